Background: an optimization exercise with open tools, aiming at small area and a short achievable clock period. Do not read the settings as production practice.
Where RTL was checked, it was by simulation tests only, not by an equivalence proof against the original.
The runs stand in the order in which they began. Some may have run side by side, so a run need not build on the results above it, and the first need not be the original design.
Not every run is shown, and edits may drop behaviour that the tests do not exercise.
No functional check of the RTL was part of runs 3 and 4.
Power figures rest on the tool's default switching activity, not on a simulated workload.

--- flow/config.mk ---
export PLATFORM = sky130hd
export DESIGN_NAME = rv_exu
export DESIGN_NICKNAME = rv_exu
export VERILOG_FILES = /design/flow/design.v
export SDC_FILE = /design/flow/constraint.sdc
export NUM_CORES = 4
export LEC_CHECK = 0
export CAP_MARGIN = 20
export CORE_MARGIN = 2
export CORE_UTILIZATION = 40
export SLEW_MARGIN = 20
--- flow/constraint.sdc ---
create_clock -name core_clock -period 24.0 [get_ports {clk}]
set_input_delay 4.8000 -clock core_clock [delete_from_list [all_inputs] [get_ports {clk}]]
set_output_delay 4.8000 -clock core_clock [all_outputs]
set_load 0.01 [all_outputs]
--- flow/design.v ---
module ALU (
    input [6:0] opcode,
    input [2:0] func3,
    input [6:0]func7,
    input [31:0] operand1,
    input [31:0] operand2,
    output reg [31:0] alu_out
);
    always @(*)
    begin
        alu_out = 32'b0;
        case (opcode)
            7'b0010011:begin
                case (func3)
                    3'b000:alu_out = operand1 + operand2;
                    3'b010:alu_out=($signed(operand1) < $signed(operand2))?32'b1:32'b0;
                    3'b011:alu_out = (operand1 < operand2)?32'b1:32'b0;
                    3'b100:alu_out = operand1 ^ operand2;
                    3'b110:alu_out = operand1 | operand2;
                    3'b111:alu_out = operand1 & operand2;
                    3'b001:alu_out = operand1 << operand2[4:0];
                    3'b101:begin
                        case (func7)
                        7'b0000000:alu_out = operand1 >> operand2[4:0];
                        7'b0100000:alu_out = $signed(operand1) >>> operand2[4:0];
                        endcase
                    end
                    default:begin  
                        alu_out=32'b0;
                    end
                endcase
            end
            7'b0110011:begin
                case (func3)
                    3'b000:begin
                        case (func7)
                            7'b0000000:alu_out = operand1 + operand2;
                            7'b0100000:alu_out = operand1 - operand2;
                        endcase
                        end
                    3'b001:alu_out = operand1 << operand2[4:0];
                    3'b010:alu_out = ($signed(operand1) < $signed(operand2))?32'b1:32'b0;
                    3'b011:alu_out = (operand1 < operand2)?32'b1:32'b0;
                    3'b100:alu_out = operand1 ^ operand2;
                    3'b101:begin
                        case (func7)
                        7'b0000000:alu_out = operand1 >> operand2[4:0];
                        7'b0100000:alu_out = $signed(operand1) >>> operand2[4:0];
                        endcase
                    end
                    3'b110:alu_out = operand1 | operand2;
                    3'b111:alu_out = operand1 & operand2;
                    default:begin  
                        alu_out=32'b0;
                    end
                endcase
            end
           7'b1100011:begin
                case(func3)
                    3'b000:alu_out=(operand1 == operand2)?1:0;
                    3'b001:alu_out=(operand1 == operand2)?0:1;
                    3'b100:alu_out=($signed(operand1) <$signed(operand2))?1:0;  
                    3'b101:alu_out=($signed(operand1) >=$signed(operand2))?1:0; 
                    3'b110:alu_out=(operand1<operand2)?1:0;  
                    3'b111:alu_out=(operand1>=operand2)?1:0;
                    default:begin  
                        alu_out=32'b0;
                    end   
                endcase
           end
            7'b0000011:begin
                case (func3)
                    3'b000:alu_out=operand1+operand2;
                    3'b001:alu_out=operand1+operand2;
                    3'b010:alu_out=operand1+operand2;
                    3'b100:alu_out=operand1+operand2;
                    3'b101:alu_out=operand1+operand2;
                    default:begin  
                        alu_out=32'b0;
                    end
                endcase
            end
            7'b0100011:begin
                case(func3)
                    3'b000:alu_out=operand1+operand2;
                    3'b001:alu_out=operand1+operand2;
                    3'b010:alu_out=operand1+operand2;
                    default:begin  
                        alu_out=32'b0;
                    end
                endcase
            end
            7'b0110111:alu_out={operand2[31:12],12'b0};
            7'b0010111:alu_out=operand1+{operand2[31:12],12'b0};
            7'b1101111:alu_out=operand1+32'd4;
            7'b1100111:alu_out=operand1+32'd4;
            default:begin  
                alu_out=32'b0;
            end
        endcase
    end
endmodule
module controller(
  input [6:0] opcode,
  input stall, 
  output reg branch,
  output reg memread,
  output reg memtoreg,
  output reg memwrite,
  output reg aluSrc,
  output reg regwrite,
  output reg [1:0] Aluop);
  always @(*)
    begin
      if (stall == 1'b1) begin
        aluSrc = 1'b0;
        memtoreg = 1'b0;
        regwrite = 1'b0;
        memread = 1'b0;
        memwrite = 1'b0;
        branch = 1'b0;
        Aluop = 2'b00;
      end else begin
        case (opcode)
          7'b0000011: begin
            aluSrc = 1'b1;
            memtoreg = 1'b1;
            regwrite = 1'b1;
            memread = 1'b1;
            memwrite = 1'b0;
            branch = 1'b0;
            Aluop = 2'b00;
          end
          7'b0100011: begin
            aluSrc = 1'b1;
            memtoreg = 1'bx;
            regwrite = 1'b0;
            memread = 1'b0;
            memwrite = 1'b1;
            branch = 1'b0;
            Aluop = 2'b00;
          end
          7'b0110011: begin
            aluSrc = 1'b0;
            memtoreg = 1'b0;
            regwrite = 1'b1;
            memread = 1'b0;
            memwrite = 1'b0;
            branch = 1'b0;
            Aluop = 2'b10;
          end
          7'b1100011: begin
            aluSrc = 1'b0;
            memtoreg = 1'bx;
            regwrite = 1'b0;
            memread = 1'b0;
            memwrite = 1'b0;
            branch = 1'b1;
            Aluop = 2'b01;
          end
          7'b0010011: begin
            aluSrc = 1'b1;
            memtoreg = 1'b0;
            regwrite = 1'b1;
            memread = 1'b0;
            memwrite = 1'b0;
            branch = 1'b0;
            Aluop = 2'b00;
          end
          default: begin
            aluSrc = 1'b0;
            memtoreg = 1'b0;
            regwrite = 1'b0;
            memread = 1'b0;
            memwrite = 1'b0;
            branch = 1'b0;
            Aluop = 2'b00;
          end
        endcase
      end
    end
endmodule
module Decoder(
  input [31:0] ir,
  output [4:0] rs1,
  output [4:0] rs2,
  output [4:0] rd,
  output [6:0] opcode,
  output [2:0] fun3,
  output [6:0] fun7
  );
	assign rs1 = ir[19:15];
	assign rs2 = ir[24:20];
	assign rd = ir[11:7];
	assign opcode = ir[6:0];
	assign fun3 = ir[14:12];
	assign fun7 = ir[31:25];
endmodule
module imm(
  input [31:0] ir,
  output [31:0] imme
  );
	assign imme = (ir[6:0] == 7'b0000011 || ir[6:0] == 7'b0010011 || ir[6:0] == 7'b1100111) ? {20'b0, ir[31:20]} :  
			   (ir[6:0] == 7'b0100011) ? {20'b0, ir[31:25], ir[11:7]} :					     
			   (ir[6:0] == 7'b1100011) ? {19'b0, ir[31], ir[7], ir[30:25], ir[11:8], 1'b0} :		     
			   (ir[6:0] == 7'b0110111 || ir[6:0] == 7'b0010111) ? {ir[31:12], 12'b0} :			     
			   (ir[6:0] == 7'b1101111) ? {11'b0, ir[31], ir[19:12], ir[20], ir[30:21], 1'b0} : 32'b0;	     
endmodule
module IFID(
    input clk,
    input rst,
    input [31:0] ir,
    input [31:0] pc_IF, 
    input flush, 
    input hazard_ifid, 
    output reg [31:0] ir_out, 
    output reg [31:0] pc_ID
  );
  always @(posedge clk) begin
      if (rst == 1'b1 || flush == 1'b1) begin
          ir_out  <= 32'b0;
          pc_ID <= 32'b0;
      end
      else if (hazard_ifid) begin
          ir_out <= ir_out;
          pc_ID <= pc_ID;
      end 
	  else begin
          ir_out <= ir;
          pc_ID <= pc_IF;
      end
    end
endmodule
module MEMWB(
  input clk,rst,
  input [31:0] mem_rdata,
  input [31:0] result_alu_in, 
  input [4:0] Rd_in,                 
  input memtoreg_in, regwrite_in ,    
  output reg [31:0] mem_rdata_out, 
  output reg [31:0] result_alu_out,
  output reg [4:0] rd,
  output reg Memtoreg, Regwrite
);
  always @(posedge clk) begin
      if (rst == 1'b1)begin
          mem_rdata_out <= 31'b0;
          result_alu_out <= 31'b0;
          rd <= 5'b0;
          Memtoreg <= 1'b0;
          Regwrite <= 1'b0;  
      end
      else begin
          mem_rdata_out <= mem_rdata;
          result_alu_out <= result_alu_in;
          rd <= Rd_in;
          Memtoreg <= memtoreg_in;
          Regwrite <= regwrite_in;
        end
    end
endmodule
module registerFile(
  input clk,
  input [4:0] rs1,
  input [4:0] rs2,
  input [4:0] rd,
  input [31:0] wdata,
  input wen,
  output reg[31:0] rdata1,
  output reg[31:0] rdata2
);
  integer i;
  reg [31:0] registers [31:0];
  always @ (*)
    begin
          rdata1 = registers[rs1];
          rdata2 = registers[rs2];
        end
  always@(negedge clk)
    begin
      if (wen == 1)
        registers[rd] = wdata;
    end
endmodule
module mux_2to1 (in_0, in_1, sel, out);
input [31:0] in_0, in_1;
input sel;
output reg [31:0] out;
	always @(in_0 or in_1 or sel) begin
		case (sel)
		1'b0:
		  out = in_0;
		1'b1:
		  out = in_1;
		endcase
	end
endmodule
module mux_3to1 (in_0, in_1 , in_2, sel, out);
    input [31:0] in_0, in_1,in_2;
    input [1:0] sel;
    output reg [31:0] out;
    always @(*)
    casex(sel)
        2'b00:
            out = in_0;
        2'b01:
            out = in_1;
        2'b10:
            out = in_2;
        default:
            out = 32'bx;
    endcase
endmodule
module mux_4to1 (in_0, in_1 , in_2 , in_3 , sel , out);
    input [31:0] in_0, in_1,in_2,in_3;
    input [1:0] sel;
    output reg [31:0] out;
    always @(*)
    casex(sel)
        2'b00:
            out = in_0;
        2'b01:
            out = in_1;
        2'b10:
            out = in_2;
		2'b11:
            out = in_3;	
    endcase
endmodule
module adder(
    input  [31:0] a,b, 
    output [31:0] sum
);
assign sum = a + b;
endmodule
module rv_exu (
  input         clk,
  input         rst,
  input  [31:0] instr,
  input  [31:0] pc,
  input         stall,
  input         flush,
  input  [31:0] dmem_rdata,
  output        dmem_re,
  output        dmem_we,
  output [31:0] dmem_addr,
  output [31:0] dmem_wdata,
  output        br_taken,
  output [31:0] br_target,
  output        wb_we,
  output [4:0]  wb_rd,
  output [31:0] wb_data
);
  wire [31:0] ir_ID, pc_ID;
  wire [4:0]  rs1, rs2, rd;
  wire [6:0]  opcode, fun7;
  wire [2:0]  fun3;
  wire [31:0] imme, rdata1, rdata2, operand2, alu_out;
  wire        branch, memread, memtoreg, memwrite, aluSrc, regwrite;
  wire [1:0]  Aluop;
  wire [31:0] mem_rdata_WB, result_WB;
  wire        memtoreg_WB;
  IFID u_ifid (
    .clk(clk), .rst(rst), .ir(instr), .pc_IF(pc), .flush(flush),
    .hazard_ifid(stall), .ir_out(ir_ID), .pc_ID(pc_ID));
  Decoder u_dec (
    .ir(ir_ID), .rs1(rs1), .rs2(rs2), .rd(rd),
    .opcode(opcode), .fun3(fun3), .fun7(fun7));
  imm u_imm (.ir(ir_ID), .imme(imme));
  controller u_ctrl (
    .opcode(opcode), .stall(stall), .branch(branch), .memread(memread),
    .memtoreg(memtoreg), .memwrite(memwrite), .aluSrc(aluSrc),
    .regwrite(regwrite), .Aluop(Aluop));
  registerFile u_rf (
    .clk(clk), .rs1(rs1), .rs2(rs2), .rd(wb_rd), .wdata(wb_data),
    .wen(wb_we), .rdata1(rdata1), .rdata2(rdata2));
  mux_2to1 u_op2 (.in_0(rdata2), .in_1(imme), .sel(aluSrc), .out(operand2));
  ALU u_alu (
    .opcode(opcode), .func3(fun3), .func7(fun7),
    .operand1(rdata1), .operand2(operand2), .alu_out(alu_out));
  adder u_btgt (.a(pc_ID), .b(imme), .sum(br_target));
  MEMWB u_memwb (
    .clk(clk), .rst(rst), .mem_rdata(dmem_rdata), .result_alu_in(alu_out),
    .Rd_in(rd), .memtoreg_in(memtoreg), .regwrite_in(regwrite),
    .mem_rdata_out(mem_rdata_WB), .result_alu_out(result_WB), .rd(wb_rd),
    .Memtoreg(memtoreg_WB), .Regwrite(wb_we));
  mux_2to1 u_wb (.in_0(result_WB), .in_1(mem_rdata_WB), .sel(memtoreg_WB), .out(wb_data));
  assign dmem_re    = memread;
  assign dmem_we    = memwrite;
  assign dmem_addr  = alu_out;
  assign dmem_wdata = rdata2;
  assign br_taken   = branch & alu_out[0];
endmodule
--- flow/run.sh ---
#!/bin/bash
# synth_recipe.tcl (not shown) runs the flow's synth.tcl, then flattens the netlist and writes it again
# the make line also repeats each setting of config.mk as NAME=value (left out here)
make -C /OpenROAD-flow-scripts/flow DESIGN_CONFIG=/design/flow/config.mk WORK_HOME=/design/flow/orfs CLKGATE_MAP_FILE= SYNTH_SCRIPT=/design/flow/synth_recipe.tcl finish
==> summary.md, run 1 <==
| Metric | Value |
|---|---|
| Run status | complete, no violations |
| Max Root-Sink Buffers | 3 |
| Mapped cell area | 64900 um2 |
| GP Congestion | 1.04 |
| DRC Markers | 0 |
| CTS Buf Count | 138 |
| Core area | 161000 um2 |
| Busiest grt layer | met2 |
| Worst-path fanout max | 7 |
| Hold Path Class | flip-flop to flip-flop |
| Setup CP Type | flip-flop to primary output |
| Total Routed Length | 261 mm |
| Area contributors post-synth | edfxtp_1, mux4_2, mux2i_1 |
| Die span in y | 407 um |
| Setup Skew | 0.0643 ns |
| Fraction of registers with async set/reset | 0 |
| # H-tree levels | 4 |
| Mapped Cells | 4855 |
| Fin. max-slew vios | 0 |
| # clock sinks | 1159 |
| Post-synth top area share | 0.474 |
| Area growth syn-to-layout | 20.2% |
| Final nets | 6281 |
| Vias per inst | 6.24 |
| Post-synthesis simple-gate area fraction | 0.0754 |
| Maximum vdd drop | 0.0000780 V |
| Largest family of logic cells by synthesized area | multiplexers |
| WL/cell | 31.3 um |
| R2R Setup Slk | 5.87 ns |
| RSZ-0062 raised after global routing | yes |
| Post-route insts no fill | 8326 |
| WP data required | 19.20 ns |
| Count leader, synth | edfxtp_1 |
| Netlist cell types | 102 |
| I/O pin count | 237 |
| Clk slew on worst S/H paths | 0.06 ns |
| Antenna Nets Post-Route | 0 |
| Syn nets | 5088 |
| Total die area | 166000 um2 |
| Hold_buf cts | 0 |
| Adder-cell share of the synthesized area | 0.0261 |
| Met3 GRT Util | 0.0796 |
| Max_cap viols | 0 |
| Worst Tran Pin Value | 1.13 ns |
| Die Wd | 407 um |
| YS warnings | 6 |
| CP endpoint kind | primary output |
| Clock Root Buffer | clkbuf_16 |
| Leakage | 0.0298 uW |
| Post-Synthesis Mean Instance Area | 13.4 um2 |
| Cell Pwr Density | 74.7 nW/um2 |
| FF+latch count, synth | 1159 |
| Hold Fails Final Rpt | 0 |
| Initial antenna violation count | 20 |
| Vias in the first global route | 52.5k |
| Port buffer count | 236 |
| Initial DRC count | 6543 |
| Multiplexer share of the synthesized area | 0.232 |
| Compound-Gate Fraction of Synth Area | 0.0995 |
| Area leader, netlist | edfxtp_1 |
| Relative slew slack | 0.249 |
| Final setup TNS | 0 ns |
| Fillers | 14.4k |
| Clk latency of the worst-skew pair | 0.79 ns |
| TritonCTS clock tree | built |
| Synth cell count leaders | edfxtp_1, mux2i_1, mux4_2 |
| Grt total ovfl | 0 |
| Initial cell density of the core | 0.403 |
| Ys flop type | edfxtp_1 |
| Hold Slack | 0.499 ns |
| GRT Total Usage | 0.311 |
| Hpwl dp | 163 mm |
| XOR/XNOR Fraction of Synth Area | 0.0125 |
| Vias | 52.0k |
| Setup Viol. Count Final | 0 |
| Number of synthesized flops with an enable pin | 1024 |
| Share of cells above drive strength 1 | 0.157 |
| CP Launch Type | flip-flop |
| Largest net degree at the start of global routing | 108 |
| Seq. cell area | 33500 um2 |
| First-pass iteration count of the detailed router | 6 |
| Tot Pwr | 5830 uW |
| Num rows | 147 |
| Post-synthesis sequential area ratio | 0.515 |
| Met2 Track Usage GR | 0.477 |
| Area occupied by multi-input gates | 29300 um2 |
| Routing usage on met1 | 0.387 |
| Data arrival time of the worst path | 19.02 ns |
| Dpl cells | 7045 |
| First-pass GRT wire length | 364 mm |
-- area by class of cell --
type                    instances  area share
flip-flops and latches       1159       0.429
clock buffers                 145      0.0454
clock inverters              1132      0.0633
inverters                     132     0.00635
diodes                          5    0.000160
multi-input cells            3203       0.376
repair buffers                390      0.0455
well taps                    2160      0.0346
-- cells by family after synthesis --
group,count (synthesis)
AND/OR/NAND/NOR,1016
flip-flops,1159
XOR/XNOR,93
AO/OA/AOI/OAI,970
multiplexers,991
buffers and inverters,493
adder cells (fa/ha/maj),133
-- worst max-delay path, cell delays in order, from the launching register on --
cell and delay, ns:
edfxtp_1 0.37, mux4_2 0.48, mux4_2 0.50, mux2_2 0.38, o21ai_0 0.34, ha_1 0.43, a21o_1 0.28, a21oi_1 0.27
o41ai_2 0.19, a31oi_1 0.73, nor3_1 0.22, buf_4 0.22, or2_2 0.34, a21oi_1 0.22, o22a_1 0.17, mux2i_1 0.10
or3_1 0.48, clkdlybuf4s50_1 0.52
-- report_power, final --
group / switching, uW / internal, uW
sequential: 13.3 / 2230
clock: 1350 / 1450
combinational: 512 / 270
total: 1880 / 3950
-- layout by cell type, fill, tap and decap left out, types with 80 or more instances in the layout --
cell type and n:
a21oi_1 256, a22oi_1 231, buf_4 153, clkbuf_16 141
clkdlybuf4s50_1 234, dfxtp_1 125, edfxtp_1 1024, ha_1 129
inv_1 1173, mux2_2 80, mux2i_1 507, mux4_2 397
nand2_1 254, nand3_1 112, nor2_1 274, o21ai_0 159
-- sequential cells by signal, indices dropped and copies added (netlist names) --
name                    flops
u_memwb.Regwrite            1
u_memwb.rd                  5
u_ifid.ir_out              32
u_rf.registers           1024
u_memwb.Memtoreg            1
u_memwb.result_alu_out     32
u_ifid.pc_ID               32
u_memwb.mem_rdata_out      32
-- metal layers --
layer | vias up | routed length, um
met1 | 26100 | 96800
met3 | 765 | 27300
li1 | 21600 | -
met5 | - | 27
met4 | 4 | 17000
met2 | 3439 | 120000
-- repair_timing --
item | in CTS | in global routing
gates resized for setup | 0 | 6
setup buffers | 0 | 0
setup endpoints to repair | 0 | 11
-- path summary, 6_finish.rpt --
check                              start                    endpoint  depth (start not counted)
hold reg to reg         u_ifid.ir_out[8]               u_memwb.rd[1]                          1
setup / recovery   u_rf.registers[15][8]               dmem_addr[22]                         17
setup reg to reg  u_rf.registers[28][18]  u_memwb.result_alu_out[19]                         18
hold / removal          u_ifid.ir_out[8]               u_memwb.rd[1]                          1
-- stage by stage --
step | instance area, um2 | util | setup WS (ns)
detailed placement | 69500 | 0.432 | 0.921
floorplan | 64900 | - | 2.28
CTS | 78000 | 0.485 | 0.0984
global placement | 69500 | 0.432 | 0.869
finish | 78100 | 0.485 | 0.183
global route | 78100 | 0.485 | -0.0600
==> run 2, diff against run 1 <==
==> flow/design.v (replaced) <==
module rv_exu (
  input         clk,
  input         rst,
  input  [31:0] instr,
  input  [31:0] pc,
  input         stall,
  input         flush,
  input  [31:0] dmem_rdata,
  output        dmem_re,
  output        dmem_we,
  output [31:0] dmem_addr,
  output [31:0] dmem_wdata,
  output        br_taken,
  output [31:0] br_target,
  output        wb_we,
  output [4:0]  wb_rd,
  output [31:0] wb_data
);
  reg [31:0] ir, pc_d;
  always @(posedge clk)
    if (rst | flush) begin
      ir   <= 32'b0;
      pc_d <= 32'b0;
    end else if (!stall) begin
      ir   <= instr;
      pc_d <= pc;
    end
  wire [6:0] op = ir[6:0];
  wire [2:0] f3 = ir[14:12];
  wire [6:0] f7 = ir[31:25];
  wire is_load  = op == 7'b0000011;
  wire is_store = op == 7'b0100011;
  wire is_op    = op == 7'b0110011;
  wire is_opi   = op == 7'b0010011;
  wire is_br    = op == 7'b1100011;
  wire regwrite = is_load | is_op | is_opi;
  reg [31:0] rf [0:31];
  wire [31:0] a  = rf[ir[19:15]];
  wire [31:0] x2 = rf[ir[24:20]];
  wire [31:0] b = is_store ? {20'b0, ir[31:25], ir[11:7]} :
                  (is_op | is_br) ? x2 : {20'b0, ir[31:20]};
  wire f7_zero = f7 == 7'b0000000;
  wire f7_alt  = f7 == 7'b0100000;
  wire sub = is_br | ((is_op | is_opi) & (f3[2:1] == 2'b01)) | (is_op & (f3 == 3'b000) & f7_alt);
  wire [31:0] bx = b ^ {32{sub}};
  wire [32:0] sum = {1'b0, a} + {1'b0, bx} + {32'b0, sub};
  wire ltu = ~sum[32];
  wire lt  = (a[31] ^ b[31]) ? a[31] : sum[31];
  wire eq  = a == b;
  wire [4:0] sh = b[4:0];
  wire [31:0] sll = a << sh;
  wire [31:0] srx = $signed({f7[5] & a[31], a}) >>> sh;
  reg [31:0] res;
  always @(*)
    case (f3)
      3'b000: res = (is_opi | f7_zero | f7_alt) ? sum[31:0] : 32'b0;
      3'b001: res = sll;
      3'b010: res = {31'b0, lt};
      3'b011: res = {31'b0, ltu};
      3'b100: res = a ^ b;
      3'b101: res = (f7_zero | f7_alt) ? srx : 32'b0;
      3'b110: res = a | b;
      default: res = a & b;
    endcase
  wire [31:0] wdata = is_load ? dmem_rdata : res;
  always @(posedge clk)
    if (regwrite & ~stall & ~rst)
      rf[ir[11:7]] <= wdata;
  reg        w_we;
  reg [4:0]  w_rd;
  reg [31:0] w_data;
  always @(posedge clk) begin
    w_we   <= ~rst & regwrite & ~stall;
    w_rd   <= ir[11:7];
    w_data <= wdata;
  end
  wire addr_ok = ~(f3[1] & f3[0]) & ~(f3[2] & (f3[1] | ir[5]));
  reg cond;
  always @(*)
    case (f3)
      3'b000: cond = eq;
      3'b001: cond = ~eq;
      3'b100: cond = lt;
      3'b101: cond = ~lt;
      3'b110: cond = ltu;
      3'b111: cond = ~ltu;
      default: cond = 1'b0;
    endcase
  assign dmem_re    = is_load & ~stall;
  assign dmem_we    = is_store & ~stall;
  assign dmem_addr  = addr_ok ? sum[31:0] : 32'b0;
  assign dmem_wdata = x2;
  assign br_taken   = is_br & ~stall & cond;
  assign br_target  = pc_d + {19'b0, ir[31], ir[7], ir[30:25], ir[11:8], 1'b0};
  assign wb_we      = w_we;
  assign wb_rd      = w_rd;
  assign wb_data    = w_data;
endmodule
==> summary.md, run 2 <==
| Metric | Value |
|---|---|
| Run status | complete, no violations |
| Setup Skew | 0.0747 ns |
| Area leader, netlist | edfxtp_1 |
| GRT Total Usage | 0.290 |
| Hpwl dp | 136 mm |
| Initial antenna violation count | 12 |
| Max Root-Sink Buffers | 3 |
| Syn nets | 4353 |
| Post-route insts no fill | 6430 |
| Util after Layout | 0.465 |
| Num rows | 142 |
| Area contributors post-synth | edfxtp_1, mux4_2, mux2i_1 |
| Hold Path Class | flip-flop to flip-flop |
| First-pass iteration count of the detailed router | 8 |
| Mapped cell area | 60100 um2 |
| Post-synthesis sequential area ratio | 0.549 |
| Post-Synthesis Mean Instance Area | 14.5 um2 |
| Initial DRC count | 5899 |
| Leakage | 0.0229 uW |
| Count leader, synth | edfxtp_1 |
| Fin crit period | 14.60 ns |
| First-pass GRT wire length | 314 mm |
| Fmax | 0.0685 GHz |
| Total die area | 153000 um2 |
| Port buffer count | 236 |
| Seq. cell area | 33000 um2 |
| Grt total ovfl | 0 |
| Die span in y | 392 um |
| Antenna Nets Post-Route | 0 |
| Synth cell count leaders | edfxtp_1, mux2i_1, mux4_2 |
| Mapped Cells | 4143 |
| Area occupied by multi-input gates | 26000 um2 |
| Commonest cells after routing, fill and taps aside | edfxtp_1, mux2i_1, mux4_2, clkdlybuf4s50_1, a22oi_1 |
| Post-synth top area share | 0.511 |
| Post CTS Setup Buffer Count | 0 |
| Worst Tran Pin Value | 1.20 ns |
| Vias per inst | 6.54 |
| Maximum vdd drop | 0.0000726 V |
| Area growth syn-to-layout | 15.8% |
| Max incr delay on CP | 0.88 ns |
| Final setup TNS | 0 ns |
| Hold Fails Final Rpt | 0 |
| Resized Gates After CTS | 0 |
| RSZ-0062 raised after global routing | no |
| Setup CP Type | flip-flop to primary output |
| Clk latency of the worst-skew pair | 0.79 ns |
| Max reg flops | 1024 |
| CTS Buf Count | 120 |
| Setup Viol. Count Final | 0 |
| Number of synthesized flops with an enable pin | 1024 |
| Initial cell density of the core | 0.402 |
| Largest net degree at the start of global routing | 148 |
| DRC Markers | 0 |
| Max_cap viols | 0 |
| Fraction of registers with async set/reset | 0 |
| Design Area, Final | 69600 um2 |
| CP endpoint kind | primary output |
| CP Launch Type | flip-flop |
| Final nets | 4513 |
| WP data required | 19.20 ns |
| I/O pin count | 237 |
| Hold_buf cts | 0 |
| Dpl cells | 6194 |
| # clock sinks | 1136 |
| Vias in the first global route | 41.5k |
| Clock Root Buffer | clkbuf_16 |
| Fillers | 13.0k |
| Fin. max-slew vios | 0 |
| Worst-path fanout max | 50 |
| Placed Area | 65300 um2 |
| Cell Pwr Density | 70.0 nW/um2 |
| Relative slew slack | 0.195 |
| Total Routed Length | 226 mm |
| Core area | 150000 um2 |
| Clk slew on worst S/H paths | 0.06 ns |
| Data arrival time of the worst path | 9.80 ns |
| # H-tree levels | 3 |
| Ys flop type | edfxtp_1 |
| Die Wd | 392 um |
| Period utilization | 0.608 |
| Crit-path cells | buf_4 > buf_4 > buf_4 > mux4_2 > mux4_2 > mux2_2 > mux2i_1 > xnor2_1 > ha_1 > a21oi_1 > o21ai_0 > and3_1 > o311a_1 > o21ai_0 > o21ai_0 > a31oi_1 > nor2_1 > a211o_1 > a21o_1 > clkdlybuf4s50_1 |
| Most common cell after layout, fill and taps aside | edfxtp_1 |
| WL/cell | 35.1 um |
| FF+latch count, synth | 1136 |
| Vias | 42.1k |
| YS warnings | 1 |
| TritonCTS clock tree | built |
| Netlist cell types | 81 |
| Share of cells above drive strength 1 | 0.203 |
| GP Congestion | 1.00 |
| Slowest CP cell | buf_4 |
==> run 2: cell types whose count changed after synthesis, sizes merged, moves of 31 or more <==
cell    delta
nand2    -146
clkbuf    +60
nor2b     -55
mux2      -31
a21oi     -99
nor2      -97
xnor2     -33
buf       -92
o21ai     -80
==> run 2: final cells by class <==
cell class,instances,area share
antenna,5,0.000180
clock buffer,150,0.0471
clock inverter,78,0.0142
inverter,96,0.00517
multi-input combinational,2583,0.374
sequential,1136,0.474
tap,2016,0.0362
timing repair buffer,366,0.0490
==> run 2: metrics by stage <==
stage / hold WS, ns / total power [uW] / setup WS (ns)
5_1_grt: 0.496 / 5000 / 8.81
2_1_floorplan: 0.354 / 2620 / 12.71
4_1_cts: 0.490 / 4880 / 9.46
6_report: 0.487 / 4880 / 9.40
3_5_place_dp: 0.483 / 2900 / 10.32
3_3_place_gp: 0.474 / 2900 / 10.32
==> run 2: critical path, delay by kind of cell (launching register included) <==
family,cells,cell delay [ns]
fa+ha+maj,1,0.41
mux,4,2.10
simple gates,2,0.33
xor+xnor,1,0.14
flops,1,0.49
buf+inv,4,2.93
compound gates,8,2.47
==> run 2: worst paths after layout <==
kind	start	to	slack [ns]	depth (start not counted)
max	flip-flop	br_taken	9.40	20
max reg2reg	flip-flop	rf[29][0]	14.85	20
min	ir[7]	w_rd[0]	0.49	0
min reg2reg	ir[7]	w_rd[0]	0.49	0
==> run 2: cells by family after synthesis <==
logic type / synth area share
DFF: 0.549
and+or+nand+nor: 0.0592
buffers and inverters: 0.0283
adders and majority gates: 0.0231
AOI/OAI and AO/OA: 0.0838
xor gates and xnor gates: 0.0122
muxes: 0.245
==> run 2: power by group <==
part	switching, uW	internal (uW)	total (uW)	leakage [uW]
Clock	832	1170	2000	0.00208
Sequential	16.6	2250	2260	0.0102
Combinational	399	216	615	0.0106
Total	1250	3630	4880	0.0229
==> run 2: routing by layer <==
metal  GRT usage  part of all wire  up-vias
met4       0.134             0.048        2
met3      0.0642              0.11      524
li1            -                 -    17000
met5           0          0.000075        -
met1       0.391              0.38    21800
met2       0.446              0.45     2811
==> run 3, diff against run 2 <==
==> flow/design.v (replaced) <==
module rv_exu (
  input         clk,
  input         rst,
  input  [31:0] instr,
  input  [31:0] pc,
  input         stall,
  input         flush,
  input  [31:0] dmem_rdata,
  output        dmem_re,
  output        dmem_we,
  output [31:0] dmem_addr,
  output [31:0] dmem_wdata,
  output        br_taken,
  output [31:0] br_target,
  output        wb_we,
  output [4:0]  wb_rd,
  output [31:0] wb_data
);
  reg        f_load, f_store, f_op, f_opi, f_br;
  reg [31:7] ir;
  reg [31:0] pc_d;
  always @(posedge clk)
    if (rst | flush) begin
      f_load  <= 1'b0;
      f_store <= 1'b0;
      f_op    <= 1'b0;
      f_opi   <= 1'b0;
      f_br    <= 1'b0;
    end else if (!stall) begin
      f_load  <= instr[6:0] == 7'b0000011;
      f_store <= instr[6:0] == 7'b0100011;
      f_op    <= instr[6:0] == 7'b0110011;
      f_opi   <= instr[6:0] == 7'b0010011;
      f_br    <= instr[6:0] == 7'b1100011;
    end
  always @(posedge clk)
    if (!stall) begin
      ir   <= instr[31:7];
      pc_d <= pc;
    end
  wire [4:0] rd  = ir[11:7];
  wire [2:0] f3  = ir[14:12];
  wire [4:0] rs1 = ir[19:15];
  wire [4:0] rs2 = ir[24:20];
  wire [6:0] f7  = ir[31:25];
  wire regwrite = f_load | f_op | f_opi;
  reg  [31:0] rf [0:31];
  wire [31:0] s1, s2;
  dec5 u_s1 (.a(rs1), .y(s1));
  dec5 u_s2 (.a(rs2), .y(s2));
  wire [31:0] a, x2;
  genvar i, j;
  generate
    for (j = 0; j < 32; j = j + 1) begin : col
      wire [31:0] q;
      for (i = 0; i < 32; i = i + 1) begin : row
        assign q[i] = rf[i][j];
      end
      rd_slice u_a (.q(q), .s(s1), .d(a[j]));
      rd_slice u_b (.q(q), .s(s2), .d(x2[j]));
    end
  endgenerate
  wire f7ok   = (f7 == 7'b0000000) | (f7 == 7'b0100000);
  wire use_x2 = f_op | f_br;
  wire sub    = f_br | (~(f_load | f_store) &
                ((f3[2:1] == 2'b01) | (f_op & (f3 == 3'b000) & f7[5])));
  wire ex     = ~f_load;
  wire sel_sum = ex & (f3 == 3'b000) & (f_opi | f7ok);
  wire sel_p   = ex & ((f3 == 3'b100) | (f3 == 3'b110));
  wire sel_g   = ex & (f3[2:1] == 2'b11);
  wire sel_shr = ex & (f3 == 3'b101) & f7ok;
  wire sel_shl = ex & (f3 == 3'b001);
  wire sel_lt  = ex & (f3 == 3'b010);
  wire sel_ltu = ex & (f3 == 3'b011);
  wire left    = ~f3[2];
  wire arith   = f7[5];
  wire [31:0] b;
  assign b[31:12] = x2[31:12] & {20{use_x2}};
  assign b[11:5]  = use_x2 ? x2[11:5] : ir[31:25];
  assign b[4:0]   = use_x2 ? x2[4:0] : (f_store ? ir[11:7] : ir[24:20]);
  wire [31:0] sum, res;
  wire        lt, ltu, eq;
  alu u_alu (
    .a(a), .b(b), .sub(sub), .left(left), .arith(arith),
    .sel_sum(sel_sum), .sel_p(sel_p), .sel_g(sel_g), .sel_shr(sel_shr),
    .sel_shl(sel_shl), .sel_lt(sel_lt), .sel_ltu(sel_ltu), .sel_rd(f_load),
    .rdata(dmem_rdata), .sum(sum), .res(res), .lt(lt), .ltu(ltu), .eq(eq));
  wire rf_we = regwrite & ~stall & ~rst;
  wire [31:0] wsel;
  dec5 u_w (.a(rd), .y(wsel));
  integer k;
  always @(posedge clk)
    for (k = 0; k < 32; k = k + 1)
      if (rf_we & wsel[k])
        rf[k] <= res;
  reg        w_we;
  reg [4:0]  w_rd;
  reg [31:0] w_data;
  always @(posedge clk) begin
    w_we   <= ~rst & regwrite & ~stall;
    w_rd   <= rd;
    w_data <= res;
  end
  wire addr_ok = ~(f3[1] & f3[0]) & ~(f3[2] & (f3[1] | f_store));
  reg cond;
  always @(*)
    case (f3)
      3'b000: cond = eq;
      3'b001: cond = ~eq;
      3'b100: cond = lt;
      3'b101: cond = ~lt;
      3'b110: cond = ltu;
      3'b111: cond = ~ltu;
      default: cond = 1'b0;
    endcase
  assign dmem_re    = f_load & ~stall;
  assign dmem_we    = f_store & ~stall;
  assign dmem_addr  = sum & {32{addr_ok}};
  assign dmem_wdata = x2;
  assign br_taken   = f_br & ~stall & cond;
  bt_add u_bt (.pc(pc_d), .imm({ir[31], ir[7], ir[30:25], ir[11:8]}), .bt(br_target));
  assign wb_we      = w_we;
  assign wb_rd      = w_rd;
  assign wb_data    = w_data;
endmodule
module dec5 (input [4:0] a, output [31:0] y);
  assign y = 32'b1 << a;
endmodule
module rd_slice (input [31:0] q, input [31:0] s, output d);
  assign d = |(q & s);
endmodule
module bt_add (input [31:0] pc, input [11:0] imm, output [31:0] bt);
  assign bt = pc + {19'b0, imm, 1'b0};
endmodule
module alu (
  input  [31:0] a, b,
  input         sub, left, arith,
  input         sel_sum, sel_p, sel_g, sel_shr, sel_shl, sel_lt, sel_ltu, sel_rd,
  input  [31:0] rdata,
  output [31:0] sum,
  output [31:0] res,
  output        lt, ltu, eq
);
  wire [31:0] bx = b ^ {32{sub}};
  wire [31:0] p = a ^ bx;
  wire [31:0] g = a & bx;
  wire [32:0] c;
  prefix32 u_pfx (.p(p), .g(g), .cin(sub), .c(c));
  assign sum = p ^ c[31:0];
  assign ltu = ~c[32];
  assign lt  = (a[31] ^ b[31]) ? a[31] : sum[31];
  assign eq  = &p;
  wire [31:0] ar;
  genvar i;
  generate
    for (i = 0; i < 32; i = i + 1) begin : rev
      assign ar[i] = a[31 - i];
    end
  endgenerate
  wire [31:0] y0 = left ? ar : a;
  wire fill = ~left & arith & a[31];
  wire [31:0] y1 = b[0] ? {fill, y0[31:1]} : y0;
  wire [31:0] y2 = b[1] ? {{2{fill}}, y1[31:2]} : y1;
  wire [31:0] y3 = b[2] ? {{4{fill}}, y2[31:4]} : y2;
  wire [31:0] y4 = b[3] ? {{8{fill}}, y3[31:8]} : y3;
  wire [31:0] y5 = b[4] ? {{16{fill}}, y4[31:16]} : y4;
  wire [31:0] yr;
  generate
    for (i = 0; i < 32; i = i + 1) begin : rev2
      assign yr[i] = y5[31 - i];
    end
  endgenerate
  assign res = (sum & {32{sel_sum}}) | (p & {32{sel_p}}) | (g & {32{sel_g}}) |
               (y5 & {32{sel_shr}}) | (yr & {32{sel_shl}}) | (rdata & {32{sel_rd}}) |
               {31'b0, (lt & sel_lt) | (ltu & sel_ltu)};
endmodule
module prefix32 (input [31:0] p, g, input cin, output [32:0] c);
  wire [31:0] gg [0:5];
  wire [31:0] pp [0:5];
  assign gg[0] = {g[31:1], g[0] | (p[0] & cin)};
  assign pp[0] = p;
  genvar l, i;
  generate
    for (l = 0; l < 5; l = l + 1) begin : lvl
      for (i = 0; i < 32; i = i + 1) begin : bt
        if ((i >> l) & 1) begin : op
          localparam integer J = ((i >> l) << l) - 1;
          assign gg[l+1][i] = gg[l][i] | (pp[l][i] & gg[l][J]);
          assign pp[l+1][i] = pp[l][i] & pp[l][J];
        end else begin : pass
          assign gg[l+1][i] = gg[l][i];
          assign pp[l+1][i] = pp[l][i];
        end
      end
    end
  endgenerate
  assign c = {gg[5], cin};
endmodule
--- a/flow/config.mk
+++ b/flow/config.mk
@@ -8,4 +8,6 @@
 export CAP_MARGIN = 20
 export CORE_MARGIN = 2
-export CORE_UTILIZATION = 40
+export CORE_UTILIZATION = 55
 export SLEW_MARGIN = 20
+export SYNTH_HIERARCHICAL = 1
+export SYNTH_MINIMUM_KEEP_SIZE = 0
==> summary.md, run 3 <==
| Metric | Value |
|---|---|
| Compound-Gate Fraction of Synth Area | 0.198 |
| Area growth syn-to-layout | 17.1% |
| Tot Pwr | 5170 uW |
| GRT Total Usage | 0.427 |
| Mapped cell area | 52600 um2 |
| TritonCTS clock tree | built |
| RSZ-0062 raised after global routing | no |
| Leakage | 0.0198 uW |
| Fraction of registers with async set/reset | 0 |
| Post-synth top area share | 0.617 |
| Area occupied by multi-input gates | 19300 um2 |
| Dpl cells | 5286 |
| Core area | 94900 um2 |
| Number of synthesized flops with an enable pin | 1081 |
| Vias in the first global route | 40.4k |
| Hold_buf cts | 0 |
| CP Launch Type | flip-flop |
| WP data required | 19.20 ns |
| Area contributors post-synth | edfxtp_1, a22oi_1, nand4_1 |
| GP Congestion | 1.01 |
| Share of cells above drive strength 1 | 0.143 |
| Adder-cell share of the synthesized area | 0.0110 |
| Worst-path fanout max | 37 |
| # clock sinks | 1124 |
| Seq. cell area | 33300 um2 |
| Initial DRC count | 7588 |
| Initial antenna violation count | 24 |
| Initial cell density of the core | 0.554 |
| Post CTS Setup Buffer Count | 0 |
| Registers with the most flip-flops | rf: 1024 flops, pc_d: 32 flops, w_data: 32 flops |
| Fin. max-slew vios | 0 |
| Data arrival time of the worst path | 8.04 ns |
| First-pass iteration count of the detailed router | 9 |
| Slowest CP cell | nor2_2 |
| Fillers | 6856 |
| Hold Fails Final Rpt | 0 |
| DRC Markers | 0 |
| Crit-path cells | or3b_1 > nor2_2 > buf_4 > a22oi_1 > nand4_1 > or4_1 > nor2_1 > a21oi_4 > buf_4 > xor2_1 > ha_1 > a21oi_2 > o21ai_2 > a21oi_4 > o31ai_4 > o21ai_1 > a21oi_1 > xor2_1 > maj3_1 > mux2i_1 > xnor2_1 > o41ai_2 > clkdlybuf4s50_1 |
| Post-synthesis simple-gate area fraction | 0.0945 |
| Max reg flops | 1024 |
| Post-synthesis sequential area ratio | 0.634 |
| Clock Root Buffer | clkbuf_16 |
| Total die area | 98100 um2 |
| Setup CP Type | flip-flop to primary output |
| Fin crit period | 12.84 ns |
| Num rows | 113 |
| WL/cell | 38.8 um |
| Relative slew slack | 0.163 |
| Die Wd | 313 um |
| Final nets | 4281 |
| Commonest cells after routing, fill and taps aside | edfxtp_1, a22oi_1, nand4_1, clkdlybuf4s50_1, buf_4 |
| Antenna Nets Post-Route | 0 |
| Synth cell count leaders | edfxtp_1, a22oi_1, nand4_1 |
| Ys flop type | edfxtp_1 |
| Setup Viol. Count Final | 0 |
| Maximum vdd drop | 0.0000770 V |
| FF+latch count, synth | 1124 |
| Post-route insts no fill | 5503 |
| Hold Slack | 0.551 ns |
| Multiplexer share of the synthesized area | 0.0360 |
| # H-tree levels | 3 |
| Area leader, netlist | edfxtp_1 |
| First-pass GRT wire length | 300 mm |
| Largest family of logic cells by synthesized area | compound AO/OA/AOI/OAI gates |
| Family with the most delay on the worst path | simple AND/OR/NAND/NOR gates |
| Max incr delay on CP | 0.97 ns |
| Max Root-Sink Buffers | 3 |
| WP buf/inv | 3 |
| Mapped Cells | 3743 |
| Clk latency of the worst-skew pair | 0.74 ns |
| Syn nets | 3888 |
| Cell Pwr Density | 83.9 nW/um2 |
| Netlist cell types | 95 |
| CP endpoint kind | primary output |
| Total Routed Length | 213 mm |
| Grt total ovfl | 0 |
| Largest net degree at the start of global routing | 68 |
| Period utilization | 0.535 |
| Post-Synthesis Mean Instance Area | 14.1 um2 |
| Count leader, synth | edfxtp_1 |
| Most common cell after layout, fill and taps aside | edfxtp_1 |
| YS warnings | 9 |
| I/O pin count | 237 |
| Worst Tran Pin Value | 1.25 ns |
| Vias | 42.8k |
| Vias per inst | 7.77 |
| Setup Skew | 0.0842 ns |
| XOR/XNOR Fraction of Synth Area | 0.0157 |
| Hold Path Class | flip-flop to flip-flop |
| Util after Layout | 0.649 |
| Hpwl dp | 139 mm |
| Fmax | 0.0779 GHz |
| Final setup TNS | 0 ns |
| Die span in y | 313 um |
| Run status | complete, no violations |
| Port buffer count | 236 |
| Clk slew on worst S/H paths | 0.07 ns |
| CTS Buf Count | 111 |
| Resized Gates After CTS | 0 |
| Max_cap viols | 0 |
==> run 3: changes by cell type after synthesis, sizes merged, moves of 64 or more <==
cell,before,now
or4,2,67
ha,108,44
mux4,415,44
a21oi,162,56
dfxtp,112,43
buf,117,51
a22oi,229,1039
mux2i,480,64
clkbuf,211,42
nand4,12,281
inv,96,26
nand3,111,31
==> run 3: tightest hold or removal path: cells and delay by family (launching register included) <==
| family | cells | cell delay (ns) |
|---|---|---|
| AO/OA/AOI/OAI | 1 | 0.06 |
| flip-flops | 1 | 0.36 |
| AND/OR/NAND/NOR | 1 | 0.08 |
==> run 3: path summary, 6_finish.rpt <==
path / start / end / slack (ns) / cells after the start
min reg2reg: f_op / f_op / 0.55 / 2
min: f_op / f_op / 0.55 / 2
max: ir[23] / br_taken / 11.16 / 23
max reg2reg: ir[23] / rf[19][0] / 16.00 / 21
==> run 3: report_power, final <==
group          switching, uW  leakage, uW  internal [uW]  total (uW)
clock network            758      0.00185           1050        1810
registers               11.1       0.0103           2250        2270
logic                    728      0.00769            364        1090
==> run 3: routing by layer <==
| metal | vias to the layer above | global-route usage | share of wire |
|---|---|---|---|
| met1 | 21000 | 0.562 | 0.34 |
| li1 | 16900 | - | - |
| met2 | 4034 | 0.623 | 0.43 |
| met5 | - | 0 | 0.00073 |
| met4 | 22 | 0.191 | 0.058 |
| met3 | 813 | 0.175 | 0.17 |
==> run 3: cells by family (layout without fill, tap and decap cells) <==
group                      after synthesis  in the layout
adders and majority gates               46             46
DFF                                   1124           1124
xor gates and xnor gates                94             94
and+or+nand+nor                        887            887
other                                    0              6
muxes                                  129            129
AOI/OAI and AO/OA                     1343           1343
buffers and inverters                  120            609
==> run 3: per-stage QoR <==
stage	setup slack [ns]	area [um2]
2_1_floorplan	12.08	52600
3_3_place_gp	11.98	57700
3_5_place_dp	11.92	57700
4_1_cts	11.32	61500
5_1_grt	10.92	61600
6_report	11.16	61600
==> run 3: final cells by class <==
class,instances,area share
Sequential cell,1124,0.541
Multi-Input combinational cell,2499,0.314
Timing Repair Buffer,373,0.0556
Clock buffer,157,0.0514
Tap cell,1265,0.0257
Clock inverter,52,0.0104
Inverter,27,0.00165
Antenna cell,6,0.000244
==> run 3: modules after synthesis, one instance, submodules excluded <==
module | cells | area [um2] | times used | flops+latches
bt_add | 131 | 956 | 1 | 0
alu | 716 | 5760 | 1 | 0
rv_exu | 1299 | 34400 | 1 | 1124
prefix32 | 112 | 713 | 1 | 0
rd_slice | 21 | 158 | 64 | 0
dec5 | 47 | 214 | 3 | 0
==> run 4, diff against run 3 <==
--- a/flow/design.v
+++ b/flow/design.v
@@ -18,6 +18,7 @@
 );
   reg        f_load, f_store, f_op, f_opi, f_br;
-  reg [31:7] ir;
-  reg [31:0] pc_d;
+  reg [31:20] ir_hi;
+  reg [14:7]  ir_lo;
+  reg [31:0]  pc_d;
   always @(posedge clk)
     if (rst | flush) begin
@@ -36,18 +37,17 @@
   always @(posedge clk)
     if (!stall) begin
-      ir   <= instr[31:7];
-      pc_d <= pc;
-    end
-  wire [4:0] rd  = ir[11:7];
-  wire [2:0] f3  = ir[14:12];
-  wire [4:0] rs1 = ir[19:15];
-  wire [4:0] rs2 = ir[24:20];
-  wire [6:0] f7  = ir[31:25];
+      ir_hi <= instr[31:20];
+      ir_lo <= instr[14:7];
+      pc_d  <= pc;
+    end
+  wire [4:0] rd  = ir_lo[11:7];
+  wire [2:0] f3  = ir_lo[14:12];
+  wire [6:0] f7  = ir_hi[31:25];
   wire regwrite = f_load | f_op | f_opi;
   reg  [31:0] rf [0:31];
   wire [31:0] s1, s2;
-  dec5 u_s1 (.a(rs1), .y(s1));
-  dec5 u_s2 (.a(rs2), .y(s2));
-  wire [31:0] a, x2;
+  dec5 u_s1 (.a(instr[19:15]), .y(s1));
+  dec5 u_s2 (.a(instr[24:20]), .y(s2));
+  wire [31:0] r1, r2;
   genvar i, j;
   generate
@@ -57,8 +57,17 @@
         assign q[i] = rf[i][j];
       end
-      rd_slice u_a (.q(q), .s(s1), .d(a[j]));
-      rd_slice u_b (.q(q), .s(s2), .d(x2[j]));
-    end
-  endgenerate
+      rd_slice u_a (.q(q), .s(s1), .d(r1[j]));
+      rd_slice u_b (.q(q), .s(s2), .d(r2[j]));
+    end
+  endgenerate
+  wire [31:0] wdata;
+  wire byp1 = regwrite & (rd == instr[19:15]);
+  wire byp2 = regwrite & (rd == instr[24:20]);
+  reg  [31:0] a, x2;
+  always @(posedge clk)
+    if (!stall) begin
+      a  <= byp1 ? wdata : r1;
+      x2 <= byp2 ? wdata : r2;
+    end
   wire f7ok   = (f7 == 7'b0000000) | (f7 == 7'b0100000);
   wire use_x2 = f_op | f_br;
@@ -77,7 +86,7 @@
   wire [31:0] b;
   assign b[31:12] = x2[31:12] & {20{use_x2}};
-  assign b[11:5]  = use_x2 ? x2[11:5] : ir[31:25];
-  assign b[4:0]   = use_x2 ? x2[4:0] : (f_store ? ir[11:7] : ir[24:20]);
-  wire [31:0] sum, res;
+  assign b[11:5]  = use_x2 ? x2[11:5] : ir_hi[31:25];
+  assign b[4:0]   = use_x2 ? x2[4:0] : (f_store ? ir_lo[11:7] : ir_hi[24:20]);
+  wire [31:0] sum;
   wire        lt, ltu, eq;
   alu u_alu (
@@ -85,5 +94,5 @@
     .sel_sum(sel_sum), .sel_p(sel_p), .sel_g(sel_g), .sel_shr(sel_shr),
     .sel_shl(sel_shl), .sel_lt(sel_lt), .sel_ltu(sel_ltu), .sel_rd(f_load),
-    .rdata(dmem_rdata), .sum(sum), .res(res), .lt(lt), .ltu(ltu), .eq(eq));
+    .rdata(dmem_rdata), .sum(sum), .res(wdata), .lt(lt), .ltu(ltu), .eq(eq));
   wire rf_we = regwrite & ~stall & ~rst;
   wire [31:0] wsel;
@@ -93,5 +102,5 @@
     for (k = 0; k < 32; k = k + 1)
       if (rf_we & wsel[k])
-        rf[k] <= res;
+        rf[k] <= wdata;
   reg        w_we;
   reg [4:0]  w_rd;
@@ -100,5 +109,5 @@
     w_we   <= ~rst & regwrite & ~stall;
     w_rd   <= rd;
-    w_data <= res;
+    w_data <= wdata;
   end
   wire addr_ok = ~(f3[1] & f3[0]) & ~(f3[2] & (f3[1] | f_store));
@@ -119,5 +128,5 @@
   assign dmem_wdata = x2;
   assign br_taken   = f_br & ~stall & cond;
-  bt_add u_bt (.pc(pc_d), .imm({ir[31], ir[7], ir[30:25], ir[11:8]}), .bt(br_target));
+  bt_add u_bt (.pc(pc_d), .imm({ir_hi[31], ir_lo[7], ir_hi[30:25], ir_lo[11:8]}), .bt(br_target));
   assign wb_we      = w_we;
   assign wb_rd      = w_rd;
@@ -128,5 +137,23 @@
 endmodule
 module rd_slice (input [31:0] q, input [31:0] s, output d);
-  assign d = |(q & s);
+  wire [10:0] n;
+  genvar t;
+  generate
+    for (t = 0; t < 10; t = t + 1) begin : g3
+      aoi222 u (.a(q[3*t]), .b(s[3*t]), .c(q[3*t+1]), .d(s[3*t+1]),
+                .e(q[3*t+2]), .f(s[3*t+2]), .y(n[t]));
+    end
+  endgenerate
+  aoi22 u_last (.a(q[30]), .b(s[30]), .c(q[31]), .d(s[31]), .y(n[10]));
+  nand_or11 u_or (.n(n), .d(d));
+endmodule
+module aoi222 (input a, b, c, d, e, f, output y);
+  assign y = ~((a & b) | (c & d) | (e & f));
+endmodule
+module aoi22 (input a, b, c, d, output y);
+  assign y = ~((a & b) | (c & d));
+endmodule
+module nand_or11 (input [10:0] n, output d);
+  assign d = ~&n[3:0] | ~&n[7:4] | ~&n[10:8];
 endmodule
 module bt_add (input [31:0] pc, input [11:0] imm, output [31:0] bt);
==> summary.md, run 4 <==
| Metric | Value |
|---|---|
| Clk pwr share | 0.368 |
| Max reg flops | 1024 |
| First-pass GRT wire length | 305 mm |
| Setup Skew | 0.101 ns |
| Worst Tran Pin Value | 1.32 ns |
| Hold Path Class | flip-flop to flip-flop |
| I/O pin count | 237 |
| Post CTS Setup Buffer Count | 0 |
| CP Launch Type | input port |
| Final nets | 4050 |
| DRC Markers | 0 |
| WP data required | 19.20 ns |
| Fin. max-slew vios | 0 |
| Clk latency of the worst-skew pair | 0.77 ns |
| Vias per inst | 8.10 |
| Max_cap viols | 0 |
| Count leader, synth | edfxtp_1 |
| Fin crit period | 11.15 ns |
| Antenna Nets Post-Route | 0 |
| Resized Gates After CTS | 0 |
| Fmax | 0.0897 GHz |
| Ys flop type | edfxtp_1 |
| Cell Pwr Density | 80.2 nW/um2 |
| Total Routed Length | 221 mm |
| Util after Layout | 0.647 |
| Clock Root Buffer | clkbuf_16 |
| Post-route insts no fill | 5299 |
| P_int | 3730 uW |
| Setup WS pre-CTS | 12.86 ns |
| CTS Buf Count | 116 |
| Dpl cells | 5067 |
| Post-route setup slack | 12.85 ns |
| WL/cell | 41.8 um |
| Die Wd | 318 um |
| Net Sw Frac | 0.266 |
| Port buffer count | 236 |
| Initial cell density of the core | 0.553 |
| Setup Viol. Count Final | 0 |
| Initial antenna violation count | 13 |
| Setup CP Type | input port to primary output |
| Hold Fails Final Rpt | 0 |
| Relative slew slack | 0.114 |
| Leakage | 0.0212 uW |
| Area contributors post-synth | edfxtp_1, a222oi_1, nand4_1 |
| FF+latch count, synth | 1183 |
| Sequential power share | 0.474 |
| Worst-path fanout max | 9 |
| # H-tree levels | 3 |
| Core area | 98000 um2 |
| Final setup TNS | 0 ns |
| Die span in y | 318 um |
| TritonCTS clock tree | built |
| Share of cells above drive strength 1 | 0.169 |
| Clk slew on worst S/H paths | 0.06 ns |
| Synth cell count leaders | edfxtp_1, a222oi_1, nor2_1 |
| Data arrival time of the worst path | 6.35 ns |
| Post-synth top area share | 0.631 |
| RSZ-0062 raised after global routing | no |
| Number of synthesized flops with an enable pin | 1140 |
| Syn nets | 3663 |
| Total die area | 101000 um2 |
| Mapped cell area | 54200 um2 |
| Run status | complete, no violations |
| GP Congestion | 0.969 |
| # clock sinks | 1183 |
| Area leader, netlist | edfxtp_1 |
| Most common cell after layout, fill and taps aside | edfxtp_1 |
| Hpwl dp | 133 mm |
| Maximum vdd drop | 0.0000770 V |
| Max Root-Sink Buffers | 3 |
| Post-synthesis sequential area ratio | 0.647 |
| R2R Setup Slk | 17.76 ns |
| Area growth syn-to-layout | 17.0% |
| Grt total ovfl | 0 |
| Hold_buf cts | 0 |
| YS warnings | 9 |
| Num rows | 115 |
| Post-Synthesis Mean Instance Area | 15.4 um2 |
| Fillers | 6953 |
| Sw power | 1360 uW |
| Vias | 42.9k |
| Combinational share of power | 0.158 |
| Netlist cell types | 91 |
| First-pass iteration count of the detailed router | 11 |
| Fraction of registers with async set/reset | 0 |
| Period utilization | 0.464 |
| CP endpoint kind | primary output |
| Commonest cells after routing, fill and taps aside | edfxtp_1, a222oi_1, clkdlybuf4s50_1, nand4_1, buf_4 |
| GRT Total Usage | 0.425 |
| Vias in the first global route | 40.7k |
| Mapped Cells | 3518 |
| Initial DRC count | 10.7k |
| Largest net degree at the start of global routing | 73 |
run 4: through the flow:
| stage | power [uW] | instance area, um2 | hold slack, ns |
|---|---|---|---|
| 2_1_floorplan | 2830 | 54200 | 0.454 |
| 3_3_place_gp | 3200 | 59300 | 0.487 |
| 3_5_place_dp | 3210 | 59300 | 0.491 |
| 4_1_cts | 5050 | 63200 | 0.505 |
| 5_1_grt | 5190 | 63400 | 0.548 |
| 6_report | 5090 | 63400 | 0.509 |
run 4: metal layers:
metal | up-vias | routed length, um | GRT usage
li1 | 16800 | - | -
met1 | 20900 | 73200 | 0.551
met2 | 4374 | 94100 | 0.619
met3 | 840 | 35500 | 0.130
met4 | 12 | 18300 | 0.284
met5 | - | 78 | 0
run 4: modules after synthesis (local to each module, per instance), a selection:
module / times used / flip-flops and latches / cells inside
rv_exu: 1 / 1183 / 1442
alu: 1 / 0 / 716
bt_add: 1 / 0 / 147
prefix32: 1 / 0 / 112
dec5: 3 / 0 / 47
nand_or11: 64 / 0 / 4
aoi22: 64 / 0 / 1
aoi222: 640 / 0 / 1
run 4: cells by family (layout without fill, tap and decap cells):
kind of cell / count (synthesis) / count (layout) / share of synthesized area
fa+ha+maj: 46 / 46 / 0.0107
xor+xnor: 101 / 101 / 0.0163
flops: 1183 / 1183 / 0.647
mux: 195 / 195 / 0.0527
simple gates: 826 / 826 / 0.0816
compound gates: 1038 / 1038 / 0.180
buf+inv: 129 / 614 / 0.0117
other cells: 0 / 9 / 0
run 4: final timing paths:
path	start	end	cells after the start
setup / recovery	stall	br_taken	3
hold / removal	f_opi	f_opi	2
setup reg to reg	ir_hi[30]	a[0]	16
hold reg to reg	f_opi	f_opi	2
run 4: critical path: stages:
cell,delay (ns)
clkdlybuf4s50_1,0.62
nor3_1,0.34
clkdlybuf4s50_1,0.59
run 4: final cells by class:
class	count	area, um2	area share
Antenna cell	9	22.5	0.000355
Clock buffer	154	3170	0.0499
Multi-Input combinational cell	2206	19200	0.302
Sequential cell	1183	35100	0.553
Clock inverter	62	781	0.0123
Inverter	25	96.3	0.00152
Timing Repair Buffer	373	3510	0.0553
Tap cell	1287	1610	0.0254
run 4: power groups by stage:
| stage | registers, uW | clock network [uW] | logic [uW] |
|---|---|---|---|
| 6_report | 2410 | 1870 | 806 |
| 5_1_grt | 2410 | 1960 | 825 |
| 3_5_place_dp | 2450 | 0 | 762 |
| 2_1_floorplan | 2430 | 0 | 392 |
| 4_1_cts | 2410 | 1870 | 765 |
| 3_3_place_gp | 2450 | 0 | 751 |
==> run 5, diff against run 4 <==
==> flow/design.v (replaced) <==
module rv_exu (
  input         clk,
  input         rst,
  input  [31:0] instr,
  input  [31:0] pc,
  input         stall,
  input         flush,
  input  [31:0] dmem_rdata,
  output        dmem_re,
  output        dmem_we,
  output [31:0] dmem_addr,
  output [31:0] dmem_wdata,
  output        br_taken,
  output [31:0] br_target,
  output        wb_we,
  output [4:0]  wb_rd,
  output [31:0] wb_data
);
  reg        f_load, f_store, f_op, f_opi, f_br;
  reg [31:7]  ir;
  reg [31:0]  bt;
  always @(posedge clk)
    if (rst | flush) begin
      f_load  <= 1'b0;
      f_store <= 1'b0;
      f_op    <= 1'b0;
      f_opi   <= 1'b0;
      f_br    <= 1'b0;
    end else if (!stall) begin
      f_load  <= instr[6:0] == 7'b0000011;
      f_store <= instr[6:0] == 7'b0100011;
      f_op    <= instr[6:0] == 7'b0110011;
      f_opi   <= instr[6:0] == 7'b0010011;
      f_br    <= instr[6:0] == 7'b1100011;
    end
  reg sub, use_x2;
  wire [6:0] i_op = instr[6:0];
  wire [2:0] i_f3 = instr[14:12];
  wire i_br = i_op == 7'b1100011;
  wire i_op_r = i_op == 7'b0110011;
  wire i_op_i = i_op == 7'b0010011;
  always @(posedge clk)
    if (!stall) begin
      ir     <= instr[31:7];
      bt     <= bt_next;
      sub    <= i_br | ((i_op_r | i_op_i) & (i_f3[2:1] == 2'b01)) |
                (i_op_r & (i_f3 == 3'b000) & instr[30]);
      use_x2 <= i_br | i_op_r;
    end
  wire [4:0] rd  = ir[11:7];
  wire [2:0] f3  = ir[14:12];
  wire [6:0] f7  = ir[31:25];
  wire regwrite = f_load | f_op | f_opi;
  wire [31:0] bt_next;
  bt_add u_bt (.pc(pc), .imm({instr[31], instr[7], instr[30:25], instr[11:8]}),
               .bt(bt_next));
  reg  [31:0] rf [0:31];
  wire [31:0] wdata;
  wire [4:0] ra1 = stall ? ir[19:15] : instr[19:15];
  wire [4:0] ra2 = stall ? ir[24:20] : instr[24:20];
  wire wr_now = regwrite & ~stall;
  wire byp2 = wr_now & (rd == instr[24:20]);
  wire nomem_i = ((i_op == 7'b0000011) & ((i_f3 == 3'b011) | (i_f3[2:1] == 2'b11))) |
                 ((i_op == 7'b0100011) & ((i_f3[1:0] == 2'b11) | i_f3[2]));
  wire nomem_d = (f_load & ((f3 == 3'b011) | (f3[2:1] == 2'b11))) |
                 (f_store & ((f3[1:0] == 2'b11) | f3[2]));
  wire nomem = stall ? nomem_d : nomem_i;
  wire byp1 = wr_now & (rd == instr[19:15]) & ~nomem;
  wire [31:0] s1, s2;
  dec5en u_s1 (.a(ra1), .en(~byp1 & ~nomem), .y(s1));
  dec5en u_s2 (.a(ra2), .en(~byp2), .y(s2));
  wire [31:0] r1, r2;
  genvar i, j;
  generate
    for (j = 0; j < 32; j = j + 1) begin : col
      wire [31:0] q;
      for (i = 0; i < 32; i = i + 1) begin : row
        assign q[i] = rf[i][j];
      end
      rd_slice u_a (.q(q), .s(s1), .w(wdata[j]), .sw(byp1), .d(r1[j]));
      rd_slice u_b (.q(q), .s(s2), .w(wdata[j]), .sw(byp2), .d(r2[j]));
    end
  endgenerate
  reg  [31:0] a, x2;
  always @(posedge clk) begin
    a  <= r1;
    x2 <= r2;
  end
  wire f7ok   = (f7 == 7'b0000000) | (f7 == 7'b0100000);
  wire ex     = ~f_load;
  wire sel_sum = ex & (f3 == 3'b000) & (f_opi | f7ok);
  wire sel_p   = ex & ((f3 == 3'b100) | (f3 == 3'b110));
  wire sel_g   = ex & (f3[2:1] == 2'b11);
  wire sel_shr = ex & (f3 == 3'b101) & f7ok;
  wire sel_shl = ex & (f3 == 3'b001);
  wire sel_lt  = ex & (f3 == 3'b010);
  wire sel_ltu = ex & (f3 == 3'b011);
  wire left    = ~f3[2];
  wire arith   = f7[5];
  wire [31:0] b;
  wire use_imm = ~use_x2 & ~nomem_d;
  assign b[31:12] = x2[31:12] & {20{use_x2}};
  assign b[11:5]  = (x2[11:5] & {7{use_x2}}) | (ir[31:25] & {7{use_imm}});
  assign b[4:0]   = (x2[4:0] & {5{use_x2}}) |
                    ((f_store ? ir[11:7] : ir[24:20]) & {5{use_imm}});
  wire [31:0] sum;
  wire        lt, ltu, eq;
  alu u_alu (
    .a(a), .b(b), .sub(sub), .left(left), .arith(arith),
    .sel_sum(sel_sum), .sel_p(sel_p), .sel_g(sel_g), .sel_shr(sel_shr),
    .sel_shl(sel_shl), .sel_lt(sel_lt), .sel_ltu(sel_ltu), .sel_rd(f_load),
    .rdata(dmem_rdata), .sum(sum), .res(wdata), .lt(lt), .ltu(ltu), .eq(eq));
  wire [31:0] wsel;
  dec5en u_w (.a(rd), .en(wr_now & ~rst), .y(wsel));
  integer k;
  always @(posedge clk)
    for (k = 0; k < 32; k = k + 1)
      if (wsel[k])
        rf[k] <= wdata;
  reg        w_we;
  reg [4:0]  w_rd;
  reg [31:0] w_data;
  always @(posedge clk) begin
    w_we   <= ~rst & regwrite & ~stall;
    w_rd   <= rd;
    w_data <= wdata;
  end
  reg cond;
  always @(*)
    case (f3)
      3'b000: cond = eq;
      3'b001: cond = ~eq;
      3'b100: cond = lt;
      3'b101: cond = ~lt;
      3'b110: cond = ltu;
      3'b111: cond = ~ltu;
      default: cond = 1'b0;
    endcase
  stall_gate u_re (.stall(stall), .n(~f_load), .y(dmem_re));
  stall_gate u_we (.stall(stall), .n(~f_store), .y(dmem_we));
  stall_gate u_brt (.stall(stall), .n(~(f_br & cond)), .y(br_taken));
  assign dmem_addr  = sum;
  assign dmem_wdata = x2;
  assign br_target  = bt;
  assign wb_we      = w_we;
  assign wb_rd      = w_rd;
  assign wb_data    = w_data;
endmodule
module stall_gate (input stall, input n, output y);
  assign y = ~(stall | n);
endmodule
module dec5 (input [4:0] a, output [31:0] y);
  assign y = 32'b1 << a;
endmodule
module dec5en (input [4:0] a, input en, output [31:0] y);
  assign y = {31'b0, en} << a;
endmodule
module rd_slice (input [31:0] q, input [31:0] s, input w, input sw, output d);
  wire [32:0] qq = {w, q};
  wire [32:0] ss = {sw, s};
  wire [10:0] n;
  genvar t;
  generate
    for (t = 0; t < 11; t = t + 1) begin : g3
      aoi222 u (.a(qq[3*t]), .b(ss[3*t]), .c(qq[3*t+1]), .d(ss[3*t+1]),
                .e(qq[3*t+2]), .f(ss[3*t+2]), .y(n[t]));
    end
  endgenerate
  nand_or11 u_or (.n(n), .d(d));
endmodule
module aoi222 (input a, b, c, d, e, f, output y);
  assign y = ~((a & b) | (c & d) | (e & f));
endmodule
module nand_or11 (input [10:0] n, output d);
  assign d = ~&n[3:0] | ~&n[7:4] | ~&n[10:8];
endmodule
module bt_add (input [31:0] pc, input [11:0] imm, output [31:0] bt);
  wire [31:0] g0, p0;
  assign g0[0] = 1'b0;
  assign p0[0] = 1'b0;
  genvar i, l;
  generate
    for (i = 1; i < 32; i = i + 1) begin : pg
      if (i <= 12) begin : lo
        assign g0[i] = pc[i] & imm[i-1];
        assign p0[i] = pc[i] ^ imm[i-1];
      end else begin : hi
        assign g0[i] = 1'b0;
        assign p0[i] = pc[i];
      end
    end
  endgenerate
  wire [31:0] gg [0:9];
  wire [31:0] pp [0:9];
  assign gg[0] = g0;
  assign pp[0] = p0;
  generate
    for (l = 0; l < 5; l = l + 1) begin : up
      for (i = 0; i < 32; i = i + 1) begin : b
        if (((i + 1) % (1 << (l + 1))) == 0) begin : op
          assign gg[l+1][i] = gg[l][i] | (pp[l][i] & gg[l][i - (1 << l)]);
          assign pp[l+1][i] = pp[l][i] & pp[l][i - (1 << l)];
        end else begin : pass
          assign gg[l+1][i] = gg[l][i];
          assign pp[l+1][i] = pp[l][i];
        end
      end
    end
    for (l = 3; l >= 0; l = l - 1) begin : dn
      for (i = 0; i < 32; i = i + 1) begin : b
        if (((i + 1) % (1 << (l + 1))) == (1 << l) && i >= (1 << (l + 1))) begin : op
          assign gg[9-l][i] = gg[8-l][i] | (pp[8-l][i] & gg[8-l][i - (1 << l)]);
        end else begin : pass
          assign gg[9-l][i] = gg[8-l][i];
        end
        assign pp[9-l][i] = pp[8-l][i];
      end
    end
  endgenerate
  assign bt[0] = pc[0];
  generate
    for (i = 1; i < 32; i = i + 1) begin : s
      assign bt[i] = p0[i] ^ gg[9][i-1];
    end
  endgenerate
endmodule
module alu (
  input  [31:0] a, b,
  input         sub, left, arith,
  input         sel_sum, sel_p, sel_g, sel_shr, sel_shl, sel_lt, sel_ltu, sel_rd,
  input  [31:0] rdata,
  output [31:0] sum,
  output [31:0] res,
  output        lt, ltu, eq
);
  wire [31:0] p, g;
  wire [32:0] c;
  genvar i;
  generate
    for (i = 0; i < 32; i = i + 1) begin : pgb
      pg_bit u (.a(a[i]), .b(b[i]), .sub(sub), .p(p[i]), .g(g[i]));
    end
  endgenerate
  prefix32 u_pfx (.p(p), .g(g), .cin(sub), .c(c));
  assign ltu = ~c[32];
  assign lt  = (a[31] ^ b[31]) ? a[31] : ltu;
  assign eq  = &p;
  wire fill = ~left & arith & a[31];
  wire [31:0] y1, y2, y3, y4, y5;
  generate
    for (i = 0; i < 32; i = i + 1) begin : sh
      sh_first u0 (.a0(a[i]), .a1(i < 31 ? a[i+1] : fill),
                   .r0(a[31-i]), .r1(i < 31 ? a[30-i] : 1'b0),
                   .left(left), .s(b[0]), .y(y1[i]));
      mux2i u1 (.a(y1[i]), .b(i + 2 < 32 ? y1[i+2] : fill), .s(b[1]), .y(y2[i]));
      mux2i u2 (.a(y2[i]), .b(i + 4 < 32 ? y2[i+4] : ~fill), .s(b[2]), .y(y3[i]));
      mux2i u3 (.a(y3[i]), .b(i + 8 < 32 ? y3[i+8] : fill), .s(b[3]), .y(y4[i]));
      mux2i u4 (.a(y4[i]), .b(i + 16 < 32 ? y4[i+16] : ~fill), .s(b[4]), .y(y5[i]));
      if (i == 0) begin : r0
        res_bit0 ur (.p(p[i]), .c(c[i]), .g(g[i]), .shr(y5[i]), .shl(y5[31-i]),
                     .rd(rdata[i]), .s_sum(sel_sum), .s_p(sel_p), .s_g(sel_g),
                     .s_shr(sel_shr), .s_shl(sel_shl), .s_rd(sel_rd),
                     .extra((lt & sel_lt) | (ltu & sel_ltu)),
                     .sum(sum[i]), .res(res[i]));
      end else begin : rn
        res_bit ur (.p(p[i]), .c(c[i]), .g(g[i]), .shr(y5[i]), .shl(y5[31-i]),
                    .rd(rdata[i]), .s_sum(sel_sum), .s_p(sel_p), .s_g(sel_g),
                    .s_shr(sel_shr), .s_shl(sel_shl), .s_rd(sel_rd),
                    .sum(sum[i]), .res(res[i]));
      end
    end
  endgenerate
endmodule
module pg_bit (input a, b, sub, output p, g);
  wire bx = b ^ sub;
  assign p = a ^ bx;
  assign g = a & bx;
endmodule
module sh_first (input a0, a1, r0, r1, left, s, output y);
  assign y = left ? (s ? r1 : r0) : (s ? a1 : a0);
endmodule
module mux2i (input a, b, s, output y);
  assign y = ~(s ? b : a);
endmodule
module res_bit (
  input  p, c, g, shr, shl, rd,
  input  s_sum, s_p, s_g, s_shr, s_shl, s_rd,
  output sum, res
);
  assign sum = p ^ c;
  assign res = (sum & s_sum) | (p & s_p) | (g & s_g) | (shr & s_shr) |
               (shl & s_shl) | (rd & s_rd);
endmodule
module res_bit0 (
  input  p, c, g, shr, shl, rd,
  input  s_sum, s_p, s_g, s_shr, s_shl, s_rd, extra,
  output sum, res
);
  assign sum = p ^ c;
  assign res = (sum & s_sum) | (p & s_p) | (g & s_g) | (shr & s_shr) |
               (shl & s_shl) | (rd & s_rd) | extra;
endmodule
module prefix32 (input [31:0] p, g, input cin, output [32:0] c);
  wire [31:0] gg [0:9];
  wire [31:0] pp [0:9];
  assign gg[0] = {g[31:1], g[0] | (p[0] & cin)};
  assign pp[0] = p;
  genvar l, i;
  generate
    for (l = 0; l < 5; l = l + 1) begin : up
      for (i = 0; i < 32; i = i + 1) begin : b
        if (((i + 1) % (1 << (l + 1))) == 0) begin : op
          assign gg[l+1][i] = gg[l][i] | (pp[l][i] & gg[l][i - (1 << l)]);
          assign pp[l+1][i] = pp[l][i] & pp[l][i - (1 << l)];
        end else begin : pass
          assign gg[l+1][i] = gg[l][i];
          assign pp[l+1][i] = pp[l][i];
        end
      end
    end
    for (l = 3; l >= 0; l = l - 1) begin : dn
      for (i = 0; i < 32; i = i + 1) begin : b
        if (((i + 1) % (1 << (l + 1))) == (1 << l) && i >= (1 << (l + 1))) begin : op
          assign gg[9-l][i] = gg[8-l][i] | (pp[8-l][i] & gg[8-l][i - (1 << l)]);
        end else begin : pass
          assign gg[9-l][i] = gg[8-l][i];
        end
        assign pp[9-l][i] = pp[8-l][i];
      end
    end
  endgenerate
  assign c = {gg[9], cin};
endmodule
==> flow/flow/run.sh (new file) <==
#!/bin/bash
# The standard layout (standard.sh, all steps), with changes made only
# through ORFS's own variables:
#  - port buffers are buf_1 cells instead of the delay cell buffer_ports picks
#    by default (every port still gets its buffer);
#  - clock tree: no dummy loads, clkbuf_8/clkbuf_16, clusters of up to 24
#    sinks within 120 um;
#  - repair_timing aims for 13.9 ns of setup slack instead of 0, so that it
#    speeds up the paths that set the achieved period.
# make's output goes to flow.log here; each ORFS step logs under orfs/logs.
set -euo pipefail
export BUFFER_PORTS_ARGS="-buffer_cell sky130_fd_sc_hd__buf_1"
export CTS_ARGS="-sink_clustering_enable -repair_clock_nets -dont_use_dummy_load -buf_list {sky130_fd_sc_hd__clkbuf_8 sky130_fd_sc_hd__clkbuf_16} -sink_clustering_size 24 -sink_clustering_max_diameter 120"
export SETUP_SLACK_MARGIN=13.9
bash standard.sh > flow.log 2>&1
==> flow/standard.sh (new file) <==
#!/bin/bash
# synth_recipe.tcl (not shown) runs the flow's synth.tcl, then flattens the netlist and writes it again
# the make line also repeats each setting of config.mk as NAME=value (left out here)
make -C /OpenROAD-flow-scripts/flow DESIGN_CONFIG=/design/flow/config.mk WORK_HOME=/design/flow/orfs CLKGATE_MAP_FILE= SYNTH_SCRIPT=/design/flow/synth_recipe.tcl "${@:-finish}"
removed: flow/run.sh
==> summary.md, run 5 <==
| Metric | Value |
|---|---|
| Share of cells above drive strength 1 | 0.124 |
| Post-synthesis sequential area ratio | 0.687 |
| Setup Skew | 0.0777 ns |
| P_int | 3240 uW |
| Mapped cell area | 50400 um2 |
| Total Routed Length | 202 mm |
| Hold_sp | f_br |
| Worst hold endpoint | f_br |
| Family with the most delay on the worst path | buffers and inverters |
| Syn nets | 3218 |
| Net Sw Frac | 0.326 |
| Initial cell density of the core | 0.553 |
| Combinational share of power | 0.260 |
| Fin. max-slew vios | 0 |
| Vias in the first global route | 36.9k |
| Ys flop type | edfxtp_1 |
| Leakage | 0.0182 uW |
| Clk slew on worst S/H paths | 0.10 ns |
| CP Launch Type | input port |
| Vias | 38.6k |
| First-pass iteration count of the detailed router | 13 |
| Fin crit period | 10.08 ns |
| Worst Tran Pin Value | 1.06 ns |
| Number of synthesized flops with an enable pin | 1083 |
| Clk pwr share | 0.214 |
| Synth cell count leaders | edfxtp_1, a222oi_1, nand4_1 |
| Relative slew slack | 0.291 |
| Max Root-Sink Buffers | 3 |
| CP endpoint kind | primary output |
| Num rows | 111 |
| Final setup TNS | 0 ns |
| WP data required | 19.20 ns |
| TritonCTS clock tree | built |
| CTS Buf Count | 55 |
| Area leader, netlist | edfxtp_1 |
| Max incr delay on CP | 0.14 ns |
| Hold_buf cts | 0 |
| Largest net degree at the start of global routing | 60 |
| YS warnings | 10 |
| Vias per inst | 8.21 |
| Die Wd | 307 um |
| Area growth syn-to-layout | 11.7% |
| # clock sinks | 1190 |
| Die span in y | 307 um |
| Hold Path Stages | 2 |
| Fmax | 0.0992 GHz |
| Worst R2R Start | ir[13] |
| Total die area | 94100 um2 |
| Setup Viol. Count Final | 0 |
| Mapped Cells | 3059 |
| Final nets | 3668 |
| Initial antenna violation count | 16 |
| DRC Markers | 0 |
| I/O pin count | 237 |
| Cell Pwr Density | 85.5 nW/um2 |
| GRT Total Usage | 0.418 |
| Count leader, synth | edfxtp_1 |
| Commonest cells after routing, fill and taps aside | edfxtp_1, a222oi_1, buf_1, buf_4, nand4_1 |
| # H-tree levels | 2 |
| Grt total ovfl | 0 |
| Netlist cell types | 68 |
| Max_cap viols | 0 |
| Post-synth top area share | 0.645 |
| Port buffer count | 236 |
| Period utilization | 0.420 |
| Setup CP Type | input port to primary output |
| RSZ-0062 raised after global routing | yes |
| GP Congestion | 1.03 |
| Data arrival time of the worst path | 5.28 ns |
| Antenna Nets Post-Route | 0 |
| WP buf/inv | 3 |
| Fraction of registers with async set/reset | 0 |
| Reg2reg end | a[0] |
| Setup WS pre-CTS | 13.79 ns |
| Sw power | 1570 uW |
| Most common cell after layout, fill and taps aside | edfxtp_1 |
| Post-Synthesis Mean Instance Area | 16.5 um2 |
| Area contributors post-synth | edfxtp_1, a222oi_1, dfxtp_1 |
| Hold Path Class | flip-flop to flip-flop |
| Run status | complete, no violations |
| Core area | 91200 um2 |
| Worst-path fanout max | 6 |
| Hold Fails Final Rpt | 0 |
| WL/cell | 43.1 um |
| First-pass GRT wire length | 277 mm |
| R2R Setup Slk | 18.26 ns |
| Slowest CP cell | buf_2 |
| Hpwl dp | 121 mm |
| Max reg flops | 1024 |
| Worst path most repeated cell | buf_2 |
| Clk latency of the worst-skew pair | 0.72 ns |
| Reg2reg path depth | 24 |
| Sequential power share | 0.526 |
| Post-route setup slack | 13.92 ns |
| Maximum vdd drop | 0.0000807 V |
| Crit-path cells | buf_2 > buf_12 > nor2_2 > buf_2 |
| Clock Root Buffer | clkbuf_16 |
| FF+latch count, synth | 1190 |
| Initial DRC count | 9651 |
==> run 5: cell types whose count changed in the layout (fill, tap and decap cells not counted), sizes merged, moves of 59 or more <==
| cell | before | now |
|---|---|---|
| clkbuf | 154 | 57 |
| dfxtp | 43 | 107 |
| a222oi | 671 | 735 |
| clkdlybuf4s50 | 236 | 0 |
| mux2i | 66 | 134 |
| nand2 | 120 | 40 |
| inv | 26 | 85 |
| nor2b | 69 | 1 |
| buf | 137 | 411 |
| mux2 | 85 | 10 |
==> run 5: worst max path at each step <==
stage | start | end | slack (ns) | depth (start not counted)
CTS | stall | br_taken | 13.91 | 4
floorplan | f_load | br_taken | 13.91 | 20
detailed placement | stall | dmem_re | 13.79 | 4
global route | ir[13] | br_taken | 13.88 | 21
finish | stall | dmem_re | 13.92 | 4
global placement | stall | br_taken | 13.79 | 4
==> run 5: cell type report <==
type	instances	area [um2]
Sequential cell	1190	34700
Tap cell	1186	1480
Multi-Input combinational cell	1758	15900
Inverter	86	323
Clock buffer	55	1380
Fill cell	6830	35000
Timing Repair Buffer	418	2500
Antenna cell	6	15.0
==> run 5: per-layer routing <==
layer / up-vias / share of wire / global-route usage
met5: - / 0.00051 / 0.00207
met4: 14 / 0.067 / 0.240
met3: 565 / 0.15 / 0.123
met2: 3603 / 0.44 / 0.627
met1: 19200 / 0.34 / 0.546
li1: 15100 / - / -
==> run 5: stage by stage <==
step	area [um2]	util	power, uW	hold slack (ns)	instances
after floorplan	50500	-	3180	0.460	3059
after global placement	54300	0.595	3700	0.501	4601
after detailed placement	54300	0.595	3720	0.507	4602
after CTS	56100	0.615	4740	0.523	4680
after global routing	56300	0.617	4920	0.557	4694
final	56300	0.617	4810	0.526	4699
==> run 5: cells by family (layout without fill, tap and decap cells) <==
family / after synthesis / after routing / synth area share
xor gates and xnor gates: 92 / 92 / 0.0160
muxes: 176 / 176 / 0.0431
other: 1 / 7 / 0.0000744
and+or+nand+nor: 530 / 530 / 0.0591
DFF: 1190 / 1190 / 0.687
AOI/OAI and AO/OA: 899 / 899 / 0.170
adders and majority gates: 60 / 60 / 0.0157
buffers and inverters: 111 / 559 / 0.00869
==> run 5: modules after synthesis (local to each module, per instance), excerpt <==
| module | area, um2 | cells | flip-flops and latches |
|---|---|---|---|
| prefix32 | 539 | 82 | 0 |
| dec5en | 234 | 47 | 0 |
| res_bit0 | 37.5 | 5 | 0 |
| res_bit | 41.3 | 6 | 0 |
| aoi222 | 10.0 | 1 | 0 |
| rv_exu | 35700 | 1344 | 1190 |
| sh_first | 22.5 | 1 | 0 |
| nand_or11 | 23.8 | 4 | 0 |
| alu | 113 | 19 | 0 |
| bt_add | 823 | 95 | 0 |
| pg_bit | 21.3 | 2 | 0 |
| stall_gate | 3.75 | 1 | 0 |
| mux2i | 10.0 | 1 | 0 |
==> run 5: power groups by stage <==
stage	registers (uW)	logic [uW]	clock network, uW
2_1_floorplan	2560	623	0
5_1_grt	2530	1290	1100
6_report	2530	1250	1030
3_5_place_dp	2570	1150	0
4_1_cts	2530	1180	1030
3_3_place_gp	2570	1130	0
==> run 5: worst reg2reg max path: cells and delay by family, from the launching register on <==
family / cells / cell delay, ns
AOI/OAI and AO/OA: 10 / 2.32
xor gates and xnor gates: 1 / 0.15
adders and majority gates: 2 / 0.67
buffers and inverters: 3 / 0.47
DFF: 1 / 0.51
and+or+nand+nor: 8 / 1.52
==> run 5: what timing repair did <==
action / CTS / global route
endpoints found under the hold margin: 0 / 0
cloned: 5 / 1
buffers inserted: 18 / 12
pin swaps: 8 / 17
setup endpoints to repair: 5 / 2
gates resized for setup: 32 / 17
==> run 6, diff against run 5 <==
--- a/flow/config.mk
+++ b/flow/config.mk
@@ -8,5 +8,5 @@
 export CAP_MARGIN = 20
 export CORE_MARGIN = 2
-export CORE_UTILIZATION = 55
+export CORE_UTILIZATION = 45
 export SLEW_MARGIN = 20
 export SYNTH_HIERARCHICAL = 1
==> summary.md, run 6 <==
| Metric | Value |
|---|---|
| Combinational share of power | 0.255 |
| Maximum vdd drop | 0.0000688 V |
| Count leader, synth | edfxtp_1 |
| Die Wd | 339 um |
| I/O pin count | 237 |
| Placed Area | 54700 um2 |
| Fin. max-slew vios | 0 |
| Multiplexer share of the synthesized area | 0.0431 |
| Dpl cells | 4903 |
| Hold Fails Final Rpt | 0 |
| CTS Buf Count | 56 |
| GRT Total Usage | 0.339 |
| Run status | complete, no violations |
| Syn nets | 3218 |
| Most common cell after layout, fill and taps aside | edfxtp_1 |
| CP endpoint kind | primary output |
| Setup Viol. Count Final | 0 |
| Share of cells above drive strength 1 | 0.120 |
| Max reg flops | 1024 |
| # clock sinks | 1190 |
| Relative slew slack | 0.288 |
| XOR/XNOR Fraction of Synth Area | 0.0160 |
| Total die area | 115000 um2 |
| First-pass GRT wire length | 278 mm |
| Post-synthesis sequential area ratio | 0.687 |
| Clock Root Buffer | clkbuf_16 |
| Largest net degree at the start of global routing | 45 |
| Total Routed Length | 202 mm |
| Hpwl dp | 121 mm |
| Clk latency of the worst-skew pair | 0.68 ns |
| Vias per inst | 7.63 |
| Initial cell density of the core | 0.454 |
| GP Congestion | 0.976 |
| Clk pwr share | 0.216 |
| Ys flop type | edfxtp_1 |
| Num rows | 122 |
| Compound-Gate Fraction of Synth Area | 0.170 |
| Post-synth top area share | 0.645 |
| Data arrival time of the worst path | 5.30 ns |
| Largest family of logic cells by synthesized area | compound AO/OA/AOI/OAI gates |
| # H-tree levels | 2 |
| Die span in y | 339 um |
| Design Area, Final | 56600 um2 |
| Post-Synthesis Mean Instance Area | 16.5 um2 |
| WP data required | 19.20 ns |
| Period utilization | 0.421 |
| Hold Path Class | flip-flop to flip-flop |
| Hold_buf cts | 0 |
| Synth cell count leaders | edfxtp_1, a222oi_1, nand4_1 |
| RSZ-0062 raised after global routing | yes |
| Grt total ovfl | 0 |
| Max incr delay on CP | 0.14 ns |
| Post-synthesis simple-gate area fraction | 0.0591 |
| Cell Pwr Density | 84.6 nW/um2 |
| Area contributors post-synth | edfxtp_1, a222oi_1, dfxtp_1 |
| Max_cap viols | 0 |
| Core area | 111000 um2 |
| Adder-cell share of the synthesized area | 0.0157 |
| Area growth syn-to-layout | 12.2% |
| Worst-path fanout max | 5 |
| DRC Markers | 0 |
| Initial DRC count | 9223 |
| Net Sw Frac | 0.324 |
| Sw power | 1550 uW |
| Number of synthesized flops with an enable pin | 1083 |
| Setup Skew | 0.0529 ns |
| YS warnings | 10 |
| Slowest CP cell | buf_2 |
| Fillers | 9128 |
| First-pass iteration count of the detailed router | 15 |
| Metal2 WL | 89.4 mm |
| WL/cell | 40.5 um |
| Hold Slack | 0.534 ns |
| TritonCTS clock tree | built |
| Antenna Nets Post-Route | 0 |
| Commonest cells after routing, fill and taps aside | edfxtp_1, a222oi_1, buf_1, buf_4, nand4_1 |
| Netlist cell types | 68 |
| Mapped cell area | 50400 um2 |
| Post-route insts no fill | 4996 |
| Final nets | 3662 |
| Sequential power share | 0.529 |
| Worst path most repeated cell | buf_2 |
| Area leader, netlist | edfxtp_1 |
| Setup CP Type | input port to primary output |
| CP Launch Type | input port |
| Tot Pwr | 4790 uW |
| Metal-1 WL | 69.0 mm |
| Port buffer count | 236 |
| Final setup TNS | 0 ns |
| FF+latch count, synth | 1190 |
| Clk slew on worst S/H paths | 0.10 ns |
| Top Metal Used | met5 |
| Leakage | 0.0182 uW |
| Metal3 WL | 28.7 mm |
| Fin crit period | 10.10 ns |
| P_int | 3240 uW |
| Max Root-Sink Buffers | 3 |
| Crit-path cells | buf_2 > buf_12 > nor2_1 > buf_2 |
| Fmax | 0.0990 GHz |
| Mapped Cells | 3059 |
| Worst Tran Pin Value | 1.07 ns |
| Vias | 38.1k |
| Fraction of registers with async set/reset | 0 |
| Vias in the first global route | 37.1k |
| Initial antenna violation count | 16 |
## run 6: cell counts after synthesis
No cell type changed its count.
## run 6: layout make-up
class	instances	area [um2]	share of cell area
well taps	1488	1860	0.0329
diodes	7	17.5	0.000310
inverters	86	323	0.00571
flip-flops and latches	1190	34700	0.613
repair buffers	411	2410	0.0426
multi-input cells	1758	15900	0.281
clock buffers	56	1400	0.0248
## run 6: kinds of logic (layout without fill, tap and decap cells)
group | Yosys count | count (layout)
flops | 1190 | 1190
compound gates | 899 | 899
simple gates | 530 | 530
mux | 176 | 176
buf+inv | 111 | 553
xor+xnor | 92 | 92
fa+ha+maj | 60 | 60
other cells | 1 | 8
## run 6: path summary, 6_finish.rpt
kind          start  endpoint  slack (ns)  cells past startpoint
min            f_br      f_br        0.53                      2
max reg2reg  ir[14]    x2[28]       18.21                     16
min reg2reg    f_br      f_br        0.53                      2
max           stall  br_taken       13.90                      4
## run 6: repair_timing
action                                  CTS  global route
endpoints found under the setup margin    3             2
pin swaps                                 2             7
gates cloned                              2             3
buffers inserted                         13            12
gates resized for setup                  23            17
## run 6: power by group through the flow
stage / sequential [uW] / combinational, uW / clock [uW]
after CTS: 2530 / 1170 / 1040
after global placement: 2570 / 1140 / 0
after detailed placement: 2580 / 1160 / 0
final: 2530 / 1220 / 1030
after floorplan: 2560 / 623 / 0
after global routing: 2540 / 1270 / 1110
## run 6: modules after synthesis (local to each module, per instance), a selection
module | copies in the design | flops+latches | cells inside | area [um2]
rv_exu | 1 | 1190 | 1344 | 35700
bt_add | 1 | 0 | 95 | 823
prefix32 | 1 | 0 | 82 | 539
dec5en | 3 | 0 | 47 | 234
alu | 1 | 0 | 19 | 113
res_bit | 31 | 0 | 6 | 41.3
res_bit0 | 1 | 0 | 5 | 37.5
nand_or11 | 64 | 0 | 4 | 23.8
sh_first | 32 | 0 | 1 | 22.5
pg_bit | 32 | 0 | 2 | 21.3
aoi222 | 704 | 0 | 1 | 10.0
mux2i | 128 | 0 | 1 | 10.0
stall_gate | 3 | 0 | 1 | 3.75
## run 6: critical path: cells and delay by family
kind,cells,cell delay [ns]
buf+inv,3,0.40
simple gates,1,0.10
## run 6: routing by layer
metal,track usage,up-vias
met5,0,-
met4,0.204,10
met3,0.0831,619
met2,0.521,3425
met1,0.436,18900
li1,-,15100
## run 6: metrics by stage
stage               setup slack [ns]   util
floorplan                      13.91      -
CTS                            13.90  0.508
detailed placement             13.81  0.493
global route                   13.84  0.510
global placement               13.78  0.493
finish                         13.90  0.510
==> run 7, diff against run 6 <==
--- a/flow/design.v
+++ b/flow/design.v
@@ -288,7 +288,15 @@
   output sum, res
 );
-  assign sum = p ^ c;
-  assign res = (sum & s_sum) | (p & s_p) | (g & s_g) | (shr & s_shr) |
-               (shl & s_shl) | (rd & s_rd);
+  wire n1, n2;
+  xor2 u_s (.a(p), .b(c), .y(sum));
+  aoi222 u_1 (.a(sum), .b(s_sum), .c(p), .d(s_p), .e(g), .f(s_g), .y(n1));
+  aoi222 u_2 (.a(shr), .b(s_shr), .c(shl), .d(s_shl), .e(rd), .f(s_rd), .y(n2));
+  nand2 u_o (.a(n1), .b(n2), .y(res));
+endmodule
+module xor2 (input a, b, output y);
+  assign y = a ^ b;
+endmodule
+module nand2 (input a, b, output y);
+  assign y = ~(a & b);
 endmodule
 module res_bit0 (
--- a/flow/flow/run.sh
+++ b/flow/flow/run.sh
@@ -6,5 +6,5 @@
 #  - clock tree: no dummy loads, clkbuf_8/clkbuf_16, clusters of up to 24
 #    sinks within 120 um;
-#  - repair_timing aims for 13.9 ns of setup slack instead of 0, so that it
+#  - repair_timing aims for 14.0 ns of setup slack instead of 0, so that it
 #    speeds up the paths that set the achieved period.
 # make's output goes to flow.log here; each ORFS step logs under orfs/logs.
@@ -12,4 +12,4 @@
 export BUFFER_PORTS_ARGS="-buffer_cell sky130_fd_sc_hd__buf_1"
 export CTS_ARGS="-sink_clustering_enable -repair_clock_nets -dont_use_dummy_load -buf_list {sky130_fd_sc_hd__clkbuf_8 sky130_fd_sc_hd__clkbuf_16} -sink_clustering_size 24 -sink_clustering_max_diameter 120"
-export SETUP_SLACK_MARGIN=13.9
+export SETUP_SLACK_MARGIN=14.0
 bash standard.sh > flow.log 2>&1
--- a/flow/config.mk
+++ b/flow/config.mk
@@ -8,5 +8,5 @@
 export CAP_MARGIN = 20
 export CORE_MARGIN = 2
-export CORE_UTILIZATION = 45
+export CORE_UTILIZATION = 50
 export SLEW_MARGIN = 20
 export SYNTH_HIERARCHICAL = 1
==> summary.md, run 7 <==
| Metric | Value |
|---|---|
| Run status | complete, no violations |
| Final nets | 3609 |
| Mapped Cells | 2997 |
| CTS Buf Count | 57 |
| Setup Skew | 0.0914 ns |
| DRC Markers | 0 |
| # clock sinks | 1190 |
| Synth cell count leaders | edfxtp_1, a222oi_1, nand4_1 |
| Area leader, netlist | edfxtp_1 |
| Fmax | 0.0997 GHz |
| Count leader, synth | edfxtp_1 |
| Worst-path fanout max | 24 |
| Clk pwr share | 0.220 |
| Netlist cell types | 68 |
| YS warnings | 10 |
| Hpwl dp | 118 mm |
| Worst R2R Start | ir[13] |
| RSZ-0062 raised after global routing | yes |
| Worst hold endpoint | f_br |
| Total die area | 103000 um2 |
| First-pass iteration count of the detailed router | 15 |
| Syn nets | 3156 |
| Initial antenna violation count | 10 |
| Setup WS pre-CTS | 13.25 ns |
| Area contributors post-synth | edfxtp_1, a222oi_1, dfxtp_1 |
| Compound-Gate Fraction of Synth Area | 0.168 |
| Fin crit period | 10.03 ns |
| Share of cells above drive strength 1 | 0.126 |
| Core area | 99700 um2 |
| Post-synthesis sequential area ratio | 0.691 |
| Port buffer count | 236 |
| Initial cell density of the core | 0.503 |
| Antenna Nets Post-Route | 0 |
| Combinational share of power | 0.249 |
| Post-Synthesis Mean Instance Area | 16.7 um2 |
| Post-route setup slack | 13.97 ns |
| R2R Setup Slk | 17.96 ns |
| Fin. max-slew vios | 0 |
| Most common cell after layout, fill and taps aside | edfxtp_1 |
| I/O pin count | 237 |
| # H-tree levels | 2 |
| Largest family of logic cells by synthesized area | compound AO/OA/AOI/OAI gates |
| Commonest cells after routing, fill and taps aside | edfxtp_1, a222oi_1, buf_1, buf_4, nand4_1 |
| Area growth syn-to-layout | 12.0% |
| Crit. Startpoint | stall |
| First-pass GRT wire length | 273 mm |
| Max Root-Sink Buffers | 3 |
| Post-synth top area share | 0.649 |
| Clk slew on worst S/H paths | 0.09 ns |
| Final setup TNS | 0 ns |
| FF+latch count, synth | 1190 |
| Leakage | 0.0184 uW |
| CP endpoint kind | primary output |
| XOR/XNOR Fraction of Synth Area | 0.0161 |
| Net Sw Frac | 0.320 |
| Setup CP Type | input port to primary output |
| Hold Path Class | flip-flop to flip-flop |
| Reg2reg end | a[30] |
| Grt total ovfl | 0 |
| Number of synthesized flops with an enable pin | 1083 |
| Die Wd | 321 um |
| Sequential power share | 0.531 |
| Vias | 37.9k |
| Adder-cell share of the synthesized area | 0.0158 |
| CP Launch Type | input port |
| Worst Tran Pin Value | 1.01 ns |
| Hold Path Stages | 2 |
| Clk latency of the worst-skew pair | 0.75 ns |
| Max_cap viols | 0 |
| GRT Total Usage | 0.376 |
| Mapped cell area | 50100 um2 |
| WP data required | 19.20 ns |
| Sw power | 1520 uW |
| Period utilization | 0.418 |
| WL/cell | 41.8 um |
| Clock Root Buffer | clkbuf_16 |
| Hold_sp | f_br |
| TritonCTS clock tree | built |
| Total Routed Length | 199 mm |
| Setup Viol. Count Final | 0 |
| Initial DRC count | 9207 |
| Cell Pwr Density | 84.6 nW/um2 |
| Hold Fails Final Rpt | 0 |
| Post-synthesis simple-gate area fraction | 0.0618 |
| Num rows | 116 |
| Data arrival time of the worst path | 5.23 ns |
| P_int | 3230 uW |
| Multiplexer share of the synthesized area | 0.0434 |
| Reg2reg path depth | 22 |
| GP Congestion | 0.953 |
| Vias per inst | 7.99 |
| Hold_buf cts | 0 |
| Largest net degree at the start of global routing | 55 |
| Relative slew slack | 0.330 |
| Max reg flops | 1024 |
| Ys flop type | edfxtp_1 |
| Maximum vdd drop | 0.0000538 V |
| Fraction of registers with async set/reset | 0 |
| Vias in the first global route | 36.3k |
| Die span in y | 321 um |
-- run 7: cell types whose count changed after synthesis, sizes merged --
cell    delta
a222oi    +31
xnor2     -31
inv       -62
a22oi     -31
nand2     +31
o211ai    -31
xor2      +31
-- run 7: how the worst max path moves through the flow --
stage	depth (start not counted)	slack (ns)	end
after detailed placement	3	13.25	br_taken
after CTS	3	13.97	br_taken
final	3	13.97	br_taken
after global placement	3	13.30	br_taken
after global routing	21	13.83	br_taken
after floorplan	20	14.01	br_taken
-- run 7: cell type report --
class	instances	area (um2)
Inverter	24	90.1
Fill cell	7856	43600
Clock buffer	57	1430
Timing Repair Buffer	419	2470
Tap cell	1298	1620
Antenna cell	2	5.00
Multi-Input combinational cell	1758	15900
Sequential cell	1190	34700
-- run 7: modules after synthesis, one instance, submodules excluded, excerpt --
module	flip-flops and latches	cells	cell area, um2	times used
xor2	0	1	8.76	31
nand_or11	0	4	23.8	64
dec5en	0	47	234	3
pg_bit	0	2	21.3	32
stall_gate	0	1	3.75	3
bt_add	0	95	823	1
aoi222	0	1	10.0	766
alu	0	19	113	1
nand2	0	1	3.75	31
sh_first	0	1	22.5	32
prefix32	0	82	539	1
rv_exu	1190	1344	35700	1
-- run 7: critical path, stage by stage --
cell and delay, ns:
buf_8 0.15, nor2_2 0.13, buf_2 0.14
-- run 7: through the flow --
stage / utilization / total power, uW / hold WS, ns / area (um2) / std cells
global route: 0.563 / 4880 / 0.573 / 56200 / 4746
global placement: 0.543 / 3650 / 0.503 / 54100 / 4647
detailed placement: 0.543 / 3670 / 0.524 / 54100 / 4648
CTS: 0.561 / 4700 / 0.538 / 55900 / 4726
finish: 0.563 / 4750 / 0.560 / 56200 / 4748
floorplan: - / 3140 / 0.460 / 50300 / 2997
-- run 7: kinds of logic after synthesis --
kind of cell | after synthesis
buf+inv | 49
fa+ha+maj | 60
other cells | 1
flops | 1190
compound gates | 868
mux | 176
xor+xnor | 92
simple gates | 561
-- run 7: layer usage --
| metal | GRT usage | routed length, um |
|---|---|---|
| met1 | 0.485 | 67200 |
| met2 | 0.572 | 88200 |
| met3 | 0.104 | 29400 |
| met4 | 0.219 | 13800 |
| met5 | 0 | 110 |
-- run 7: power groups by stage --
stage | clock network (uW) | registers [uW] | logic [uW]
final | 1040 | 2520 | 1180
after global routing | 1120 | 2530 | 1230
after CTS | 1050 | 2520 | 1130
after detailed placement | 0 | 2570 | 1100
after global placement | 0 | 2570 | 1080
after floorplan | 0 | 2550 | 588
-- run 7: repair_timing --
action                                  CTS  global route
gates cloned                              4             0
buffers inserted                         17            20
endpoints found under the setup margin    7             3
gates resized for setup                  28            16
endpoints found under the hold margin     0             0
pin swaps                                 8            14
==> run 8, diff against run 7 <==
==> flow/flow/run.sh (replaced) <==
#!/bin/bash
# The standard layout (standard.sh, all steps), with changes made only
# through ORFS's own variables:
#  - port buffers are buf_1 cells instead of the delay cell buffer_ports picks
#    by default (every port still gets its buffer);
#  - clock tree: no dummy loads, clkbuf_8/clkbuf_16, clusters of up to 30
#    sinks within 100 um;
#  - repair_timing aims for 14.0 ns of setup slack instead of 0, so that it
#    speeds up the paths that set the achieved period.
# make's output goes to flow.log here; each ORFS step logs under orfs/logs.
set -euo pipefail
export BUFFER_PORTS_ARGS="-buffer_cell sky130_fd_sc_hd__buf_1"
export CTS_ARGS="-sink_clustering_enable -repair_clock_nets -dont_use_dummy_load -buf_list {sky130_fd_sc_hd__clkbuf_8 sky130_fd_sc_hd__clkbuf_16} -sink_clustering_size 30 -sink_clustering_max_diameter 100"
export SETUP_SLACK_MARGIN=14.0
bash standard.sh > flow.log 2>&1
==> summary.md, run 8 <==
| Metric | Value |
|---|---|
| Max_cap viols | 0 |
| GP Congestion | 0.953 |
| Worst Tran Pin Value | 1.04 ns |
| GRT Total Usage | 0.374 |
| CP Launch Type | input port |
| Final setup TNS | 0 ns |
| Post-synthesis sequential area ratio | 0.691 |
| Clock Root Buffer | clkbuf_16 |
| Slowest CP cell | buf_8 |
| Count leader, synth | edfxtp_1 |
| Initial antenna violation count | 10 |
| Netlist cell types | 68 |
| Number of synthesized flops with an enable pin | 1083 |
| FF+latch count, synth | 1190 |
| Total Routed Length | 198 mm |
| Leakage | 0.0183 uW |
| RSZ-0062 raised after global routing | yes |
| TritonCTS clock tree | built |
| Combinational share of power | 0.254 |
| Period utilization | 0.418 |
| Clk latency of the worst-skew pair | 0.71 ns |
| Initial cell density of the core | 0.503 |
| Synth cell count leaders | edfxtp_1, a222oi_1, nand4_1 |
| Relative slew slack | 0.310 |
| Final nets | 3600 |
| Setup CP Type | input port to primary output |
| Data arrival time of the worst path | 5.23 ns |
| Area contributors post-synth | edfxtp_1, a222oi_1, dfxtp_1 |
| P_int | 3170 uW |
| WP data required | 19.20 ns |
| I/O pin count | 237 |
| Die Wd | 321 um |
| Most common cell after layout, fill and taps aside | edfxtp_1 |
| DRC Markers | 0 |
| Sw power | 1510 uW |
| # H-tree levels | 2 |
| Initial DRC count | 8628 |
| Vias | 38.0k |
| Setup Viol. Count Final | 0 |
| Fin. max-slew vios | 0 |
| Post-synth top area share | 0.649 |
| Port buffer count | 236 |
| Clk pwr share | 0.206 |
| Post-route insts no fill | 4746 |
| Sequential power share | 0.540 |
| Area growth syn-to-layout | 11.6% |
| First-pass iteration count of the detailed router | 15 |
| Fraction of registers with async set/reset | 0 |
| Syn nets | 3156 |
| Max incr delay on CP | 0.15 ns |
| Vias in the first global route | 36.1k |
| WL/cell | 41.8 um |
| Setup Skew | 0.0788 ns |
| First-pass GRT wire length | 272 mm |
| Dpl cells | 4648 |
| Run status | complete, no violations |
| Tot Pwr | 4680 uW |
| Maximum vdd drop | 0.0000516 V |
| Ys flop type | edfxtp_1 |
| Fmax | 0.0997 GHz |
| Post-Synthesis Mean Instance Area | 16.7 um2 |
| Grt total ovfl | 0 |
| CP endpoint kind | primary output |
| Cell Pwr Density | 83.6 nW/um2 |
| Share of cells above drive strength 1 | 0.123 |
| Hold Path Class | flip-flop to flip-flop |
| YS warnings | 10 |
| Crit-path cells | buf_8 > nor2_2 > buf_2 |
| Hold Fails Final Rpt | 0 |
| Largest net degree at the start of global routing | 55 |
| Max reg flops | 1024 |
| Core area | 99700 um2 |
| Vias per inst | 8.02 |
| Total die area | 103000 um2 |
| Mapped cell area | 50100 um2 |
| Antenna Nets Post-Route | 0 |
| # clock sinks | 1190 |
| Worst-path fanout max | 24 |
| Commonest cells after routing, fill and taps aside | edfxtp_1, a222oi_1, buf_1, buf_4, nand4_1 |
| Hold_buf cts | 0 |
| Die span in y | 321 um |
| Net Sw Frac | 0.323 |
| Fin crit period | 10.03 ns |
| Hpwl dp | 118 mm |
| Area leader, netlist | edfxtp_1 |
| Num rows | 116 |
| CTS Buf Count | 48 |
| Mapped Cells | 2997 |
| Clk slew on worst S/H paths | 0.11 ns |
| Max Root-Sink Buffers | 3 |
[run 8: per-layer routing]
| metal | up-vias | track usage | share of wire |
|---|---|---|---|
| met5 | - | 0 | 0.00043 |
| met4 | 14 | 0.221 | 0.069 |
| met3 | 546 | 0.101 | 0.15 |
| met2 | 3338 | 0.568 | 0.44 |
| met1 | 19100 | 0.486 | 0.34 |
| li1 | 15000 | - | - |
[run 8: what timing repair did]
action,CTS,global route
setup buffers,17,20
setup endpoints to repair,8,3
cloned,4,0
resized for setup,30,15
hold endpoints to repair,0,0
pin swaps,8,14
[run 8: cell type report]
cell class	count	area [um2]
diodes	9	22.5
clock buffers	48	1200
fillers	7873	43800
inverters	24	90.1
multi-input cells	1758	15900
flip-flops and latches	1190	34700
well taps	1298	1620
repair buffers	419	2470
[run 8: final timing paths]
kind / cells after the start / to / startpoint / slack [ns]
worst max-delay path: 3 / br_taken / stall / 13.97
worst min-delay path: 2 / f_br / f_br / 0.55
worst max register to register: 22 / a[30] / ir[13] / 17.94
worst min register to register: 2 / f_br / f_br / 0.55
[run 8: per-module statistics from Yosys (local to each module, per instance), excerpt]
module,cells,copies in the design,flops+latches,cell area [um2]
prefix32,82,1,0,539
mux2i,1,128,0,10.0
alu,19,1,0,113
sh_first,1,32,0,22.5
aoi222,1,766,0,10.0
dec5en,47,3,0,234
nand_or11,4,64,0,23.8
res_bit0,5,1,0,37.5
stall_gate,1,3,0,3.75
pg_bit,2,32,0,21.3
bt_add,95,1,0,823
nand2,1,31,0,3.75
rv_exu,1344,1,1190,35700
xor2,1,31,0,8.76
[run 8: worst max-delay path, delay by kind of cell]
family | cells | cell delay [ns]
AND/OR/NAND/NOR | 1 | 0.13
buffers and inverters | 2 | 0.29
[run 8: power by group through the flow]
stage               registers (uW)  logic (uW)  clock network (uW)
detailed placement            2570        1100                   0
floorplan                     2550         588                   0
finish                        2520        1190                 964
global route                  2530        1230                1040
global placement              2570        1080                   0
CTS                           2520        1130                 972
[run 8: through the flow]
| step | worst slack [ns] | area [um2] | hold WS, ns | util |
|---|---|---|---|---|
| global placement | 13.30 | 54100 | 0.503 | 0.543 |
| CTS | 13.97 | 55700 | 0.540 | 0.559 |
| detailed placement | 13.25 | 54100 | 0.524 | 0.543 |
| global route | 13.87 | 55900 | 0.570 | 0.561 |
| finish | 13.97 | 56000 | 0.549 | 0.561 |
| floorplan | 14.01 | 50300 | 0.460 | - |
[run 8: logic make-up (layout without fill, tap and decap cells)]
kind of cell	after synthesis	count (layout)	share of synthesized area
mux	176	176	0.0434
other cells	1	10	0.0000748
flops	1190	1190	0.691
buf+inv	49	491	0.00409
simple gates	561	561	0.0618
compound gates	868	868	0.168
fa+ha+maj	60	60	0.0158
xor+xnor	92	92	0.0161
==> run 9, diff against run 8 <==
--- a/flow/config.mk
+++ b/flow/config.mk
@@ -6,8 +6,8 @@
 export NUM_CORES = 4
 export LEC_CHECK = 0
-export CAP_MARGIN = 20
+export CAP_MARGIN = 10
 export CORE_MARGIN = 2
-export CORE_UTILIZATION = 50
-export SLEW_MARGIN = 20
+export CORE_UTILIZATION = 65
+export SLEW_MARGIN = 10
 export SYNTH_HIERARCHICAL = 1
 export SYNTH_MINIMUM_KEEP_SIZE = 0
==> summary.md, run 9 <==
| Metric | Value |
|---|---|
| Sw power | 1480 uW |
| Post-Synthesis Mean Instance Area | 16.7 um2 |
| Worst-path fanout max | 6 |
| Cell Pwr Density | 83.6 nW/um2 |
| Hold Path Stages | 2 |
| Grt total ovfl | 0 |
| Initial cell density of the core | 0.658 |
| Post-synth top area share | 0.649 |
| Ys flop type | edfxtp_1 |
| DRC Markers | 0 |
| I/O pin count | 237 |
| Post-route insts no fill | 4474 |
| Worst Tran Pin Value | 1.27 ns |
| Share of cells above drive strength 1 | 0.122 |
| Fin crit period | 10.02 ns |
| Port buffer count | 236 |
| WL/cell | 42.2 um |
| Clk slew on worst S/H paths | 0.11 ns |
| Reg2reg end | a[30] |
| # clock sinks | 1190 |
| Multiplexer share of the synthesized area | 0.0434 |
| FF+latch count, synth | 1190 |
| Worst R2R Start | ir[12] |
| Worst hold endpoint | f_br |
| CP endpoint kind | primary output |
| RSZ-0062 raised after global routing | yes |
| Net Sw Frac | 0.318 |
| Area contributors post-synth | edfxtp_1, a222oi_1, dfxtp_1 |
| Clock Root Buffer | clkbuf_16 |
| Sequential power share | 0.544 |
| Die span in y | 282 um |
| Netlist cell types | 68 |
| Setup Viol. Count Final | 0 |
| GP Congestion | 1.03 |
| Total Routed Length | 189 mm |
| GRT Total Usage | 0.465 |
| Largest family of logic cells by synthesized area | compound AO/OA/AOI/OAI gates |
| Run status | complete, no violations |
| WP data required | 19.20 ns |
| First-pass GRT wire length | 260 mm |
| Commonest cells after routing, fill and taps aside | edfxtp_1, a222oi_1, buf_1, buf_4, nand4_1 |
| Fmax | 0.0998 GHz |
| Fillers | 4934 |
| Vias per inst | 8.69 |
| Data arrival time of the worst path | 5.22 ns |
| R2R Setup Slk | 17.71 ns |
| First-pass iteration count of the detailed router | 15 |
| Syn nets | 3156 |
| Clk latency of the worst-skew pair | 0.68 ns |
| Combinational share of power | 0.251 |
| Setup CP Type | flip-flop to primary output |
| Hold Fails Final Rpt | 0 |
| Max incr delay on CP | 0.49 ns |
| Hold Path Class | flip-flop to flip-flop |
| Die Wd | 282 um |
| Seq. cell area | 34700 um2 |
| Total die area | 79400 um2 |
| Dpl cells | 4377 |
| CTS Buf Count | 48 |
| Antenna Nets Post-Route | 0 |
| Count leader, synth | edfxtp_1 |
| CP Launch Type | flip-flop |
| Area growth syn-to-layout | 10.9% |
| Area occupied by multi-input gates | 15900 um2 |
| Hpwl dp | 111 mm |
| Most common cell after layout, fill and taps aside | edfxtp_1 |
| Hold_sp | f_br |
| Vias | 38.9k |
| Vias in the first global route | 36.7k |
| Max reg flops | 1024 |
| Post-synthesis simple-gate area fraction | 0.0618 |
| P_int | 3170 uW |
| Fin. max-slew vios | 0 |
| Leakage | 0.0183 uW |
| TritonCTS clock tree | built |
| Setup Skew | 0.111 ns |
| Relative slew slack | 0.149 |
| Synth cell count leaders | edfxtp_1, a222oi_1, nand4_1 |
| Final nets | 3601 |
| Final setup TNS | 0 ns |
| Mapped cell area | 50100 um2 |
| Clk pwr share | 0.205 |
| Num rows | 101 |
| Max Root-Sink Buffers | 3 |
| YS warnings | 10 |
| Reg2reg path depth | 21 |
| Adder-cell share of the synthesized area | 0.0158 |
| Initial antenna violation count | 11 |
| Family with the most delay on the worst path | compound AO/OA/AOI/OAI gates |
| Post-synthesis sequential area ratio | 0.691 |
| Initial DRC count | 10.5k |
| Mapped Cells | 2997 |
| Maximum vdd drop | 0.0000724 V |
| Compound-Gate Fraction of Synth Area | 0.168 |
| Slowest CP cell | a221o_2 |
| Period utilization | 0.418 |
| Crit-path cells | a21oi_4 > nor2_4 > o31ai_4 > buf_12 > xor2_2 > ha_1 > a21o_1 > a31o_4 > a211o_4 > nand4_4 > a21oi_4 > a221o_2 > a31oi_4 > o21ai_1 > inv_1 > maj3_2 > mux2i_1 > xnor2_1 > a31oi_2 > nor2_4 > buf_6 |
| Largest net degree at the start of global routing | 60 |
| Fraction of registers with async set/reset | 0 |
| WP buf/inv | 3 |
| # H-tree levels | 2 |
| XOR/XNOR Fraction of Synth Area | 0.0161 |
| Core area | 76200 um2 |
| Number of synthesized flops with an enable pin | 1083 |
| Max_cap viols | 0 |
| Area leader, netlist | edfxtp_1 |
run 9: cell types whose count changed in the layout (fill, tap and decap cells not counted), moves of 2 or more:
cell     change
diode_2      -5
nand2_2      -2
a21oi_2      -2
nand2_1      +2
buf_4        +3
run 9: how the worst max path moves through the flow:
stage                 from       end  cells after the start
floorplan           f_load  br_taken                     20
global placement     stall  br_taken                      3
detailed placement   stall  br_taken                      3
CTS                 ir[13]  br_taken                     21
global route        ir[12]  br_taken                     21
finish              ir[12]  br_taken                     21
run 9: area by class of cell:
cell class	instances	share of cell area
repair buffers	420	0.0442
inverters	24	0.00162
clock buffers	48	0.0216
well taps	1030	0.0232
flip-flops and latches	1190	0.624
diodes	4	0.000180
multi-input cells	1758	0.286
run 9: logic make-up after synthesis:
| family | after synthesis |
|---|---|
| flops | 1190 |
| compound gates | 868 |
| simple gates | 561 |
| mux | 176 |
| xor+xnor | 92 |
| fa+ha+maj | 60 |
| buf+inv | 49 |
| other cells | 1 |
run 9: repair_timing:
item | in CTS | in global routing
endpoints found under the setup margin | 6 | 2
gates resized for setup | 30 | 15
cloned | 3 | 1
pin swaps | 5 | 20
hold buffers | 0 | 0
setup buffers | 14 | 27
run 9: modules after synthesis (local to each module, per instance), a selection:
module	flops+latches	copies in the design	cell area, um2
rv_exu	1190	1	35700
bt_add	0	1	823
prefix32	0	1	539
dec5en	0	3	234
nand_or11	0	64	23.8
sh_first	0	32	22.5
xor2	0	31	8.76
stall_gate	0	3	3.75
nand2	0	31	3.75
run 9: worst reg2reg max path, delay by kind of cell, from the launching register on:
kind / cells / cell delay (ns)
flip-flops: 1 / 0.48
XOR/XNOR: 2 / 0.41
AO/OA/AOI/OAI: 10 / 3.24
AND/OR/NAND/NOR: 5 / 1.17
buffers and inverters: 3 / 0.57
adder cells (fa/ha/maj): 1 / 0.31
run 9: power groups by stage:
| stage | Combinational [uW] | Sequential [uW] | Clock [uW] |
|---|---|---|---|
| floorplan | 588 | 2550 | 0 |
| global placement | 1030 | 2560 | 0 |
| detailed placement | 1060 | 2570 | 0 |
| CTS | 1080 | 2520 | 945 |
| global route | 1200 | 2530 | 1010 |
| finish | 1170 | 2530 | 954 |
run 9: stage by stage:
stage	worst slack, ns	utilization	hold WS [ns]	instance area, um2	power [uW]
after floorplan	14.01	-	0.460	50300	3140
after global placement	13.29	0.706	0.511	53800	3590
after detailed placement	13.22	0.706	0.530	53800	3630
after CTS	14.00	0.726	0.552	55300	4550
after global routing	13.87	0.729	0.572	55600	4730
final	13.98	0.730	0.557	55600	4640
run 9: routing by layer:
| metal | vias up | track usage | part of all wire |
|---|---|---|---|
| met5 | - | 0.0214 | 0.0015 |
| met4 | 10 | 0.348 | 0.094 |
| met3 | 960 | 0.149 | 0.18 |
| met2 | 4258 | 0.688 | 0.43 |
| met1 | 18600 | 0.576 | 0.29 |
| li1 | 15000 | - | - |
==> run 10, diff against run 9 <==
--- a/flow/flow/run.sh
+++ b/flow/flow/run.sh
@@ -6,5 +6,5 @@
 #  - clock tree: no dummy loads, clkbuf_8/clkbuf_16, clusters of up to 30
 #    sinks within 100 um;
-#  - repair_timing aims for 14.0 ns of setup slack instead of 0, so that it
+#  - repair_timing aims for 14.2 ns of setup slack instead of 0, so that it
 #    speeds up the paths that set the achieved period.
 # make's output goes to flow.log here; each ORFS step logs under orfs/logs.
@@ -12,4 +12,4 @@
 export BUFFER_PORTS_ARGS="-buffer_cell sky130_fd_sc_hd__buf_1"
 export CTS_ARGS="-sink_clustering_enable -repair_clock_nets -dont_use_dummy_load -buf_list {sky130_fd_sc_hd__clkbuf_8 sky130_fd_sc_hd__clkbuf_16} -sink_clustering_size 30 -sink_clustering_max_diameter 100"
-export SETUP_SLACK_MARGIN=14.0
+export SETUP_SLACK_MARGIN=14.2
 bash standard.sh > flow.log 2>&1
--- a/flow/config.mk
+++ b/flow/config.mk
@@ -6,8 +6,8 @@
 export NUM_CORES = 4
 export LEC_CHECK = 0
-export CAP_MARGIN = 10
+export CAP_MARGIN = 20
 export CORE_MARGIN = 2
-export CORE_UTILIZATION = 65
-export SLEW_MARGIN = 10
+export CORE_UTILIZATION = 50
+export SLEW_MARGIN = 20
 export SYNTH_HIERARCHICAL = 1
 export SYNTH_MINIMUM_KEEP_SIZE = 0
==> summary.md, run 10 <==
| Metric | Value |
|---|---|
| TritonCTS clock tree | built |
| Max reg flops | 1024 |
| # H-tree levels | 2 |
| Cell Pwr Density | 84.1 nW/um2 |
| Grt total ovfl | 0 |
| Worst Tran Pin Value | 1.09 ns |
| Post-synthesis sequential area ratio | 0.691 |
| Largest net degree at the start of global routing | 45 |
| Clock Root Buffer | clkbuf_16 |
| Post-synth top area share | 0.649 |
| CTS Buf Count | 48 |
| First-pass iteration count of the detailed router | 15 |
| Fin crit period | 10.04 ns |
| DRC Markers | 0 |
| WL/cell | 43.8 um |
| Maximum vdd drop | 0.0000579 V |
| First-pass GRT wire length | 283 mm |
| Share of cells above drive strength 1 | 0.123 |
| Initial DRC count | 9696 |
| WP buf/inv | 3 |
| Setup CP Type | flip-flop to primary output |
| CP endpoint kind | primary output |
| Fmax | 0.0996 GHz |
| YS warnings | 10 |
| Area contributors post-synth | edfxtp_1, a222oi_1, dfxtp_1 |
| Mapped cell area | 50100 um2 |
| Run status | complete, no violations |
| Max_cap viols | 0 |
| Count leader, synth | edfxtp_1 |
| Family with the most delay on the worst path | compound AO/OA/AOI/OAI gates |
| Hold Slack | 0.549 ns |
| Setup Skew | 0.105 ns |
| Leakage | 0.0183 uW |
| Period utilization | 0.418 |
| Hold Path Class | flip-flop to flip-flop |
| Syn nets | 3156 |
| Vias in the first global route | 36.8k |
| Final nets | 3599 |
| Hold Path Stages | 2 |
| Area leader, netlist | edfxtp_1 |
| Post-Synthesis Mean Instance Area | 16.7 um2 |
| Commonest cells after routing, fill and taps aside | edfxtp_1, a222oi_1, buf_1, buf_4, nand4_1 |
| Total Routed Length | 208 mm |
| Clk latency of the worst-skew pair | 0.70 ns |
| Netlist cell types | 68 |
| I/O pin count | 237 |
| Crit-path cells | a21oi_4 > nor2_4 > o31ai_4 > buf_12 > xor2_1 > ha_1 > a21o_1 > a31o_4 > a211o_4 > nand4_4 > a21oi_4 > a221o_2 > a31oi_4 > o21ai_1 > inv_1 > maj3_2 > mux2i_4 > xnor2_2 > a31oi_2 > nor2_4 > buf_6 |
| Setup Viol. Count Final | 0 |
| Number of synthesized flops with an enable pin | 1083 |
| Max incr delay on CP | 0.51 ns |
| Max Root-Sink Buffers | 3 |
| FF+latch count, synth | 1190 |
| RSZ-0062 raised after global routing | yes |
| Mapped Cells | 2997 |
| Relative slew slack | 0.276 |
| Most common cell after layout, fill and taps aside | edfxtp_1 |
| Fraction of registers with async set/reset | 0 |
| Data arrival time of the worst path | 5.24 ns |
| GRT Total Usage | 0.393 |
| Port buffer count | 236 |
| Hold_buf cts | 0 |
| R2R Setup Slk | 17.66 ns |
| CP Depth | 21 |
| Hold Fails Final Rpt | 0 |
| Worst-path fanout max | 6 |
| Slowest CP cell | edfxtp_1 |
| Core area | 99700 um2 |
| Clk slew on worst S/H paths | 0.12 ns |
| Synth cell count leaders | edfxtp_1, a222oi_1, nand4_1 |
| Hpwl dp | 121 mm |
| Reg2reg path depth | 15 |
| Area growth syn-to-layout | 11.7% |
| Vias per inst | 8.15 |
| Antenna Nets Post-Route | 0 |
| WP data required | 19.20 ns |
| Die span in y | 321 um |
| Ys flop type | edfxtp_1 |
| Initial antenna violation count | 13 |
| Final setup TNS | 0 ns |
| # clock sinks | 1190 |
| Vias | 38.6k |
| GP Congestion | 0.969 |
| Fin. max-slew vios | 0 |
| Die Wd | 321 um |
| Initial cell density of the core | 0.503 |
| Num rows | 116 |
| Total die area | 103000 um2 |
| CP Launch Type | flip-flop |
[run 10: cell counts after synthesis]
Identical to the previous run, type by type.
[run 10: worst paths after layout]
path,start,to
max,ir[13],br_taken
min,f_br,f_br
max reg2reg,ir[14],a[17]
min reg2reg,f_br,f_br
[run 10: tightest hold or removal path, cell delays in order, from the launching register on]
cell and delay (ns):
dfxtp_1 0.37, nand2_1 0.09, a211oi_2 0.05
[run 10: report_power, final]
group          switching [uW]  internal [uW]  leakage, uW
clock network             610            360     0.000592
registers                69.2           2450       0.0108
logic                     862            354      0.00685
[run 10: kinds of logic after synthesis]
kind of cell / after synthesis / synth area share
AO/OA/AOI/OAI: 868 / 0.168
XOR/XNOR: 92 / 0.0161
adder cells (fa/ha/maj): 60 / 0.0158
buffers and inverters: 49 / 0.00409
flip-flops: 1190 / 0.691
multiplexers: 176 / 0.0434
other: 1 / 0.0000748
AND/OR/NAND/NOR: 561 / 0.0618
[run 10: cell type report]
| class | count | area, um2 |
|---|---|---|
| flip-flops and latches | 1190 | 34700 |
| multi-input cells | 1758 | 15900 |
| repair buffers | 418 | 2500 |
| clock buffers | 48 | 1200 |
| fillers | 7838 | 43700 |
| diodes | 5 | 12.5 |
| well taps | 1298 | 1620 |
| inverters | 24 | 90.1 |
[run 10: metrics by stage]
step                      setup slack (ns)   util  cell area, um2  instances  power (uW)
final                                13.96  0.562           56000       4741        4710
after global routing                 13.86  0.561           56000       4736        4820
after CTS                            13.96  0.560           55900       4727        4650
after detailed placement             13.80  0.543           54100       4649        3680
after global placement               13.79  0.543           54100       4649        3670
after floorplan                      14.01      -           50300       2997        3140
[run 10: per-module statistics from Yosys, one instance, submodules excluded, excerpt]
| module | cells | flops+latches | times used |
|---|---|---|---|
| sh_first | 1 | 0 | 32 |
| dec5en | 47 | 0 | 3 |
| alu | 19 | 0 | 1 |
| xor2 | 1 | 0 | 31 |
| aoi222 | 1 | 0 | 766 |
| nand_or11 | 4 | 0 | 64 |
| mux2i | 1 | 0 | 128 |
| rv_exu | 1344 | 1190 | 1 |
| nand2 | 1 | 0 | 31 |
| stall_gate | 1 | 0 | 3 |
| pg_bit | 2 | 0 | 32 |
[run 10: layer usage]
metal  up-vias  part of all wire  global-route usage
met3       682              0.16               0.125
li1      15000                 -                   -
met4        14             0.078               0.259
met2      3708              0.43               0.570
met1     19200              0.34               0.508
met5         -            0.0012             0.00331
[run 10: what timing repair did]
item | CTS | global route
setup buffers | 25 | 9
gates resized for setup | 42 | 12
gates cloned | 5 | 0
pin swaps | 15 | 17
endpoints found under the setup margin | 12 | 3

==> static timing again, ports no longer ideal <==
The results above use ideal ports. As a check the final layouts listed here were re-extracted and re-timed, cells and wires unchanged. Step 1, drivers: a clkbuf_16 drives clk and a buf_2 each remaining input, both assumed. Step 2 also shifts input and output timing later by t, the mid clock arrival at the registers, as if the neighbouring blocks saw the same clock. Slacks: ideal ports / drivers / drivers and shift; pairs: ideal ports / drivers.
| run | t, ns | setup slack, ns | clock arrival spread, ns | worst register clock-pin slew, ns | worst data-port slew with drivers (ns) |
|---|---|---|---|---|---|
| run 2 | 0.838 | 9.402 / 9.319 / 10.156 | 0.075 / 0.075 | 0.07 / 0.07 | 0.10 |
| run 3 | 0.771 | 11.164 / 11.090 / 11.862 | 0.084 / 0.085 | 0.08 / 0.08 | 0.10 |
| run 4 | 0.789 | 12.854 / 12.827 / 12.827 | 0.104 / 0.104 | 0.07 / 0.07 | 0.13 |
| run 5 | 0.753 | 13.922 / 13.902 / 13.902 | 0.078 / 0.078 | 0.10 / 0.10 | 0.15 |
| run 6 | 0.724 | 13.903 / 13.877 / 13.877 | 0.059 / 0.059 | 0.10 / 0.10 | 0.09 |
| run 7 | 0.782 | 13.968 / 13.899 / 13.927 | 0.093 / 0.093 | 0.10 / 0.10 | 0.07 |
| run 8 | 0.748 | 13.972 / 13.931 / 13.931 | 0.079 / 0.079 | 0.12 / 0.12 | 0.08 |
| run 9 | 0.704 | 13.977 / 13.901 / 13.961 | 0.117 / 0.117 | 0.12 / 0.12 | 0.05 |
| run 10 | 0.732 | 13.964 / 13.884 / 13.930 | 0.107 / 0.108 | 0.12 / 0.12 | 0.06 |
After both steps setup and hold are still met in every run listed.
